This design comes from an exercise in tuning for small area and a short achievable clock period on the open sky130 flow, not from production work. RTL that was checked went through simulation tests only; none was proved equivalent to the original. Runs are listed by start time; runs that overlapped did not see each other's results, and the first one shown may already differ from the original design. Not every run is shown, and edits may drop behaviour that the tests do not exercise. No functional check of the RTL was part of run 3. No driver is modelled on the clock port, so clocking that relies on it looks cheaper here than on a real chip. Power is estimated from default activity; no workload was simulated.

`flow/run.sh`:
```
#!/bin/bash
# synth_recipe.tcl (not shown) runs the flow's synth.tcl, then flattens the netlist and writes it again
# the make line also repeats each setting of config.mk as NAME=value (left out here)
make -C /OpenROAD-flow-scripts/flow DESIGN_CONFIG=/design/flow/config.mk WORK_HOME=/design/flow/orfs CLKGATE_MAP_FILE= SYNTH_SCRIPT=/design/flow/synth_recipe.tcl finish
```
`flow/config.mk`:
```
export PLATFORM = sky130hd
export DESIGN_NAME = fp16_mult
export DESIGN_NICKNAME = fp16_mult
export VERILOG_FILES = /design/flow/design.v
export SDC_FILE = /design/flow/constraint.sdc
export NUM_CORES = 4
export LEC_CHECK = 0
export CAP_MARGIN = 20
export CORE_MARGIN = 2
export CORE_UTILIZATION = 40
export SLEW_MARGIN = 20
```
`flow/constraint.sdc`:
```
create_clock -name core_clock -period 5.5 [get_ports {clk}]
set_input_delay 1.1000 -clock core_clock [delete_from_list [all_inputs] [get_ports {clk}]]
set_output_delay 1.1000 -clock core_clock [all_outputs]
set_load 0.01 [all_outputs]
```
`flow/design.v`:
```
`default_nettype none
module fp16_mult (
	input wire clk, reset,
   input wire [15:0] a, b,
   output reg [15:0] result
);
	reg sign_a, sign_b, sign_res, sign_norm;
	reg [4:0] exp_a, exp_b, exp_res, exp_norm;
	reg [10:0] mant_a, mant_b;
	reg [21:0] mant_res, mant_norm;
	always @(posedge clk) begin
			sign_a <= a[15];
			sign_b <= b[15];
			exp_a  <= a[14:10];
			exp_b  <= b[14:10];
			mant_a <= {1'b1, a[9:0]};   
			mant_b <= {1'b1, b[9:0]};
			mant_res <= mant_a * mant_b;
			exp_res  <= exp_a + exp_b - 15;   
			sign_res <= sign_a ^ sign_b;
			sign_norm <= sign_res;
			if (mant_res[21]) begin
				mant_norm <= mant_res >> 1;
				exp_norm  <= exp_res + 1;
			end
			else begin
				mant_norm <= mant_res;
				exp_norm  <= exp_res;
			end
	end
	always @(posedge clk or posedge reset) begin
		if (reset) 
			result <= 0;
		else
			result <= {sign_norm, exp_norm[4:0], mant_norm[19:10]};   
	end
endmodule
```
==> flow_summary.toml, run 1 <==
[outcome]
outcome = "no timing/DRC/antenna violations"

[timing]
period_needed_ps = 5044
worst_pin_slew_ps = 593.1
relSlewSlack_pct = 60.41
finalSetupViolCount = 0
rsz0062_at_grt = "false"
finalHoldViolCount = 0
timing.final.ws_setup_ps = 456.2
setup_tns_ps = 0
timing.final.crit_share_pct = 91.70
hold_slack_ps = 326.4
clock.fmax_mhz = 198.3
finalMaxSlewViolations = 0
finClkSkew_ps = 7.518

[detailed_routing]
drt_iter0_drc = 142
dr.pass1.iters = 4
dr_wl_met3_microns = 425
wl_met1_microns = 4707
routedWlPerCell_microns = 13.65
wl_met2_microns = 5151
drtAntennaViolNets = 0
num_vias = 3608
highest_layer = "met4"
routed_via_density = 4.655
drc = 0
wirelength_microns = 10580

[layout]
drive_gt1_share_pct = 6.555
finalNonFillerCells = 775
syn2layout_area_growth_pct = 16.50
nets = 768
nFillCells = 1335
postLayoutCellArea_sq_um = 6704
antennaDiodeCount = 0
postLayoutCoreUtil_pct = 47.92

[floorplanning]
pin_count = 50
die_height_microns = 123.9
core_area_sq_um = 13990
die_x_microns = 123.9
initial_core_util_pct = 41.14
num_rows = 43
fp.dieArea_sq_um = 15360

[power_and_ir_drop]
switching_share_pct = 39.43
seqPwrFrac_pct = 26.1
comb_power_share_pct = 57.6
vdd_drop_max_uv = 263.8
clock_power_share_pct = 16.2
p_int_mw = 2.069
power_density_nw_per_um2 = 509.4
p_total_mw = 3.415
power_switching_mw = 1.347
leakagePower_nw = 3.220

[setup_path]
critPathLaunchType = "flip-flop"
criticalPathCategory = "reg2reg"
crit_arrival_ps = 5260
crit_fanout = 8
worstReg2RegStart = "mant_b[2]$_DFF_P_"
critPathCaptureType = "flip-flop"
crit_required_ps = 5720
r2r_cells = 16
rr_endpoint = "mant_res[20]$_DFF_P_"
r2r_setup_slack_ps = 460

[clocking]
numCtsBuffers = 9
cts_buffer_depth = 2
h-tree-depth = 3
path_clk_slew_ps = 60
ctsRootBufferMaster = "clkbuf_16"
cts_setup_buffers = 0
cts.sinks = 82
cts-hold-fix-buffers = 0
cts-resized-gates = 0
clock_latency_ps = 340
cts_tree = "done"

[synthesis]
synth_edf_count = 0
synth-async-reset-ratio_pct = 19.51
synth_top_area_share_pct = 27.83
netlist_instances = 545
ys_top_cells_by_area = "fa_1 28%, dfxtp_1 23%, ha_1 14%"
syn-cell-area_sq_um = 5754
ys_types = 38
synth_area_leader_cell = "fa_1"
yosysSeqAreaShare_pct = 29.92
yosysWarningCount = 1
ys_ff_latch = 82
syn_area_per_cell_sq_um = 10.56
ys.flop_type = "dfxtp_1"
postSynthNetCount = 723

[placed_design]
place_worst_setup_slack_ps = 455.7
dp_hpwl_microns = 8959
dpl_cell_area_sq_um = 6424
gp_congestion = 0.8692
dp.cells = 759
portBuffers = 49

[min_path]
hold-path-endpoint = "result[13]$_DFF_PP0_"
hp-start = "exp_norm[3]$_DFF_P_"
min_path_cells = 0
hp-class = "reg2reg"

[global_routing]
antenna_found_initial = 0
grt_max_degree = 17
grt_usage_pct = 15.60
grt_pass1_wl_microns = 18240
grt_pass1_vias = 3845
overflow = 0

[job]
drv_cap = 0
worst max-delay path: stages, from the launching register on:
cell and delay, ps:
dfxtp_1 490, inv_1 220, fa_1 580, inv_1 60, fa_1 540, fa_1 450, fa_1 540, inv_1 50
fa_1 530, inv_1 40, ha_1 350, a21o_1 200, a31oi_1 220, o21ba_2 190, o31a_1 180, o21ai_0 130
xor2_1 160
cell usage after synthesis (2+ instances only):
library cell / count
inv_1: 105
fa_1: 80
xnor2_1: 15
and2_2: 5
a31oi_1: 2
o21ai_0: 5
nand2_1: 64
a21o_1: 4
a21oi_1: 10
dfxtp_1: 66
and2_1: 28
dfrtp_1: 16
o31a_1: 2
clkbuf_1: 17
nor2_1: 15
nand3b_1: 2
mux2_2: 11
nand3_1: 5
ha_1: 64
nand4_1: 4
xor2_1: 7
o211ai_1: 2
how the worst max path moves through the flow:
| stage | start | endpoint | slack [ps] | cells past startpoint |
|---|---|---|---|---|
| 5_1_grt | mant_b[8]$_DFF_P_ | mant_res[20]$_DFF_P_ | 180 | 16 |
| 3_5_place_dp | mant_b[9]$_DFF_P_ | mant_res[20]$_DFF_P_ | 460 | 16 |
| 4_1_cts | mant_b[9]$_DFF_P_ | mant_res[20]$_DFF_P_ | 430 | 16 |
| 3_3_place_gp | mant_a[2]$_DFF_P_ | mant_res[20]$_DFF_P_ | 530 | 16 |
| 6_report | mant_b[2]$_DFF_P_ | mant_res[20]$_DFF_P_ | 460 | 16 |
| 2_1_floorplan | mant_b[9]$_DFF_P_ | mant_res[20]$_DFF_P_ | 700 | 17 |
registers in the layout (all words and copies together) (netlist names):
| register | cells |
|---|---|
| sign_norm | 1 |
| sign_b | 1 |
| sign_a | 1 |
| mant_b | 10 |
| exp_res | 5 |
| exp_norm | 5 |
| result | 16 |
| mant_a | 10 |
| exp_a | 5 |
| mant_norm | 10 |
| sign_res | 1 |
| exp_b | 5 |
| mant_res | 12 |
power groups by stage:
stage               clock network, mW  logic, mW  registers, mW
finish                          0.555       1.97          0.892
global route                    0.600       2.26          0.915
floorplan                           0       1.50          0.891
detailed placement                  0       1.98          0.908
CTS                             0.577       1.99          0.895
global placement                    0       1.94          0.903
layout by cell type (no fill, tap or decap), types with 2 or more instances in the layout:
cell type        instances
nor2_1                  15
clkinvlp_4               3
clkbuf_16                9
nand3b_1                 2
clkinv_2                 2
nand4_1                  4
xnor2_1                 15
dfxtp_1                 66
and2_1                  28
dfrtp_1                 16
fa_1                    80
a31oi_1                  2
o21ai_0                  5
nand3_1                  5
clkdlybuf4s50_1         49
a21o_1                   4
o211ai_1                 2
nand2_1                 64
o31a_1                   2
inv_1                  105
xor2_1                   7
a21oi_1                 10
mux2_2                  11
ha_1                    64
and2_2                   5
buf_4                    3
layout make-up:
cell class	instances	area (sq um)	share of cell area, %
multi-input combinational	340	3570	53.25
timing repair buffer	52	513.0	7.652
inverter	105	394.1	5.879
tap	180	225.2	3.359
clock inverter	6	41.29	0.6159
sequential	82	1722	25.68
clock buffer	10	239.0	3.565
routing by layer:
layer	vias up	global-route usage, %
met5	-	0
met4	0	6.531
met3	18	2.885
met2	78	26.37
met1	1752	19.65
li1	1760	-
cells by family after synthesis:
logic type | Yosys count | share of synthesized area, %
fa+ha+maj | 144 | 41.75
simple gates | 128 | 10.65
buf+inv | 123 | 8.045
flops | 82 | 29.92
compound gates | 34 | 3.957
xor+xnor | 22 | 3.349
mux | 12 | 2.327
==> run 2: changes to the inputs <==
==> flow/design.v (replaced) <==
`default_nettype none
module fp16_mult (
  input wire clk, reset,
  input wire [15:0] a, b,
  output reg [15:0] result
);
  reg [4:0] e0;
  reg s0;
  reg [9:0] ma;
  reg [4:0] bo1, bo2, bng;
  reg b5t;
  reg q0_c99;
  reg q0_s106;
  reg q0_c101;
  reg q0_lowsum0_8;
  reg q0_s112;
  reg q0_c107;
  reg q0_s110;
  reg q0_c113;
  reg q0_c111;
  reg q0_s118;
  reg q0_s122;
  reg q0_c119;
  reg q0_s124;
  reg q0_s132;
  reg q0_c125;
  reg q0_s130;
  reg q0_c131;
  reg q0_s138;
  reg q0_s140;
  reg q0_s144;
  reg q0_c141;
  reg q0_s146;
  reg q0_s150;
  reg q0_s152;
  reg q0_c147;
  reg q0_c151;
  reg q0_s156;
  reg q0_c153;
  reg q0_s158;
  reg q0_s160;
  reg q0_c157;
  reg q0_c159;
  reg q0_s162;
  reg q0_c161;
  reg q0_pp64;
  reg q0_s164;
  reg q0_c163;
  reg q0_pp65;
  reg q0_pp76;
  reg q0_c165;
  reg q0_pp77;
  reg [4:0] e1;
  reg s1;
  reg [11:0] pr;
  reg [4:0] e2;
  reg s2;
  wire [4:0] e_in = a[14:10] + b[14:10];
  wire s_in = a[15] ^ b[15];
  wire bo1_d0 = b[0] ^ 1'b0;
  wire bo2_d0 = (b[1] & ~b[0] & ~1'b0) | (~b[1] & b[0] & 1'b0);
  wire bo1_d1 = b[2] ^ b[1];
  wire bo2_d1 = (b[3] & ~b[2] & ~b[1]) | (~b[3] & b[2] & b[1]);
  wire bo1_d2 = b[4] ^ b[3];
  wire bo2_d2 = (b[5] & ~b[4] & ~b[3]) | (~b[5] & b[4] & b[3]);
  wire bo1_d3 = b[6] ^ b[5];
  wire bo2_d3 = (b[7] & ~b[6] & ~b[5]) | (~b[7] & b[6] & b[5]);
  wire bo1_d4 = b[8] ^ b[7];
  wire bo2_d4 = (b[9] & ~b[8] & ~b[7]) | (~b[9] & b[8] & b[7]);
  wire pp1 = ((bo1[0] & ma[0])) ^ bng[0];
  wire pp2 = ((bo1[0] & ma[1]) | (bo2[0] & ma[0])) ^ bng[0];
  wire pp3 = ((bo1[0] & ma[2]) | (bo2[0] & ma[1])) ^ bng[0];
  wire pp4 = ((bo1[0] & ma[3]) | (bo2[0] & ma[2])) ^ bng[0];
  wire pp5 = ((bo1[0] & ma[4]) | (bo2[0] & ma[3])) ^ bng[0];
  wire pp6 = ((bo1[0] & ma[5]) | (bo2[0] & ma[4])) ^ bng[0];
  wire pp7 = ((bo1[0] & ma[6]) | (bo2[0] & ma[5])) ^ bng[0];
  wire pp8 = ((bo1[0] & ma[7]) | (bo2[0] & ma[6])) ^ bng[0];
  wire pp9 = ((bo1[0] & ma[8]) | (bo2[0] & ma[7])) ^ bng[0];
  wire pp10 = ((bo1[0] & ma[9]) | (bo2[0] & ma[8])) ^ bng[0];
  wire pp11 = (bo1[0] | (bo2[0] & ma[9])) ^ bng[0];
  wire pp12 = (bo2[0]) ^ bng[0];
  wire pp13 = ~bng[0];
  wire pp14 = ((bo1[1] & ma[0])) ^ bng[1];
  wire pp15 = ((bo1[1] & ma[1]) | (bo2[1] & ma[0])) ^ bng[1];
  wire pp16 = ((bo1[1] & ma[2]) | (bo2[1] & ma[1])) ^ bng[1];
  wire pp17 = ((bo1[1] & ma[3]) | (bo2[1] & ma[2])) ^ bng[1];
  wire pp18 = ((bo1[1] & ma[4]) | (bo2[1] & ma[3])) ^ bng[1];
  wire pp19 = ((bo1[1] & ma[5]) | (bo2[1] & ma[4])) ^ bng[1];
  wire pp20 = ((bo1[1] & ma[6]) | (bo2[1] & ma[5])) ^ bng[1];
  wire pp21 = ((bo1[1] & ma[7]) | (bo2[1] & ma[6])) ^ bng[1];
  wire pp22 = ((bo1[1] & ma[8]) | (bo2[1] & ma[7])) ^ bng[1];
  wire pp23 = ((bo1[1] & ma[9]) | (bo2[1] & ma[8])) ^ bng[1];
  wire pp24 = (bo1[1] | (bo2[1] & ma[9])) ^ bng[1];
  wire pp25 = (bo2[1]) ^ bng[1];
  wire pp26 = ~bng[1];
  wire pp27 = ((bo1[2] & ma[0])) ^ bng[2];
  wire pp28 = ((bo1[2] & ma[1]) | (bo2[2] & ma[0])) ^ bng[2];
  wire pp29 = ((bo1[2] & ma[2]) | (bo2[2] & ma[1])) ^ bng[2];
  wire pp30 = ((bo1[2] & ma[3]) | (bo2[2] & ma[2])) ^ bng[2];
  wire pp31 = ((bo1[2] & ma[4]) | (bo2[2] & ma[3])) ^ bng[2];
  wire pp32 = ((bo1[2] & ma[5]) | (bo2[2] & ma[4])) ^ bng[2];
  wire pp33 = ((bo1[2] & ma[6]) | (bo2[2] & ma[5])) ^ bng[2];
  wire pp34 = ((bo1[2] & ma[7]) | (bo2[2] & ma[6])) ^ bng[2];
  wire pp35 = ((bo1[2] & ma[8]) | (bo2[2] & ma[7])) ^ bng[2];
  wire pp36 = ((bo1[2] & ma[9]) | (bo2[2] & ma[8])) ^ bng[2];
  wire pp37 = (bo1[2] | (bo2[2] & ma[9])) ^ bng[2];
  wire pp38 = (bo2[2]) ^ bng[2];
  wire pp39 = ~bng[2];
  wire pp40 = ((bo1[3] & ma[0])) ^ bng[3];
  wire pp41 = ((bo1[3] & ma[1]) | (bo2[3] & ma[0])) ^ bng[3];
  wire pp42 = ((bo1[3] & ma[2]) | (bo2[3] & ma[1])) ^ bng[3];
  wire pp43 = ((bo1[3] & ma[3]) | (bo2[3] & ma[2])) ^ bng[3];
  wire pp44 = ((bo1[3] & ma[4]) | (bo2[3] & ma[3])) ^ bng[3];
  wire pp45 = ((bo1[3] & ma[5]) | (bo2[3] & ma[4])) ^ bng[3];
  wire pp46 = ((bo1[3] & ma[6]) | (bo2[3] & ma[5])) ^ bng[3];
  wire pp47 = ((bo1[3] & ma[7]) | (bo2[3] & ma[6])) ^ bng[3];
  wire pp48 = ((bo1[3] & ma[8]) | (bo2[3] & ma[7])) ^ bng[3];
  wire pp49 = ((bo1[3] & ma[9]) | (bo2[3] & ma[8])) ^ bng[3];
  wire pp50 = (bo1[3] | (bo2[3] & ma[9])) ^ bng[3];
  wire pp51 = (bo2[3]) ^ bng[3];
  wire pp52 = ~bng[3];
  wire pp53 = ((bo1[4] & ma[0])) ^ bng[4];
  wire pp54 = ((bo1[4] & ma[1]) | (bo2[4] & ma[0])) ^ bng[4];
  wire pp55 = ((bo1[4] & ma[2]) | (bo2[4] & ma[1])) ^ bng[4];
  wire pp56 = ((bo1[4] & ma[3]) | (bo2[4] & ma[2])) ^ bng[4];
  wire pp57 = ((bo1[4] & ma[4]) | (bo2[4] & ma[3])) ^ bng[4];
  wire pp58 = ((bo1[4] & ma[5]) | (bo2[4] & ma[4])) ^ bng[4];
  wire pp59 = ((bo1[4] & ma[6]) | (bo2[4] & ma[5])) ^ bng[4];
  wire pp60 = ((bo1[4] & ma[7]) | (bo2[4] & ma[6])) ^ bng[4];
  wire pp61 = ((bo1[4] & ma[8]) | (bo2[4] & ma[7])) ^ bng[4];
  wire pp62 = ((bo1[4] & ma[9]) | (bo2[4] & ma[8])) ^ bng[4];
  wire pp63 = (bo1[4] | (bo2[4] & ma[9])) ^ bng[4];
  wire pp64 = (bo2[4]) ^ bng[4];
  wire pp65 = ~bng[4];
  wire pp66 = (~b5t & ma[0]);
  wire pp67 = (~b5t & ma[1]) | (b5t & ma[0]);
  wire pp68 = (~b5t & ma[2]) | (b5t & ma[1]);
  wire pp69 = (~b5t & ma[3]) | (b5t & ma[2]);
  wire pp70 = (~b5t & ma[4]) | (b5t & ma[3]);
  wire pp71 = (~b5t & ma[5]) | (b5t & ma[4]);
  wire pp72 = (~b5t & ma[6]) | (b5t & ma[5]);
  wire pp73 = (~b5t & ma[7]) | (b5t & ma[6]);
  wire pp74 = (~b5t & ma[8]) | (b5t & ma[7]);
  wire pp75 = (~b5t & ma[9]) | (b5t & ma[8]);
  wire pp76 = ~b5t | (b5t & ma[9]);
  wire pp77 = b5t;
  wire s78 = bng[1] ^ pp3;
  wire c79 = bng[1] & pp3;
  wire s80 = pp4 ^ pp15;
  wire c81 = pp4 & pp15;
  wire s82 = bng[2] ^ pp5 ^ pp16;
  wire c83 = (bng[2] & pp5) | (bng[2] & pp16) | (pp5 & pp16);
  wire s84 = pp27 ^ c81;
  wire c85 = pp27 & c81;
  wire s86 = pp6 ^ pp17 ^ pp28;
  wire c87 = (pp6 & pp17) | (pp6 & pp28) | (pp17 & pp28);
  wire s88 = c83 ^ c85;
  wire c89 = c83 & c85;
  wire s90 = bng[3] ^ pp7 ^ pp18;
  wire c91 = (bng[3] & pp7) | (bng[3] & pp18) | (pp7 & pp18);
  wire s92 = pp29 ^ pp40 ^ c87;
  wire c93 = (pp29 & pp40) | (pp29 & c87) | (pp40 & c87);
  wire s94 = s90 ^ c89;
  wire c95 = s90 & c89;
  wire s96 = pp8 ^ pp19 ^ pp30;
  wire c97 = (pp8 & pp19) | (pp8 & pp30) | (pp19 & pp30);
  wire s98 = pp41 ^ c91 ^ s96;
  wire c99 = (pp41 & c91) | (pp41 & s96) | (c91 & s96);
  wire s100 = c93 ^ c95;
  wire c101 = c93 & c95;
  wire s102 = bng[4] ^ pp9 ^ pp20;
  wire c103 = (bng[4] & pp9) | (bng[4] & pp20) | (pp9 & pp20);
  wire s104 = pp31 ^ pp42 ^ pp53;
  wire c105 = (pp31 & pp42) | (pp31 & pp53) | (pp42 & pp53);
  wire s106 = c97 ^ s102 ^ s104;
  wire c107 = (c97 & s102) | (c97 & s104) | (s102 & s104);
  wire s108 = pp10 ^ pp21 ^ pp32;
  wire c109 = (pp10 & pp21) | (pp10 & pp32) | (pp21 & pp32);
  wire s110 = pp43 ^ pp54 ^ c103;
  wire c111 = (pp43 & pp54) | (pp43 & c103) | (pp54 & c103);
  wire s112 = c105 ^ s108;
  wire c113 = c105 & s108;
  wire s114 = pp66 ^ pp11 ^ pp22;
  wire c115 = (pp66 & pp11) | (pp66 & pp22) | (pp11 & pp22);
  wire s116 = pp33 ^ pp44 ^ pp55;
  wire c117 = (pp33 & pp44) | (pp33 & pp55) | (pp44 & pp55);
  wire s118 = c109 ^ s114 ^ s116;
  wire c119 = (c109 & s114) | (c109 & s116) | (s114 & s116);
  wire s120 = pp67 ^ pp12 ^ pp23;
  wire c121 = (pp67 & pp12) | (pp67 & pp23) | (pp12 & pp23);
  wire s122 = pp34 ^ pp45 ^ pp56;
  wire c123 = (pp34 & pp45) | (pp34 & pp56) | (pp45 & pp56);
  wire s124 = c115 ^ c117 ^ s120;
  wire c125 = (c115 & c117) | (c115 & s120) | (c117 & s120);
  wire s126 = 1'b1 ^ pp13 ^ pp68;
  wire c127 = (1'b1 & pp13) | (1'b1 & pp68) | (pp13 & pp68);
  wire s128 = pp24 ^ pp35 ^ pp46;
  wire c129 = (pp24 & pp35) | (pp24 & pp46) | (pp35 & pp46);
  wire s130 = pp57 ^ s126 ^ c121;
  wire c131 = (pp57 & s126) | (pp57 & c121) | (s126 & c121);
  wire s132 = c123 ^ s128;
  wire c133 = c123 & s128;
  wire s134 = 1'b1 ^ pp69 ^ pp25;
  wire c135 = (1'b1 & pp69) | (1'b1 & pp25) | (pp69 & pp25);
  wire s136 = pp36 ^ pp47 ^ pp58;
  wire c137 = (pp36 & pp47) | (pp36 & pp58) | (pp47 & pp58);
  wire s138 = c127 ^ c129 ^ s134;
  wire c139 = (c127 & c129) | (c127 & s134) | (c129 & s134);
  wire s140 = s136 ^ c133;
  wire c141 = s136 & c133;
  wire s142 = pp26 ^ pp70 ^ pp37;
  wire c143 = (pp26 & pp70) | (pp26 & pp37) | (pp70 & pp37);
  wire s144 = pp48 ^ pp59 ^ c135;
  wire c145 = (pp48 & pp59) | (pp48 & c135) | (pp59 & c135);
  wire s146 = c137 ^ s142 ^ c139;
  wire c147 = (c137 & s142) | (c137 & c139) | (s142 & c139);
  wire s148 = 1'b1 ^ pp71 ^ pp38;
  wire c149 = (1'b1 & pp71) | (1'b1 & pp38) | (pp71 & pp38);
  wire s150 = pp49 ^ pp60 ^ c143;
  wire c151 = (pp49 & pp60) | (pp49 & c143) | (pp60 & c143);
  wire s152 = s148 ^ c145;
  wire c153 = s148 & c145;
  wire s154 = pp39 ^ pp72 ^ pp50;
  wire c155 = (pp39 & pp72) | (pp39 & pp50) | (pp72 & pp50);
  wire s156 = pp61 ^ c149 ^ s154;
  wire c157 = (pp61 & c149) | (pp61 & s154) | (c149 & s154);
  wire s158 = 1'b1 ^ pp73 ^ pp51;
  wire c159 = (1'b1 & pp73) | (1'b1 & pp51) | (pp73 & pp51);
  wire s160 = pp62 ^ c155;
  wire c161 = pp62 & c155;
  wire s162 = pp52 ^ pp74 ^ pp63;
  wire c163 = (pp52 & pp74) | (pp52 & pp63) | (pp74 & pp63);
  wire s164 = 1'b1 ^ pp75;
  wire c165 = 1'b1 & pp75;
  wire [8:0] lowsum0 = {1'b0, s98, s92, s86, s82, c79, pp14, pp2, bng[0]} + {1'b0, s100, s94, s88, s84, s80, s78, 1'b0, pp1};
  wire s166 = q0_c99 ^ q0_s106 ^ q0_c101;
  wire c167 = (q0_c99 & q0_s106) | (q0_c99 & q0_c101) | (q0_s106 & q0_c101);
  wire s168 = q0_s112 ^ q0_c107 ^ q0_s110;
  wire c169 = (q0_s112 & q0_c107) | (q0_s112 & q0_s110) | (q0_c107 & q0_s110);
  wire s170 = q0_c113 ^ q0_c111 ^ q0_s118;
  wire c171 = (q0_c113 & q0_c111) | (q0_c113 & q0_s118) | (q0_c111 & q0_s118);
  wire s172 = q0_s122 ^ q0_c119 ^ q0_s124;
  wire c173 = (q0_s122 & q0_c119) | (q0_s122 & q0_s124) | (q0_c119 & q0_s124);
  wire s174 = q0_s132 ^ q0_c125 ^ q0_s130;
  wire c175 = (q0_s132 & q0_c125) | (q0_s132 & q0_s130) | (q0_c125 & q0_s130);
  wire s176 = q0_c131 ^ q0_s138 ^ q0_s140;
  wire c177 = (q0_c131 & q0_s138) | (q0_c131 & q0_s140) | (q0_s138 & q0_s140);
  wire s178 = q0_s144 ^ q0_c141 ^ q0_s146;
  wire c179 = (q0_s144 & q0_c141) | (q0_s144 & q0_s146) | (q0_c141 & q0_s146);
  wire s180 = q0_s150 ^ q0_s152 ^ q0_c147;
  wire c181 = (q0_s150 & q0_s152) | (q0_s150 & q0_c147) | (q0_s152 & q0_c147);
  wire s182 = q0_c151 ^ q0_s156 ^ q0_c153;
  wire c183 = (q0_c151 & q0_s156) | (q0_c151 & q0_c153) | (q0_s156 & q0_c153);
  wire s184 = q0_s158 ^ q0_s160 ^ q0_c157;
  wire c185 = (q0_s158 & q0_s160) | (q0_s158 & q0_c157) | (q0_s160 & q0_c157);
  wire s186 = q0_c159 ^ q0_s162 ^ q0_c161;
  wire c187 = (q0_c159 & q0_s162) | (q0_c159 & q0_c161) | (q0_s162 & q0_c161);
  wire s188 = q0_pp64 ^ q0_s164 ^ q0_c163;
  wire c189 = (q0_pp64 & q0_s164) | (q0_pp64 & q0_c163) | (q0_s164 & q0_c163);
  wire s190 = q0_pp65 ^ q0_pp76 ^ q0_c165;
  wire c191 = (q0_pp65 & q0_pp76) | (q0_pp65 & q0_c165) | (q0_pp76 & q0_c165);
  wire s192 = 1'b1 ^ q0_pp77;
  wire c193 = 1'b1 & q0_pp77;
  wire [13:0] cx = {s192, c189, c187, c185, c183, c181, c179, c177, c175, c173, c171, c169, c167, q0_lowsum0_8};
  wire [13:0] cy = {c191, s190, s188, s186, s184, s182, s180, s178, s176, s174, s172, s170, s168, s166};
  wire [13:0] cs = cx + cy;
  wire p21 = cs[13];
  wire [9:0] mhi = {cs[12], cs[11], cs[10], cs[9], cs[8], cs[7], cs[6], cs[5], cs[4], cs[3]};
  wire [9:0] mlo = {cs[11], cs[10], cs[9], cs[8], cs[7], cs[6], cs[5], cs[4], cs[3], cs[2]};
  wire [4:0] ef = e2 + 5'd17 + {4'd0, pr[11]};
  wire [15:0] res_d = {s2, ef, pr[11] ? pr[10:1] : pr[9:0]};
  always @(posedge clk) begin
    e0 <= e_in;
    s0 <= s_in;
    ma <= a[9:0];
    bo1 <= {bo1_d4, bo1_d3, bo1_d2, bo1_d1, bo1_d0};
    bo2 <= {bo2_d4, bo2_d3, bo2_d2, bo2_d1, bo2_d0};
    bng <= {b[9], b[7], b[5], b[3], b[1]};
    b5t <= b[9];
    q0_c99 <= c99;
    q0_s106 <= s106;
    q0_c101 <= c101;
    q0_lowsum0_8 <= lowsum0[8];
    q0_s112 <= s112;
    q0_c107 <= c107;
    q0_s110 <= s110;
    q0_c113 <= c113;
    q0_c111 <= c111;
    q0_s118 <= s118;
    q0_s122 <= s122;
    q0_c119 <= c119;
    q0_s124 <= s124;
    q0_s132 <= s132;
    q0_c125 <= c125;
    q0_s130 <= s130;
    q0_c131 <= c131;
    q0_s138 <= s138;
    q0_s140 <= s140;
    q0_s144 <= s144;
    q0_c141 <= c141;
    q0_s146 <= s146;
    q0_s150 <= s150;
    q0_s152 <= s152;
    q0_c147 <= c147;
    q0_c151 <= c151;
    q0_s156 <= s156;
    q0_c153 <= c153;
    q0_s158 <= s158;
    q0_s160 <= s160;
    q0_c157 <= c157;
    q0_c159 <= c159;
    q0_s162 <= s162;
    q0_c161 <= c161;
    q0_pp64 <= pp64;
    q0_s164 <= s164;
    q0_c163 <= c163;
    q0_pp65 <= pp65;
    q0_pp76 <= pp76;
    q0_c165 <= c165;
    q0_pp77 <= pp77;
    e1 <= e0;
    s1 <= s0;
    pr <= {p21, mhi[9], mlo};
    e2 <= e1;
    s2 <= s1;
  end
  always @(posedge clk or posedge reset) begin
    if (reset) result <= 16'd0;
    else result <= res_d;
  end
endmodule
==> flow/flow/run.sh (new file) <==
#!/bin/bash
# Own layout flow: the standard ORFS flow (standard.sh) with
#  - port buffers of a chosen cell (every input and output port still gets one),
#  - a clock tree of clkbuf cells without dummy loads.
# Each tool's full output is kept in the ORFS logs folder; make's output goes to flow_make.log.
set -euo pipefail
HERE=$(cd "$(dirname "$0")" && pwd)
export BUFFER_PORTS_ARGS="-buffer_cell ${PORT_BUF:-sky130_fd_sc_hd__buf_2}"
export CTS_ARGS="-sink_clustering_enable -repair_clock_nets -dont_use_dummy_load -buf_list {sky130_fd_sc_hd__clkbuf_8}"
bash standard.sh > flow_make.log 2>&1
==> flow/standard.sh (new file) <==
#!/bin/bash
# synth_recipe.tcl (not shown) runs the flow's synth.tcl, then flattens the netlist and writes it again
# the make line also repeats each setting of config.mk as NAME=value (left out here)
make -C /OpenROAD-flow-scripts/flow DESIGN_CONFIG=/design/flow/config.mk WORK_HOME=/design/flow/orfs CLKGATE_MAP_FILE= SYNTH_SCRIPT=/design/flow/synth_recipe.tcl "${@:-finish}"
--- a/flow/config.mk
+++ b/flow/config.mk
@@ -7,5 +7,6 @@
 export LEC_CHECK = 0
 export CAP_MARGIN = 20
 export CORE_MARGIN = 2
-export CORE_UTILIZATION = 40
+export CORE_UTILIZATION = 60
+export SETUP_SLACK_MARGIN = 3.0
 export SLEW_MARGIN = 20
removed: flow/run.sh
==> run 2 against run 1 <==
Combinational power fell by 16%. Sequential share of layout area rose by 12 points. Maximum frequency rose by 110%. Power fell by 4.7%. Synthesized cell count fell by 9.7%. Design area fell by 6.7%. Clock skew rose by 35 ps. Hold slack improved by 12 ps. Critical path type unchanged. Critical endpoint is now q0_lowsum0_8$_DFF_P_. Highest routed layer unchanged.
==> flow_summary.toml, run 2 <==
[clocking]
path_clk_slew_ps = 90
cts_buffer_depth = 2
cts_tree = "done"
numCtsBuffers = 9
ctsRootBufferMaster = "clkbuf_8"
h-tree-depth = 3
clock_latency_ps = 380
cts.sinks = 112

[layout]
nFillCells = 741
reg.largest.list = "result: 16 flops, pr: 12 flops, ma: 10 flops"
largest_reg_flops = 16
nets = 644
syn2layout_area_growth_pct = 9.320
layout_commonest_cell = "dfxtp_1"
mostFrequentLayoutCells = "78 x dfxtp_1, 66 x xnor2_1, 49 x buf_2, 44 x inv_1, 42 x a22oi_1"
antennaDiodeCount = 0
top_register = "result"
drive_gt1_share_pct = 21.25

[detailed_routing]
drc = 0
wirelength_microns = 9820
drt_iter0_drc = 172
dr.pass1.iters = 5
routed_via_density = 5.253
drtAntennaViolNets = 0
num_vias = 3446
routedWlPerCell_microns = 14.97

[synthesis]
synth_area_leader_cell = "dfxtp_1"
synth_most_common_cell = "dfxtp_1"
ys_ff_latch = 112
synth-async-reset-ratio_pct = 14.29
yosysWarningCount = 1
ys_types = 44
synthTopCellsByCount = "96 x dfxtp_1, 66 x xnor2_1, 44 x a22oi_1, 44 x inv_1, 42 x fa_1"
ys_top_cells_by_area = "dfxtp_1 34%, fa_1 15%, xnor2_1 10%"
netlist_instances = 492
postSynthNetCount = 607
syn_area_per_cell_sq_um = 11.62
ys.flop_type = "dfxtp_1"
synth_edf_count = 0
yosysSeqAreaShare_pct = 40.60
synth_top_area_share_pct = 33.60
syn-cell-area_sq_um = 5719

[timing]
setup_tns_ps = 0
finClkSkew_ps = 42.09
finalHoldViolCount = 0
finalSetupViolCount = 0
timing.final.crit_share_pct = 43.81
clock.fmax_mhz = 415.0
worst_pin_slew_ps = 653.1
period_needed_ps = 2409
relSlewSlack_pct = 56.41
finalMaxSlewViolations = 0
rsz0062_at_grt = "true"

[setup_path]
crit_required_ps = 5740
criticalPathCategory = "reg2reg"
cp_cell_sequence = "a22oi_1 > xnor2_1 > fa_1 > inv_1 > fa_1 > inv_1 > ha_1 > nor2_1 > a21oi_2"
rr_endpoint = "q0_lowsum0_8$_DFF_P_"
crit_fanout = 11
path_buf_inv = 2
slowest_stage = "fa_1"
critPathCaptureType = "flip-flop"
r2r_setup_slack_ps = 3090
crit_arrival_ps = 2650
worstReg2RegStart = "bo2[0]$_DFF_P_"
critPathLaunchType = "flip-flop"
critical_path.top_delay_family = "adder cells"
cpPeakStageDelay_ps = 540
r2r_cells = 9

[power_and_ir_drop]
power_density_nw_per_um2 = 520.8
p_total_mw = 3.256
leakagePower_nw = 2.713
vdd_drop_max_uv = 307.9

[floorplanning]
initial_core_util_pct = 61.90
die_height_microns = 101.6
die_x_microns = 101.6
num_rows = 35
fp.dieArea_sq_um = 10330
pin_count = 50
core_area_sq_um = 9240

[min_path]
hp-class = "reg2reg"
hold-path-endpoint = "s1$_DFF_P_"
hp-start = "s0$_DFF_P_"
min_path_cells = 0

[global_routing]
antenna_found_initial = 0
grt_pass1_wl_microns = 16730
grt_pass1_vias = 3559
grt_usage_pct = 21.17
grt_max_degree = 25
overflow = 0

[job]
drv_cap = 0

[placed_design]
portBuffers = 49
gp_congestion = 0.8351
dp_hpwl_microns = 7518

[outcome]
outcome = "no timing/DRC/antenna violations"
==> run 2: changes by cell type after synthesis, sizes merged, moves of 30 or more <==
cell,delta
a22oi,+46
and2,-32
dfxtp,+30
fa,-38
inv,-61
nand2,-57
xnor2,+51
==> run 2: how the worst max path moves through the flow <==
stage | startpoint | end | depth (start not counted)
3_3_place_gp | bng[1]$_DFF_P_ | q0_lowsum0_8$_DFF_P_ | 9
3_5_place_dp | bng[1]$_DFF_P_ | q0_lowsum0_8$_DFF_P_ | 9
6_report | bo2[0]$_DFF_P_ | q0_lowsum0_8$_DFF_P_ | 9
2_1_floorplan | bo2[0]$_DFF_P_ | q0_lowsum0_8$_DFF_P_ | 10
4_1_cts | ma[7]$_DFF_P_ | q0_lowsum0_8$_DFF_P_ | 9
5_1_grt | ma[5]$_DFF_P_ | q0_lowsum0_8$_DFF_P_ | 9
==> run 2: cells by family after synthesis <==
family          count (synthesis)  share of synthesized area (%)
compound gates                 88                          11.73
xor+xnor                       82                          12.56
fa+ha+maj                      81                          23.23
buf+inv                        75                          5.076
flops                         112                          40.60
mux                            19                          3.610
simple gates                   35                          3.194
==> run 2: metal layers <==
| layer | global-route usage [%] | vias to the layer above | wire [microns] |
|---|---|---|---|
| li1 | - | 1697 | - |
| met1 | 28.18 | 1643 | 4391 |
| met2 | 34.21 | 97 | 4699 |
| met3 | 4.762 | 9 | 595 |
| met4 | 7.380 | 0 | 133 |
| met5 | 0 | - | 0 |
==> run 2: per-stage QoR <==
step                      hold WS, ps  instances  utilization, %  instance area [sq um]  setup slack, ps
after floorplan                 309.6        492               -                   5722             3008
after CTS                       339.9        653           66.97                   6188             3020
final                           337.9        656           67.66                   6252             3091
after global placement          309.9        643           65.17                   6022             2780
after detailed placement        312.1        643           65.17                   6022             2646
after global routing            343.7        656           67.66                   6252             2952
==> run 2: area by class of cell <==
type	count	area [sq um]	share of cell area [%]
clock buffers	9	123.9	1.981
well taps	129	161.4	2.582
inverters	47	182.7	2.922
flip-flops and latches	112	2377	38.02
multi-input cells	305	3124	49.97
repair buffers	54	282.8	4.523
==> run 2: worst register-to-register path, cell delays in order (launching register included) <==
cell	delay, ps
dfxtp_4	400
a22oi_1	220
xnor2_1	120
fa_1	540
inv_1	50
fa_1	470
inv_1	40
ha_1	270
nor2_1	150
a21oi_2	50
==> run 2: power breakdown <==
group / internal, mW / switching, mW / leakage, nW
Combinational: 0.800 / 0.853 / 1.65
Sequential: 1.08 / 0.145 / 1.00
Clock: 0.148 / 0.234 / 0.0647
==> run 2: repair_timing <==
action	4_1_cts	5_1_grt
gates resized for setup	23	14
pin swaps	0	0
buffers inserted	1	3
hold buffers	0	0
setup endpoints to repair	3	3
==> run 3: changes to the inputs <==
--- a/flow/design.v
+++ b/flow/design.v
@@ -52,7 +52,26 @@
   reg q0_pp77;
   reg [4:0] e1;
   reg s1;
-  reg [11:0] pr;
+  reg q1_lowsum1_2;
+  reg q1_lowsum1_3;
+  reg q1_lowsum1_4;
+  reg q1_lowsum1_5;
+  reg q1_lowsum1_6;
+  reg q1_lowsum1_7;
+  reg q1_c181;
+  reg q1_s182;
+  reg q1_lowsum1_8;
+  reg q1_c183;
+  reg q1_s184;
+  reg q1_c185;
+  reg q1_s186;
+  reg q1_c187;
+  reg q1_s188;
+  reg q1_c189;
+  reg q1_s190;
+  reg q1_s192;
+  reg q1_c191;
+  reg q1_c193;
   reg [4:0] e2;
   reg s2;
   wire [4:0] e_in = a[14:10] + b[14:10];
@@ -261,14 +280,27 @@
   wire c191 = (q0_pp65 & q0_pp76) | (q0_pp65 & q0_c165) | (q0_pp76 & q0_c165);
   wire s192 = 1'b1 ^ q0_pp77;
   wire c193 = 1'b1 & q0_pp77;
-  wire [13:0] cx = {s192, c189, c187, c185, c183, c181, c179, c177, c175, c173, c171, c169, c167, q0_lowsum0_8};
-  wire [13:0] cy = {c191, s190, s188, s186, s184, s182, s180, s178, s176, s174, s172, s170, s168, s166};
-  wire [13:0] cs = cx + cy;
-  wire p21 = cs[13];
-  wire [9:0] mhi = {cs[12], cs[11], cs[10], cs[9], cs[8], cs[7], cs[6], cs[5], cs[4], cs[3]};
-  wire [9:0] mlo = {cs[11], cs[10], cs[9], cs[8], cs[7], cs[6], cs[5], cs[4], cs[3], cs[2]};
-  wire [4:0] ef = e2 + 5'd17 + {4'd0, pr[11]};
-  wire [15:0] res_d = {s2, ef, pr[11] ? pr[10:1] : pr[9:0]};
+  wire [8:0] lowsum1 = {1'b0, c179, c177, c175, c173, c171, c169, c167, q0_lowsum0_8} + {1'b0, s180, s178, s176, s174, s172, s170, s168, s166};
+  wire s194 = q1_c181 ^ q1_s182;
+  wire c195 = q1_c181 & q1_s182;
+  wire s196 = q1_c183 ^ q1_s184;
+  wire c197 = q1_c183 & q1_s184;
+  wire s198 = q1_c185 ^ q1_s186;
+  wire c199 = q1_c185 & q1_s186;
+  wire s200 = q1_c187 ^ q1_s188;
+  wire c201 = q1_c187 & q1_s188;
+  wire s202 = q1_c189 ^ q1_s190;
+  wire c203 = q1_c189 & q1_s190;
+  wire s204 = q1_s192 ^ q1_c191;
+  wire c205 = q1_s192 & q1_c191;
+  wire [11:0] cx = {c203, c201, c199, c197, c195, q1_lowsum1_8, q1_lowsum1_7, q1_lowsum1_6, q1_lowsum1_5, q1_lowsum1_4, q1_lowsum1_3, q1_lowsum1_2};
+  wire [11:0] cy = {s204, s202, s200, s198, s196, s194, 1'b0, 1'b0, 1'b0, 1'b0, 1'b0, 1'b0};
+  wire [11:0] cs = cx + cy;
+  wire p21 = cs[11];
+  wire [9:0] mhi = {cs[10], cs[9], cs[8], cs[7], cs[6], cs[5], cs[4], cs[3], cs[2], cs[1]};
+  wire [9:0] mlo = {cs[9], cs[8], cs[7], cs[6], cs[5], cs[4], cs[3], cs[2], cs[1], cs[0]};
+  wire [4:0] ef = e2 + 5'd17 + {4'd0, p21};
+  wire [15:0] res_d = {s2, ef, p21 ? mhi : mlo};
   always @(posedge clk) begin
     e0 <= e_in;
     s0 <= s_in;
@@ -320,7 +352,26 @@
     q0_pp77 <= pp77;
     e1 <= e0;
     s1 <= s0;
-    pr <= {p21, mhi[9], mlo};
+    q1_lowsum1_2 <= lowsum1[2];
+    q1_lowsum1_3 <= lowsum1[3];
+    q1_lowsum1_4 <= lowsum1[4];
+    q1_lowsum1_5 <= lowsum1[5];
+    q1_lowsum1_6 <= lowsum1[6];
+    q1_lowsum1_7 <= lowsum1[7];
+    q1_c181 <= c181;
+    q1_s182 <= s182;
+    q1_lowsum1_8 <= lowsum1[8];
+    q1_c183 <= c183;
+    q1_s184 <= s184;
+    q1_c185 <= c185;
+    q1_s186 <= s186;
+    q1_c187 <= c187;
+    q1_s188 <= s188;
+    q1_c189 <= c189;
+    q1_s190 <= s190;
+    q1_s192 <= s192;
+    q1_c191 <= c191;
+    q1_c193 <= c193;
     e2 <= e1;
     s2 <= s1;
   end
--- a/flow/flow/run.sh
+++ b/flow/flow/run.sh
@@ -6,5 +6,5 @@
 set -euo pipefail
 HERE=$(cd "$(dirname "$0")" && pwd)
 export BUFFER_PORTS_ARGS="-buffer_cell ${PORT_BUF:-sky130_fd_sc_hd__buf_2}"
-export CTS_ARGS="-sink_clustering_enable -repair_clock_nets -dont_use_dummy_load -buf_list {sky130_fd_sc_hd__clkbuf_8}"
+export CTS_ARGS="-sink_clustering_enable -repair_clock_nets -dont_use_dummy_load -root_buf sky130_fd_sc_hd__clkbuf_16 -buf_list {sky130_fd_sc_hd__clkbuf_8} -sink_clustering_size 10"
 bash standard.sh > flow_make.log 2>&1
==> run 3 against run 2 <==
Global-route usage rose by 1.6 points. First-iteration DRC count fell by 6.4%. Clock skew fell by 13 ps. Via count rose by 2.1%. Combinational power barely moved. Critical path depth rose by 1. Maximum frequency fell by 3.4%. Highest routed layer unchanged. Clock power rose by 48%. Clock-buffer cell count rose by 8. Design area rose by 6.5%. Critical path type unchanged. Register-to-register slack got worse by 80 ps.
==> flow_summary.toml, run 3 <==
[timing]
rsz0062_at_grt = "true"
finClkSkew_ps = 28.96
timing.final.ws_setup_ps = 3007
clock.fmax_mhz = 401.1
worst_pin_slew_ps = 571.8
relSlewSlack_pct = 61.84
finalHoldViolCount = 0
period_needed_ps = 2493
finalSetupViolCount = 0
timing.final.crit_share_pct = 45.33
finalMaxSlewViolations = 0
setup_tns_ps = 0

[clocking]
clock_latency_ps = 360
cts-hold-fix-buffers = 0
path_clk_slew_ps = 60
h-tree-depth = 4
ctsRootBufferMaster = "clkbuf_16"
numCtsBuffers = 17
cts_buffer_depth = 2
cts_tree = "done"
cts.sinks = 119

[floorplanning]
pin_count = 50
die_height_microns = 102.4
die_x_microns = 102.4
core_area_sq_um = 9328
initial_core_util_pct = 62.27
fp.dieArea_sq_um = 10480
num_rows = 35

[placed_design]
dpl_cell_area_sq_um = 6131
place_worst_setup_slack_ps = 2517
portBuffers = 49
gp_congestion = 0.8860
dp_hpwl_microns = 7776

[global_routing]
grt_pass1_wl_microns = 17870
grt_usage_pct = 22.76
grt_pass1_vias = 3748
overflow = 0
grt_max_degree = 19
antenna_found_initial = 0

[layout]
antennaDiodeCount = 0
mostFrequentLayoutCells = "85 x dfxtp_1, 61 x xnor2_1, 49 x buf_2, 41 x fa_1, 40 x inv_1"
nFillCells = 683
nets = 662
reg.largest.list = "result: 16 flops, ma: 10 flops"
largest_reg_flops = 16
postLayoutCellArea_sq_um = 6659
layout_commonest_cell = "dfxtp_1"
drive_gt1_share_pct = 25.60
syn2layout_area_growth_pct = 14.65
top_register = "result"

[synthesis]
synth-async-reset-ratio_pct = 13.45
yosysWarningCount = 1
syn_area_per_cell_sq_um = 12.00
ys_ff_latch = 119
synth_most_common_cell = "dfxtp_1"
postSynthNetCount = 605
synthXorXnorAreaFrac_pct = 12.21
synth_edf_count = 0
synthTopCellsByCount = "103 x dfxtp_1, 65 x xnor2_1, 44 x a22oi_1, 44 x ha_1, 43 x fa_1"
yosys.area_share.adder_pct = 24.30
ys_types = 32
ys_top_cells_by_area = "dfxtp_1 36%, fa_1 15%, xnor2_1 9.8%"
synth_area_leader_cell = "dfxtp_1"
yosysSeqAreaShare_pct = 42.40
synth_top_area_share_pct = 35.50
syn-cell-area_sq_um = 5808
yosys.area_share.simple_pct = 2.456
synth_compound_area_share_pct = 9.673
netlist_instances = 484
ys.flop_type = "dfxtp_1"
synth_top_family_by_area = "adder cells"
synth_mux_area_share_pct = 4.136

[detailed_routing]
drc = 0
num_vias = 3518
wirelength_microns = 10510
routedWlPerCell_microns = 15.74
drtAntennaViolNets = 0
dr.pass1.iters = 6
routed_via_density = 5.266
drt_iter0_drc = 161

[min_path]
hp-class = "reg2reg"
hp-start = "e0[0]$_DFF_P_"

[setup_path]
cp-startpoint = "bo2[0]$_DFF_P_"
critPathLaunchType = "flip-flop"
cp_cell_sequence = "buf_4 > a22oi_2 > xnor2_2 > fa_1 > ha_1 > ha_2 > ha_4 > ha_4 > a21o_1 > a31o_2"
critical_path.most_common_cell = "ha_4"
criticalPathCategory = "reg2reg"
crit_arrival_ps = 2740
crit_fanout = 7
slowest_stage = "fa_1"
cpPeakStageDelay_ps = 410
worstReg2RegStart = "bo2[0]$_DFF_P_"
critPathCaptureType = "flip-flop"
crit_required_ps = 5750

[power_and_ir_drop]
leakagePower_nw = 2.967
vdd_drop_max_uv = 349.1
power_density_nw_per_um2 = 528.2

[outcome]
outcome = "no timing/DRC/antenna violations"

[job]
drv_cap = 0
-- run 3: cell count changes in the layout (fill, tap and decap cells not counted), moves of 4 or more --
| cell | change |
|---|---|
| mux2_2 | -9 |
| buf_4 | +10 |
| nor2_1 | -5 |
| a21o_1 | +4 |
| mux2_4 | +9 |
| ha_4 | +5 |
| clkbuf_8 | +7 |
| xnor2_2 | +4 |
| xnor2_1 | -5 |
| inv_1 | -4 |
| dfxtp_1 | +7 |
-- run 3: power breakdown --
group | leakage [nW] | internal [mW] | switching [mW]
Combinational | 1.78 | 0.885 | 0.784
Sequential | 1.06 | 1.15 | 0.136
Clock | 0.127 | 0.289 | 0.279
Total | 2.97 | 2.32 | 1.20
-- run 3: per-layer routing --
metal	vias to the layer above	track usage [%]	part of all wire [%]
li1	1701	-	-
met1	1682	28.36	43
met2	109	37.30	49
met3	26	5.814	5.3
met4	0	10.67	2.7
met5	-	0	0
-- run 3: final timing paths --
check | end | slack (ps) | depth (start not counted)
hold reg to reg | e1[0]$_DFF_P_ | 320 | 0
max in group asynchronous | result[3]$_DFF_PP0_ | 4330 | 2
setup reg to reg | q0_lowsum0_8$_DFF_P_ | 3010 | 10
setup / recovery | q0_lowsum0_8$_DFF_P_ | 3010 | 10
min in group asynchronous | result[8]$_DFF_PP0_ | 780 | 2
hold / removal | e1[0]$_DFF_P_ | 320 | 0
-- run 3: metrics by stage --
step                      hold WS, ps  utilization [%]  std cells  power (mW)
after CTS                       318.8            69.64        661       3.483
after detailed placement        314.7            65.73        636       2.858
after global placement          310.0            65.73        636       2.762
after global routing            324.5            71.39        668       3.820
after floorplan                 309.6                -        484       2.488
final                           316.7            71.39        668       3.517
-- run 3: cells by family after synthesis --
| kind of cell | count (synthesis) |
|---|---|
| flops | 119 |
| fa+ha+maj | 87 |
| compound gates | 81 |
| xor+xnor | 81 |
| buf+inv | 71 |
| simple gates | 26 |
| mux | 19 |
-- run 3: worst max-delay path, delay by kind of cell, from the launching register on --
family	cells	cell delay (ps)
adder cells (fa/ha/maj)	5	1260
AO/OA/AOI/OAI	3	540
buffers and inverters	1	130
flip-flops	1	370
XOR/XNOR	1	90
-- run 3: final cells by class --
class,instances,area [sq um],share of cell area [%]
inverter,43,165.2,2.480
multi-input combinational,294,3191,47.91
tap,129,161.4,2.424
timing repair buffer,66,374.1,5.618
clock buffer,17,245.2,3.683
sequential,119,2522,37.88
-- run 3: what timing repair did --
| action | 4_1_cts | 5_1_grt |
|---|---|---|
| gates resized for setup | 33 | 16 |
| pin swaps | 0 | 6 |
| buffers inserted | 8 | 7 |
| setup endpoints to repair | 6 | 4 |
==> run 4: changes to the inputs <==
==> flow/design.v: back to that of run 2 <==
==> run 4 against run 3 <==
Sequential power is 5% lower. First-iteration DRC count is 20% higher. Design area is 4.6% lower. Still clean. Final cell count is 1.9% lower. Synthesized area is 1.5% lower. Via count is 2.2% lower. Critical path depth is 1 lower.
==> flow_summary.toml, run 4 <==
[timing]
finalHoldViolCount = 0
finalSetupViolCount = 0
hold_slack_ps = 331.9
worst_pin_slew_ps = 657.0
timing.final.crit_share_pct = 43.94
finalMaxSlewViolations = 0
rsz0062_at_grt = "true"
relSlewSlack_pct = 56.15
setup_tns_ps = 0
clock.fmax_mhz = 413.8
finClkSkew_ps = 26.88
period_needed_ps = 2417

[detailed_routing]
num_vias = 3440
drtAntennaViolNets = 0
wirelength_microns = 9817
routed_via_density = 5.252
drc = 0
routedWlPerCell_microns = 14.99
drt_iter0_drc = 193
dr.pass1.iters = 4

[floorplanning]
num_rows = 35
die_x_microns = 101.6
fp.dieArea_sq_um = 10330
initial_core_util_pct = 61.90
core_area_sq_um = 9240
pin_count = 50
die_height_microns = 101.6

[min_path]
min_path_cells = 0
hold-path-endpoint = "s1$_DFF_P_"
hp-start = "s0$_DFF_P_"
hp-class = "reg2reg"

[global_routing]
grt_max_degree = 25
grt_usage_pct = 21.24
overflow = 0
antenna_found_initial = 0
grt_pass1_vias = 3544
grt_pass1_wl_microns = 16850

[setup_path]
criticalPathCategory = "reg2reg"
critical_path.top_delay_family = "adder cells"
slowest_stage = "fa_1"
crit_fanout = 11
crit_arrival_ps = 2630
cp_cell_sequence = "a22oi_1 > xnor2_1 > fa_1 > inv_1 > fa_1 > inv_1 > ha_1 > nor2_1 > a21oi_2"
r2r_setup_slack_ps = 3080
path_buf_inv = 2
critPathLaunchType = "flip-flop"
critPathCaptureType = "flip-flop"
r2r_cells = 9
cpPeakStageDelay_ps = 540
worstReg2RegStart = "bo2[0]$_DFF_P_"
rr_endpoint = "q0_lowsum0_8$_DFF_P_"
crit_required_ps = 5720

[synthesis]
synth_most_common_cell = "dfxtp_1"
synth_area_leader_cell = "dfxtp_1"
synth_top_area_share_pct = 33.60
postSynthNetCount = 607
yosysWarningCount = 1
ys_types = 44
ys.flop_type = "dfxtp_1"
synth_edf_count = 0
ys_top_cells_by_area = "dfxtp_1 34%, fa_1 15%, xnor2_1 10%"
yosysSeqAreaShare_pct = 40.60
syn-cell-area_sq_um = 5719
syn_area_per_cell_sq_um = 11.62
synthTopCellsByCount = "96 x dfxtp_1, 66 x xnor2_1, 44 x a22oi_1, 44 x inv_1, 42 x fa_1"
synth-async-reset-ratio_pct = 14.29
ys_ff_latch = 112
netlist_instances = 492

[clocking]
cts.sinks = 112
clock_latency_ps = 350
cts_tree = "done"
h-tree-depth = 3
path_clk_slew_ps = 70
cts_buffer_depth = 2
ctsRootBufferMaster = "clkbuf_16"
numCtsBuffers = 9

[layout]
reg.largest.list = "result: 16 flops, pr: 12 flops, ma: 10 flops"
multi_input_area_sq_um = 3129
seq_area_sq_um = 2377
layout_commonest_cell = "dfxtp_1"
nets = 643
antennaDiodeCount = 0
nFillCells = 724
syn2layout_area_growth_pct = 11.03
postLayoutCoreUtil_pct = 68.72
largest_reg_flops = 16
drive_gt1_share_pct = 21.29
mostFrequentLayoutCells = "78 x dfxtp_1, 66 x xnor2_1, 49 x buf_2, 44 x inv_1"
top_register = "result"

[placed_design]
portBuffers = 49
dp_hpwl_microns = 7518
gp_congestion = 0.8351

[power_and_ir_drop]
vdd_drop_max_uv = 308.1
p_total_mw = 3.418
leakagePower_nw = 2.759
power_density_nw_per_um2 = 538.3

[job]
drv_cap = 0

[outcome]
outcome = "no timing/DRC/antenna violations"
[run 4: area by class of cell]
cell class                 instances  share of cell area [%]
sequential                       112                   37.44
tap                              129                   2.542
multi-input combinational        305                   49.28
timing repair buffer              53                   4.335
inverter                          47                   2.857
clock buffer                       9                   3.547
[run 4: logic make-up after synthesis]
logic type	synth area share, %
and+or+nand+nor	3.194
xor gates and xnor gates	12.56
muxes	3.610
DFF	40.60
buffers and inverters	5.076
adders and majority gates	23.23
AOI/OAI and AO/OA	11.73
[run 4: worst max-delay path by stage]
| stage | start | end | slack (ps) | cells past startpoint |
|---|---|---|---|---|
| after global routing | ma[4]$_DFF_P_ | q0_lowsum0_8$_DFF_P_ | 2970 | 9 |
| after global placement | bng[1]$_DFF_P_ | q0_lowsum0_8$_DFF_P_ | 2780 | 9 |
| final | bo2[0]$_DFF_P_ | q0_lowsum0_8$_DFF_P_ | 3080 | 9 |
| after floorplan | bo2[0]$_DFF_P_ | q0_lowsum0_8$_DFF_P_ | 3010 | 10 |
| after detailed placement | bng[1]$_DFF_P_ | q0_lowsum0_8$_DFF_P_ | 2650 | 9 |
| after CTS | bng[2]$_DFF_P_ | q0_lowsum0_8$_DFF_P_ | 2930 | 9 |
[run 4: where the power goes]
part	switching (mW)	leakage, nW	internal (mW)
Clock	0.253	0.111	0.289
Combinational	0.851	1.65	0.800
Sequential	0.147	1.00	1.08
[run 4: per-layer routing]
metal  part of all wire [%]  vias up  global-route usage [%]  wire length [microns]
met3                    5.6       14                   3.796                    554
met5                      0        -                       0                      0
met4                    1.7        0                   6.965                    165
met2                     48      101                   35.17                   4745
li1                       -     1697                       -                      -
met1                     44     1628                   28.34                   4352
[run 4: what timing repair did]
item,CTS,global route
setup buffers,0,3
gates resized for setup,18,21
hold buffers,0,0
setup endpoints to repair,4,2
[run 4: stage by stage]
stage	worst slack, ps	instance area [sq um]	instances
floorplan	3008	5722	492
global placement	2780	6022	643
detailed placement	2646	6022	643
CTS	2928	6271	652
global route	2969	6350	655
finish	3083	6350	655
==> run 5: changes to the inputs <==
==> flow/flow/run.sh (replaced) <==
#!/bin/bash
# Own layout flow: the standard ORFS flow (standard.sh) with
#  - port buffers of a chosen cell (every input and output port still gets one),
#  - a clock tree of clkbuf cells without dummy loads,
set -euo pipefail
HERE=$(cd "$(dirname "$0")" && pwd)
S=sky130_fd_sc_hd__
export BUFFER_PORTS_ARGS="-buffer_cell ${S}buf_2"
export CTS_ARGS="-sink_clustering_enable -repair_clock_nets -dont_use_dummy_load -root_buf ${S}clkbuf_16 -buf_list {${S}clkbuf_8} -sink_clustering_size 10"
export SKEW_GROUPS="{q0_* 20 ${S}clkdlybuf4s25_1 ${S}clkbuf_1 ${S}clkbuf_1 ${S}clkbuf_8} {pr* 20 ${S}clkdlybuf4s50_1 ${S}clkbuf_8}"
export POST_CTS_TCL="$HERE/post_cts.tcl"
bash standard.sh > flow_make.log 2>&1
==> flow/flow/post_cts.tcl (new file) <==
# POST_CTS hook: add the useful-skew clock buffers (skew.tcl), then legalise and repair
# setup and hold as cts.tcl does after clock tree synthesis.
source [file join [file dirname [info script]] skew.tcl]
estimate_parasitics -placement
detailed_placement
estimate_parasitics -placement
repair_timing_helper
detailed_placement
check_placement -verbose
==> flow/flow/skew.tcl (new file) <==

proc skew_root_net { } {
  set clk_net [get_nets clk]
  foreach pin [get_pins -of_objects $clk_net] {
    set inst [get_cells -of_objects $pin]
    if { [string match *clkbuf* [get_property $inst ref_name]] } {
      return [get_nets -of_objects [get_pins [get_full_name $inst]/X]]
    }
  }
  error "skew: no root clock buffer on net clk"
}

proc skew_cluster_group { root pattern maxregs cells } {
  set block [ord::get_db_block]
  set regs {}
  foreach inst [$block getInsts] {
    if { ![string match $pattern [$inst getName]] } { continue }
    if { [$inst findITerm CLK] == "NULL" } { continue }
    set loc [$inst getLocation]
    lappend regs [list [$inst getName] [lindex $loc 0] [lindex $loc 1]]
  }
  set n [llength $regs]
  if { $n == 0 } { return }
  set k [expr {($n + $maxregs - 1) / $maxregs}]
  # split into k clusters: sort by x, cut into k columns of equal size
  set regs [lsort -integer -index 1 $regs]
  set per [expr {($n + $k - 1) / $k}]
  set dbu [$block getDbUnitsPerMicron]
  set tag [string map {* x ? x [ x ] x} $pattern]
  for { set c 0 } { $c < $k } { incr c } {
    set chunk [lrange $regs [expr {$c * $per}] [expr {($c + 1) * $per - 1}]]
    if { [llength $chunk] == 0 } { continue }
    set sx 0; set sy 0; set pins {}
    foreach r $chunk {
      set sx [expr {$sx + [lindex $r 1]}]
      set sy [expr {$sy + [lindex $r 2]}]
      lappend pins [get_pins "[lindex $r 0]/CLK"]
    }
    set x [expr {double($sx) / [llength $chunk] / $dbu}]
    set y [expr {double($sy) / [llength $chunk] / $dbu}]
    set cur [get_full_name $root]
    set i 0
    foreach cell $cells {
      set bname "skewbuf_${tag}_${c}_$i"
      set nname "skewnet_${tag}_${c}_$i"
      if { $i == 0 } {
        insert_buffer -buffer_cell $cell -net [get_nets $cur] -load_pins $pins \
          -load_pins_on_diff_nets -location [list $x $y] -buffer_name $bname -net_name $nname
      } else {
        insert_buffer -buffer_cell $cell -net [get_nets $cur] -load_pins $pins \
          -location [list $x $y] -buffer_name $bname -net_name $nname
      }
      set cur $nname
      incr i
    }
    puts "skew: $pattern cluster $c: [llength $chunk] registers behind $cells"
  }
}

proc skew_remove_idle_clock_buffers { } {
  set block [ord::get_db_block]
  set again 1
  while { $again } {
    set again 0
    foreach inst [$block getInsts] {
      if { ![string match *clkbuf* [[$inst getMaster] getName]] } { continue }
      set x [$inst findITerm X]
      if { $x == "NULL" } { continue }
      set net [$x getNet]
      if { $net == "NULL" } { continue }
      if { [llength [$net getITerms]] == 1 && [llength [$net getBTerms]] == 0 } {
        puts "skew: removing idle clock buffer [$inst getName]"
        set nname [$net getName]
        delete_instance [get_cells [$inst getName]]
        delete_net [get_nets $nname]
        set again 1
        break
      }
    }
  }
}

set skew_root [skew_root_net]
foreach g $::env(SKEW_GROUPS) {
  skew_cluster_group $skew_root [lindex $g 0] [lindex $g 1] [lrange $g 2 end]
}
skew_remove_idle_clock_buffers
==> run 5 against run 4 <==
Worst setup slack better by 240 ps. Routed wire length rose by 3.4%. Hold slack worse by 170 ps. Critical path depth down 2. Critical endpoint is now pr[6]$_DFF_P_. Largest cell class unchanged. Largest power group unchanged. Highest routed layer unchanged.
==> flow_summary.toml, run 5 <==
[synthesis]
ys_types = 44
ys.flop_type = "dfxtp_1"
postSynthNetCount = 607
synth_top_area_share_pct = 33.60
netlist_instances = 492
synth_most_common_cell = "dfxtp_1"
synth-async-reset-ratio_pct = 14.29
syn_area_per_cell_sq_um = 11.62
synth_edf_count = 0
yosysSeqAreaShare_pct = 40.60
ys_top_cells_by_area = "dfxtp_1 34%, fa_1 15%, xnor2_1 10%"
ys_ff_latch = 112
synth_area_leader_cell = "dfxtp_1"
syn-cell-area_sq_um = 5719
yosysWarningCount = 1
synthTopCellsByCount = "96 x dfxtp_1, 66 x xnor2_1, 44 x a22oi_1, 44 x inv_1, 42 x fa_1"

[placed_design]
gp_congestion = 0.8351
dp_hpwl_microns = 7518
portBuffers = 49
dp.cells = 643
place_worst_setup_slack_ps = 2646

[outcome]
outcome = "no timing/DRC/antenna violations"

[timing]
timing.final.ws_setup_ps = 3321
rsz0062_at_grt = "false"
worst_pin_slew_ps = 653.2
clock.fmax_mhz = 459.0
timing.final.crit_share_pct = 39.61
finalSetupViolCount = 0
finalMaxSlewViolations = 0
finClkSkew_ps = 542.6
setup_tns_ps = 0
finalHoldViolCount = 0
relSlewSlack_pct = 56.40
period_needed_ps = 2179

[detailed_routing]
dr.pass1.iters = 9
drc = 0
wl_met2_microns = 4944
num_vias = 3572
routedWlPerCell_microns = 15.24
wl_met1_microns = 4287
dr_wl_met3_microns = 704
routed_via_density = 5.363
drt_iter0_drc = 298
wirelength_microns = 10150
drtAntennaViolNets = 0
highest_layer = "met4"

[setup_path]
crit_fanout = 6
cpPeakStageDelay_ps = 450
rr_endpoint = "pr[6]$_DFF_P_"
critical_path.top_delay_family = "compound AO/OA/AOI/OAI gates"
slowest_stage = "fa_1"
path_buf_inv = 0
crit_cells = 7
crit_arrival_ps = 2930
critPathLaunchType = "flip-flop"
cp-startpoint = "q0_c107$_DFF_P_"
crit_required_ps = 6250
r2r_setup_slack_ps = 3320
crit_path_end = "pr[6]$_DFF_P_"
worstReg2RegStart = "q0_c107$_DFF_P_"
r2r_cells = 7
criticalPathCategory = "reg2reg"
critPathCaptureType = "flip-flop"
cp_cell_sequence = "fa_1 > ha_1 > a31oi_4 > a22oi_4 > a21oi_2 > o22ai_1 > o31a_1"

[layout]
antennaDiodeCount = 0
finalNonFillerCells = 666
reg.largest.list = "result: 16 flops, pr: 12 flops, ma: 10 flops"
largest_reg_flops = 16
nets = 654
layout_commonest_cell = "dfxtp_1"
drive_gt1_share_pct = 19.74
syn2layout_area_growth_pct = 11.70
multi_input_area_sq_um = 3107
seq_area_sq_um = 2345
nFillCells = 716
top_register = "result"
mostFrequentLayoutCells = "80 x dfxtp_1, 66 x xnor2_1, 49 x buf_2, 44 x a22oi_1, 44 x inv_1"

[floorplanning]
pin_count = 50
die_x_microns = 101.6
core_area_sq_um = 9240
die_height_microns = 101.6
fp.dieArea_sq_um = 10330
num_rows = 35
initial_core_util_pct = 61.90

[global_routing]
grt_max_degree = 25
grt_pass1_vias = 3686
grt_usage_pct = 24.09
overflow = 0
antenna_found_initial = 0
grt_pass1_wl_microns = 17230

[clocking]
cts_tree = "done"
cts.sinks = 112
clock_latency_ps = 860
path_clk_slew_ps = 90

[min_path]
hp-class = "reg2reg"

[job]
drv_cap = 0

[power_and_ir_drop]
power_density_nw_per_um2 = 560.2
leakagePower_nw = 2.791
p_total_mw = 3.579
vdd_drop_max_uv = 309.1
==> run 5: cell counts after synthesis <==
No cell type changed its count.
==> run 5: worst reg2reg max path, cell delays in order, from the launching register on <==
cell     delay, ps
dfxtp_1        320
fa_1           450
ha_1           320
a31oi_4        250
a22oi_4        170
a21oi_2        240
o22ai_1        120
o31a_1         250
==> run 5: cell type report, without the clock buffers <==
class / instances / share of cell area (%)
inverter: 47 / 2.820
multi-input combinational: 305 / 48.63
sequential: 112 / 36.70
tap: 129 / 2.526
timing repair buffer: 50 / 3.956
==> run 5: cells by family after synthesis <==
logic type | Yosys count | share of synthesized area [%]
DFF | 112 | 40.60
muxes | 19 | 3.610
and+or+nand+nor | 35 | 3.194
xor gates and xnor gates | 82 | 12.56
AOI/OAI and AO/OA | 88 | 11.73
buffers and inverters | 75 | 5.076
adders and majority gates | 81 | 23.23
==> run 5: worst min-delay path by stage <==
| stage | from | to | cells after the start |
|---|---|---|---|
| after floorplan | e0[0]$_DFF_P_ | e1[0]$_DFF_P_ | 0 |
| after global placement | e1[1]$_DFF_P_ | e2[1]$_DFF_P_ | 0 |
| after detailed placement | e1[3]$_DFF_P_ | e2[3]$_DFF_P_ | 0 |
| after global routing | bng[4]$_DFF_P_ | q0_pp77$_DFF_P_ | 1 |
| final | bng[4]$_DFF_P_ | q0_pp77$_DFF_P_ | 1 |
==> run 5: routing by layer <==
metal	global-route usage, %	vias to the layer above
li1	-	1718
met1	29.36	1671
met2	41.55	158
met3	5.659	25
met4	8.940	0
met5	0	-
==> run 5: where the power goes <==
group / internal (mW) / total (mW) / switching [mW] / leakage [nW]
clock: 0.407 / 0.704 / 0.297 / 0.162
combinational: 0.794 / 1.65 / 0.854 / 1.63
sequential: 1.08 / 1.23 / 0.146 / 0.996
==> run 5: through the flow <==
| stage | util (%) | instance area [sq um] | hold WS [ps] |
|---|---|---|---|
| after global routing | 69.14 | 6389 | 163.3 |
| after detailed placement | 65.17 | 6022 | 312.1 |
| after global placement | 65.17 | 6022 | 309.9 |
| after floorplan | - | 5722 | 309.6 |
| final | 69.14 | 6389 | 160.8 |
==> run 6: changes to the inputs <==
==> flow/flow/run.sh (replaced) <==
#!/bin/bash
# Own layout flow: the standard ORFS flow (standard.sh) with
#  - port buffers of a chosen cell (every input and output port still gets one),
#  - a clock tree of clkbuf cells without dummy loads,
set -euo pipefail
HERE=$(cd "$(dirname "$0")" && pwd)
S=sky130_fd_sc_hd__
export BUFFER_PORTS_ARGS="-buffer_cell ${S}buf_1"
export CTS_ARGS="-sink_clustering_enable -repair_clock_nets -dont_use_dummy_load -buf_list {${S}clkbuf_8} -sink_clustering_size 12"
export SKEW_GROUPS="{q0_* 20 ${S}clkdlybuf4s25_1 ${S}clkbuf_8} {pr* 20 ${S}clkdlybuf4s25_1 ${S}clkbuf_8}"
export POST_CTS_TCL="$HERE/post_cts.tcl"
bash standard.sh > flow_make.log 2>&1
--- a/flow/flow/skew.tcl
+++ b/flow/flow/skew.tcl
@@ -10,6 +10,7 @@
   error "skew: no root clock buffer on net clk"
 }
 
+# returns the list of chain-head nets (net after the first cell of each cluster's chain)
 proc skew_cluster_group { root pattern maxregs cells } {
   set block [ord::get_db_block]
   set regs {}
@@ -20,13 +21,13 @@
     lappend regs [list [$inst getName] [lindex $loc 0] [lindex $loc 1]]
   }
   set n [llength $regs]
-  if { $n == 0 } { return }
+  if { $n == 0 } { return {} }
   set k [expr {($n + $maxregs - 1) / $maxregs}]
-  # split into k clusters: sort by x, cut into k columns of equal size
   set regs [lsort -integer -index 1 $regs]
   set per [expr {($n + $k - 1) / $k}]
   set dbu [$block getDbUnitsPerMicron]
   set tag [string map {* x ? x [ x ] x} $pattern]
+  set heads {}
   for { set c 0 } { $c < $k } { incr c } {
     set chunk [lrange $regs [expr {$c * $per}] [expr {($c + 1) * $per - 1}]]
     if { [llength $chunk] == 0 } { continue }
@@ -40,21 +41,60 @@
     set y [expr {double($sy) / [llength $chunk] / $dbu}]
     set cur [get_full_name $root]
     set i 0
+    set chain {}
     foreach cell $cells {
       set bname "skewbuf_${tag}_${c}_$i"
       set nname "skewnet_${tag}_${c}_$i"
-      if { $i == 0 } {
-        insert_buffer -buffer_cell $cell -net [get_nets $cur] -load_pins $pins \
-          -load_pins_on_diff_nets -location [list $x $y] -buffer_name $bname -net_name $nname
-      } else {
-        insert_buffer -buffer_cell $cell -net [get_nets $cur] -load_pins $pins \
-          -location [list $x $y] -buffer_name $bname -net_name $nname
-      }
+      set extra {}
+      if { $i == 0 } { set extra -load_pins_on_diff_nets }
+      insert_buffer -buffer_cell $cell -net [get_nets $cur] -load_pins $pins \
+        {*}$extra -location [list $x $y] -buffer_name $bname -net_name $nname
       set cur $nname
       incr i
     }
     puts "skew: $pattern cluster $c: [llength $chunk] registers behind $cells"
   }
+  return $heads
+}
+
+# add one delay cell right before the last cell of every chain of the group
+proc skew_add_step { pattern cell } {
+  set block [ord::get_db_block]
+  set tag [string map {* x ? x [ x ] x} $pattern]
+  set done 0
+  foreach inst [$block getInsts] {
+    set nm [$inst getName]
+    if { ![string match "skewbuf_${tag}_*" $nm] } { continue }
+    # the last cell of a chain drives the registers: its output net has a CLK load
+    set xnet [[$inst findITerm X] getNet]
+    set drives_regs 0
+    foreach it [$xnet getITerms] {
+      if { [[$it getMTerm] getName] == "CLK" } { set drives_regs 1; break }
+    }
+    if { !$drives_regs } { continue }
+    set anet [[$inst findITerm A] getNet]
+    set loc [$inst getLocation]
+    set dbu [$block getDbUnitsPerMicron]
+    global skew_step_count
+    incr skew_step_count
+    insert_buffer -buffer_cell $cell -net [get_nets [$anet getName]] \
+      -load_pins [get_pins "$nm/A"] \
+      -location [list [expr {double([lindex $loc 0]) / $dbu}] [expr {double([lindex $loc 1]) / $dbu}]] \
+      -buffer_name "skewstep_${tag}_$skew_step_count" -net_name "skewstepnet_${tag}_$skew_step_count"
+    incr done
+  }
+  return $done
+}
+
+proc skew_worst { pattern } {
+  set pins [get_pins -quiet "$pattern/D"]
+  if { [llength $pins] == 0 } { return 1e9 }
+  set w 1e9
+  foreach p $pins {
+    set s [get_property $p slack_max]
+    if { $s < $w } { set w $s }
+  }
+  return $w
 }
 
 proc skew_remove_idle_clock_buffers { } {
@@ -80,8 +120,34 @@
   }
 }
 
+set skew_step_count 0
 set skew_root [skew_root_net]
 foreach g $::env(SKEW_GROUPS) {
   skew_cluster_group $skew_root [lindex $g 0] [lindex $g 1] [lrange $g 2 end]
 }
 skew_remove_idle_clock_buffers
+
+# stage endpoints: A ends at q0_*, B at pr*, C at result*
+set step_cell sky130_fd_sc_hd__clkbuf_1
+if { [info exists ::env(SKEW_STEP)] } { set step_cell $::env(SKEW_STEP) }
+set step_est 0.09
+for { set it 0 } { $it < 12 } { incr it } {
+  estimate_parasitics -placement
+  set sa [skew_worst {q0_*}]
+  set sb [skew_worst {pr*}]
+  set sc [skew_worst {result*}]
+  puts [format "skew: step %d slacks A %.3f B %.3f C %.3f" $it $sa $sb $sc]
+  if { $sa <= $sb && $sa <= $sc } {
+    if { $sb - $step_est > $sa + 0.02 } {
+      skew_add_step {q0_*} $step_cell
+    } elseif { $sc - $step_est > $sa + 0.02 } {
+      skew_add_step {pr*} $step_cell
+    } else {
+      break
+    }
+  } elseif { $sb <= $sc && $sc - $step_est > $sb + 0.02 } {
+    skew_add_step {pr*} $step_cell
+  } else {
+    break
+  }
+}
==> run 6 against run 5 <==
Synthesized cell count unchanged. Critical endpoint is now result[14]$_DFF_PP0_. Via count up 0.25%. Sequential power about the same. Power down 4.5%. First-iteration DRC count up 2.0%. Maximum frequency up 3.0%.
==> flow_summary.toml, run 6 <==
[layout]
syn2layout_area_growth_pct = 9.407
finalNonFillerCells = 668
reg.largest.list = "result: 16 flops, pr: 12 flops, ma: 10 flops"
layout_commonest_cell = "dfxtp_1"
mostFrequentLayoutCells = "78 x dfxtp_1, 66 x xnor2_1, 49 x buf_1, 44 x a22oi_1, 44 x inv_1"
postLayoutCoreUtil_pct = 67.72
largest_reg_flops = 16
postLayoutCellArea_sq_um = 6257
top_register = "result"
nets = 656
antennaDiodeCount = 0
drive_gt1_share_pct = 11.32

[timing]
hold_slack_ps = 280.3
finalMaxSlewViolations = 0
finalSetupViolCount = 0
finClkSkew_ps = 574.6
finalHoldViolCount = 0
period_needed_ps = 2115
setup_tns_ps = 0
clock.fmax_mhz = 472.9
worst_pin_slew_ps = 675.3
timing.final.crit_share_pct = 38.45
relSlewSlack_pct = 54.93
rsz0062_at_grt = "false"

[global_routing]
grt_pass1_wl_microns = 17210
antenna_found_initial = 0
overflow = 0
grt_usage_pct = 24.18
grt_pass1_vias = 3702
grt_max_degree = 25

[synthesis]
synth_compound_area_share_pct = 11.73
postSynthNetCount = 607
synthTopCellsByCount = "96 x dfxtp_1, 66 x xnor2_1, 44 x a22oi_1, 44 x inv_1, 42 x fa_1"
ys_ff_latch = 112
syn_area_per_cell_sq_um = 11.62
synth_area_leader_cell = "dfxtp_1"
yosysWarningCount = 1
ys_top_cells_by_area = "dfxtp_1 34%, fa_1 15%, xnor2_1 10%"
ys_types = 44
synth_edf_count = 0
synth-async-reset-ratio_pct = 14.29
yosys.area_share.adder_pct = 23.23
synth_top_area_share_pct = 33.60
syn-cell-area_sq_um = 5719
synth_mux_area_share_pct = 3.610
yosys.area_share.simple_pct = 3.194
synth_most_common_cell = "dfxtp_1"
synthXorXnorAreaFrac_pct = 12.56
ys.flop_type = "dfxtp_1"
yosysSeqAreaShare_pct = 40.60
synth_top_family_by_area = "adder cells"
netlist_instances = 492

[placed_design]
portBuffers = 49
gp_congestion = 0.8472
dp_hpwl_microns = 7470
dp.cells = 643
dpl_cell_area_sq_um = 5961

[detailed_routing]
routed_via_density = 5.361
dr.pass1.iters = 9
routedWlPerCell_microns = 15.09
wirelength_microns = 10080
drc = 0
drtAntennaViolNets = 0
drt_iter0_drc = 304
num_vias = 3581

[setup_path]
crit_fanout = 11
slowest_stage = "dfxtp_1"
critPathCaptureType = "flip-flop"
cp_cell_sequence = "inv_1 > ha_1 > inv_1 > ha_1 > nand3_1 > xor2_1"
critPathLaunchType = "flip-flop"
crit_arrival_ps = 2410
critical_path.top_delay_family = "flip-flops"
crit_required_ps = 5800
criticalPathCategory = "reg2reg"
cpPeakStageDelay_ps = 620
path_buf_inv = 2

[min_path]
hp-class = "reg2reg"

[clocking]
clock_latency_ps = 910
cts_tree = "done"
path_clk_slew_ps = 110
cts.sinks = 112

[power_and_ir_drop]
p_int_mw = 2.124
seqPwrFrac_pct = 35.8
switching_share_pct = 37.87
clock_power_share_pct = 16.0
comb_power_share_pct = 48.2
power_density_nw_per_um2 = 546.5
vdd_drop_max_uv = 302.6
power_switching_mw = 1.295
leakagePower_nw = 2.618

[floorplanning]
initial_core_util_pct = 61.90
num_rows = 35
die_height_microns = 101.6
core_area_sq_um = 9240
die_x_microns = 101.6
pin_count = 50
fp.dieArea_sq_um = 10330

[outcome]
outcome = "no timing/DRC/antenna violations"

[job]
drv_cap = 0
[run 6: per-stage QoR]
stage | worst slack, ps | power [mW]
final | 3385 | 3.419
after global routing | 3165 | 3.743
after detailed placement | 2642 | 2.886
after global placement | 2770 | 2.839
after floorplan | 3008 | 2.544
[run 6: power groups by stage]
stage | clock, mW | sequential [mW] | combinational, mW
floorplan | 0 | 1.21 | 1.33
global placement | 0 | 1.24 | 1.60
finish | 0.548 | 1.22 | 1.65
global route | 0.608 | 1.26 | 1.88
detailed placement | 0 | 1.25 | 1.64
[run 6: final cells by class, without the clock buffers]
| type | count | area (sq um) |
|---|---|---|
| fillers | 720 | 2983 |
| multi-input cells | 305 | 3109 |
| inverters | 47 | 178.9 |
| repair buffers | 52 | 206.4 |
| well taps | 129 | 161.4 |
| flip-flops and latches | 112 | 2360 |
[run 6: path summary, 6_finish.rpt]
check	from	end	slack, ps	cells after the start
setup / recovery	pr[11]$_DFF_P_	result[14]$_DFF_PP0_	3390	6
hold / removal	bo2[4]$_DFF_P_	q0_pp64$_DFF_P_	280	1
setup reg to reg	pr[11]$_DFF_P_	result[14]$_DFF_PP0_	3390	6
hold reg to reg	bo2[4]$_DFF_P_	q0_pp64$_DFF_P_	280	1
max in group asynchronous	reset	result[1]$_DFF_PP0_	4240	2
min in group asynchronous	reset	result[10]$_DFF_PP0_	760	2
[run 6: kinds of logic (layout without fill, tap and decap cells)]
kind of cell,count (synthesis),after routing
multiplexers,19,19
buffers and inverters,75,122
XOR/XNOR,82,82
AND/OR/NAND/NOR,35,35
flip-flops,112,112
adder cells (fa/ha/maj),81,81
AO/OA/AOI/OAI,88,88
[run 6: routing by layer]
| layer | GRT usage (%) | vias to the layer above | routed length, microns |
|---|---|---|---|
| li1 | - | 1715 | - |
| met1 | 28.98 | 1684 | 4279 |
| met2 | 39.93 | 160 | 4884 |
| met3 | 6.487 | 22 | 728 |
| met4 | 12.47 | 0 | 187 |
| met5 | 0 | - | 0 |
[run 6: worst reg2reg max path, delay by kind of cell, from the launching register on]
kind / cells / cell delay (ps)
flip-flops: 1 / 620
buffers and inverters: 2 / 230
adder cells (fa/ha/maj): 2 / 400
AND/OR/NAND/NOR: 1 / 100
XOR/XNOR: 1 / 150
==> run 7: changes to the inputs <==
--- a/flow/flow/run.sh
+++ b/flow/flow/run.sh
@@ -9,4 +9,6 @@
 export CTS_ARGS="-sink_clustering_enable -repair_clock_nets -dont_use_dummy_load -buf_list {${S}clkbuf_8} -sink_clustering_size 12"
 export SKEW_GROUPS="{q0_* 20 ${S}clkdlybuf4s25_1 ${S}clkbuf_8} {pr* 20 ${S}clkdlybuf4s25_1 ${S}clkbuf_8}"
 export POST_CTS_TCL="$HERE/post_cts.tcl"
+export PRE_GLOBAL_ROUTE_TCL="$HERE/pre_grt.tcl"
+export SKEW_MARGIN=${SKEW_MARGIN:-3.45}
 bash standard.sh > flow_make.log 2>&1
==> flow/flow/post_cts.tcl (replaced) <==
# POST_CTS hook: add the useful-skew clock buffers (skew.tcl), then legalise and repair
# setup and hold as cts.tcl does after clock tree synthesis, now with the setup margin
# SKEW_MARGIN (the stages are balanced only from here on).
source [file join [file dirname [info script]] skew.tcl]
if { [info exists ::env(SKEW_MARGIN)] } { set ::env(SETUP_SLACK_MARGIN) $::env(SKEW_MARGIN) }
estimate_parasitics -placement
detailed_placement
estimate_parasitics -placement
repair_timing_helper
detailed_placement
check_placement -verbose
==> flow/flow/pre_grt.tcl (new file) <==
# PRE_GLOBAL_ROUTE hook: repair after global routing with the setup margin SKEW_MARGIN.
if { [info exists ::env(SKEW_MARGIN)] } { set ::env(SETUP_SLACK_MARGIN) $::env(SKEW_MARGIN) }
--- a/flow/flow/skew.tcl
+++ b/flow/flow/skew.tcl
@@ -128,25 +128,31 @@
 skew_remove_idle_clock_buffers
 
 # stage endpoints: A ends at q0_*, B at pr*, C at result*
-set step_cell sky130_fd_sc_hd__clkbuf_1
-if { [info exists ::env(SKEW_STEP)] } { set step_cell $::env(SKEW_STEP) }
-set step_est 0.09
-for { set it 0 } { $it < 12 } { incr it } {
+# the step cell: a slow delay cell while the stages are far apart, a small buffer near balance
+proc skew_step { pattern gap } {
+  if { $gap > 0.5 } {
+    skew_add_step $pattern sky130_fd_sc_hd__clkdlybuf4s25_1
+  } else {
+    skew_add_step $pattern sky130_fd_sc_hd__clkbuf_1
+  }
+}
+for { set it 0 } { $it < 16 } { incr it } {
   estimate_parasitics -placement
   set sa [skew_worst {q0_*}]
   set sb [skew_worst {pr*}]
   set sc [skew_worst {result*}]
   puts [format "skew: step %d slacks A %.3f B %.3f C %.3f" $it $sa $sb $sc]
+  set small 0.09
   if { $sa <= $sb && $sa <= $sc } {
-    if { $sb - $step_est > $sa + 0.02 } {
-      skew_add_step {q0_*} $step_cell
-    } elseif { $sc - $step_est > $sa + 0.02 } {
-      skew_add_step {pr*} $step_cell
+    if { $sb - $small > $sa + 0.02 } {
+      skew_step {q0_*} [expr {$sb - $sa}]
+    } elseif { $sc - $small > $sa + 0.02 } {
+      skew_step {pr*} [expr {$sc - $sa}]
     } else {
       break
     }
-  } elseif { $sb <= $sc && $sc - $step_est > $sb + 0.02 } {
-    skew_add_step {pr*} $step_cell
+  } elseif { $sb <= $sc && $sc - $small > $sb + 0.02 } {
+    skew_step {pr*} [expr {$sc - $sb}]
   } else {
     break
   }
==> run 7 against run 6 <==
Still clean on timing, DRC and antenna. Synthesized cell count unchanged. Maximum frequency increased by 5.1%. Critical path depth increased by 1. Highest routed layer unchanged. Power increased by 2.0%. Routed wire length increased by 0.29%. Critical endpoint is now pr[8]$_DFF_P_. Sequential cell count unchanged. Core utilization increased by 0.91 points.
==> flow_summary.toml, run 7 <==
[timing]
worst_pin_slew_ps = 672.2
timing.final.crit_share_pct = 36.57
finalSetupViolCount = 0
clock.fmax_mhz = 497.2
relSlewSlack_pct = 55.14
finalMaxSlewViolations = 0
period_needed_ps = 2011
finClkSkew_ps = 604.6
setup_tns_ps = 0
finalHoldViolCount = 0
rsz0062_at_grt = "true"

[global_routing]
grt_usage_pct = 24.08
antenna_found_initial = 0
grt_pass1_vias = 3674
use_met1_pct = 28.72
grt_max_degree = 25
use_met3_pct = 6.073
grtUsageMet2_pct = 42.61
grt_pass1_wl_microns = 17100
grt_busiest_layer = "met2"
overflow = 0

[detailed_routing]
dr.pass1.iters = 16
routed_via_density = 5.382
wirelength_microns = 10110
drt_iter0_drc = 289
drc = 0
num_vias = 3595
drtAntennaViolNets = 0
routedWlPerCell_microns = 15.13

[floorplanning]
initial_core_util_pct = 61.90
fp.dieArea_sq_um = 10330
die_x_microns = 101.6
die_height_microns = 101.6
pin_count = 50
num_rows = 35
core_area_sq_um = 9240

[clocking]
clock_latency_ps = 940
cts_tree = "done"
cts.sinks = 112
path_clk_slew_ps = 100

[layout]
drive_gt1_share_pct = 14.29
top_register = "result"
syn2layout_area_growth_pct = 10.87
largest_reg_flops = 16
reg.largest.list = "result: 16 flops, pr: 12 flops, ma: 10 flops"
mostFrequentLayoutCells = "75 x dfxtp_1, 66 x xnor2_1, 45 x buf_1, 44 x inv_1, 42 x a22oi_1"
layout_commonest_cell = "dfxtp_1"
antennaDiodeCount = 0
postLayoutCoreUtil_pct = 68.63
nFillCells = 709
nets = 656

[synthesis]
synthTopCellsByCount = "96 x dfxtp_1, 66 x xnor2_1, 44 x a22oi_1, 44 x inv_1, 42 x fa_1"
ys.flop_type = "dfxtp_1"
ys_top_cells_by_area = "dfxtp_1 34%, fa_1 15%, xnor2_1 10%"
synth_most_common_cell = "dfxtp_1"
synth_top_area_share_pct = 33.60
syn_area_per_cell_sq_um = 11.62
syn-cell-area_sq_um = 5719
synth-async-reset-ratio_pct = 14.29
ys_types = 44
yosysSeqAreaShare_pct = 40.60
postSynthNetCount = 607
ys_ff_latch = 112
synth_area_leader_cell = "dfxtp_1"
synth_edf_count = 0
yosysWarningCount = 1
netlist_instances = 492

[placed_design]
gp_congestion = 0.8472
dp_hpwl_microns = 7470
portBuffers = 49

[setup_path]
criticalPathCategory = "reg2reg"
crit_arrival_ps = 2840
cpPeakStageDelay_ps = 580
worstReg2RegStart = "q0_s150$_DFF_P_"
r2r_setup_slack_ps = 3490
cp_cell_sequence = "fa_1 > ha_4 > a21oi_1 > o22ai_2 > a311oi_4 > o21bai_2 > xor2_1"
rr_endpoint = "pr[8]$_DFF_P_"
crit_cells = 7
crit_path_end = "pr[8]$_DFF_P_"
cp-startpoint = "q0_s150$_DFF_P_"
crit_required_ps = 6330
crit_fanout = 5
critical_path.top_delay_family = "adder cells"
r2r_cells = 7
critPathLaunchType = "flip-flop"
critPathCaptureType = "flip-flop"
slowest_stage = "fa_1"
path_buf_inv = 0

[power_and_ir_drop]
power_density_nw_per_um2 = 549.8
vdd_drop_max_uv = 313.3
leakagePower_nw = 2.632

[job]
drv_cap = 0

[outcome]
outcome = "no timing/DRC/antenna violations"

[min_path]
hp-class = "reg2reg"
==> run 7: cell count changes in the layout (fill, tap and decap cells not counted), sizes merged <==
cell / previous run / this run
clkbuf: 19 / 23
clkinv: 3 / 2
clkinvlp: 0 / 1
buf: 52 / 48
==> run 7: per-layer routing <==
layer | wire length, microns | vias to the layer above
met5 | 0 | -
met2 | 4830 | 152
li1 | - | 1718
met3 | 643 | 40
met1 | 4316 | 1685
met4 | 319 | 0
==> run 7: worst min-delay path by stage <==
stage,endpoint,cells after the start,slack (ps),start
global route,q0_pp76$_DFF_P_,1,280,ma[9]$_DFF_P_
floorplan,e1[0]$_DFF_P_,0,310,e0[0]$_DFF_P_
global placement,e2[1]$_DFF_P_,0,310,e1[1]$_DFF_P_
finish,q0_s164$_DFF_P_,1,250,ma[9]$_DFF_P_
detailed placement,e2[3]$_DFF_P_,0,310,e1[3]$_DFF_P_
==> run 7: cells by family (layout without fill, tap and decap cells) <==
logic type                 count (synthesis)  count (layout)  synth area share (%)
DFF                                      112             112                 40.60
and+or+nand+nor                           35              35                 3.194
adders and majority gates                 81              81                 23.23
xor gates and xnor gates                  82              82                 12.56
buffers and inverters                     75             122                 5.076
muxes                                     19              19                 3.610
AOI/OAI and AO/OA                         88              88                 11.73
==> run 7: layout make-up, without the clock buffers <==
class,instances,area (sq um),area share (%)
multi-input cells,305,3161,49.84
flip-flops and latches,112,2384,37.59
repair buffers,52,211.5,3.335
inverters,47,182.7,2.881
well taps,129,161.4,2.545
==> run 7: power by group <==
part | total, mW | internal [mW] | leakage (nW) | switching, mW
clock network | 0.546 | 0.265 | 0.116 | 0.281
logic | 1.72 | 0.829 | 1.52 | 0.886
registers | 1.22 | 1.08 | 1.00 | 0.144
total | 3.49 | 2.17 | 2.63 | 1.31
==> run 7: metrics by stage <==
stage / instance area [sq um] / setup WS (ps) / power (mW) / hold WS, ps / cells
2_1_floorplan: 5722 / 3008 / 2.544 / 309.6 / 492
3_3_place_gp: 5961 / 2770 / 2.839 / 310.0 / 643
6_report: 6341 / 3489 / 3.486 / 248.1 / 668
5_1_grt: 6341 / 3369 / 3.815 / 275.2 / 668
3_5_place_dp: 5961 / 2642 / 2.886 / 312.1 / 643
==> run 8: changes to the inputs <==
--- a/flow/flow/run.sh
+++ b/flow/flow/run.sh
@@ -10,5 +10,5 @@
 export SKEW_GROUPS="{q0_* 20 ${S}clkdlybuf4s25_1 ${S}clkbuf_8} {pr* 20 ${S}clkdlybuf4s25_1 ${S}clkbuf_8}"
 export POST_CTS_TCL="$HERE/post_cts.tcl"
 export PRE_GLOBAL_ROUTE_TCL="$HERE/pre_grt.tcl"
-export SKEW_MARGIN=${SKEW_MARGIN:-3.45}
+export SKEW_MARGIN=${SKEW_MARGIN:-3.6}
 bash standard.sh > flow_make.log 2>&1
--- a/flow/config.mk
+++ b/flow/config.mk
@@ -7,6 +7,6 @@
 export LEC_CHECK = 0
 export CAP_MARGIN = 20
 export CORE_MARGIN = 2
-export CORE_UTILIZATION = 60
+export CORE_UTILIZATION = 50
 export SETUP_SLACK_MARGIN = 3.0
 export SLEW_MARGIN = 20
==> run 8 against run 7 <==
Still clean on timing, DRC and antenna. Critical path depth is 6 lower. Power grew 6.0%. Sequential power is essentially flat. Combinational power up 13%. Via count up 2.0%. Die area is 19% higher. Final cell count increased by 4.8%. Sequential share of layout area is 1.4 points lower. Design area rose by 4.5%. Routed wire length is 4.5% higher. Worst setup slack improved by 19 ps. Critical path type is now reg2out. Highest routed layer unchanged.
==> flow_summary.toml, run 8 <==
[detailed_routing]
drt_iter0_drc = 333
routedWlPerCell_microns = 15.09
dr.pass1.iters = 5
routed_via_density = 5.237
wirelength_microns = 10570
num_vias = 3666
drc = 0
drtAntennaViolNets = 0

[placed_design]
portBuffers = 49
gp_congestion = 0.9059
dp_hpwl_microns = 7459
place_worst_setup_slack_ps = 2717

[synthesis]
synth_most_common_cell = "dfxtp_1"
synth_area_leader_cell = "dfxtp_1"
ys_top_cells_by_area = "dfxtp_1 34%, fa_1 15%, xnor2_1 10%"
synth_edf_count = 0
syn_area_per_cell_sq_um = 11.62
synth-async-reset-ratio_pct = 14.29
netlist_instances = 492
yosysSeqAreaShare_pct = 40.60
synth_top_area_share_pct = 33.60
synthTopCellsByCount = "96 x dfxtp_1, 66 x xnor2_1, 44 x a22oi_1, 44 x inv_1, 42 x fa_1"
ys_types = 44
syn-cell-area_sq_um = 5719
yosysWarningCount = 1
postSynthNetCount = 607
ys.flop_type = "dfxtp_1"
ys_ff_latch = 112

[setup_path]
crit_fanout = 1
cp_cell_sequence = "clkbuf_2"
slowest_stage = "dfrtp_1"
critPathCaptureType = "output port"
rr_endpoint = "pr[8]$_DFF_P_"
criticalPathCategory = "reg2out"
critical_path.top_delay_family = "flip-flops"
crit_arrival_ps = 890
r2r_cells = 7
r2r_setup_slack_ps = 3530
cpPeakStageDelay_ps = 380
path_buf_inv = 1
crit_required_ps = 4400
worstReg2RegStart = "q0_c131$_DFF_P_"
critPathLaunchType = "flip-flop"

[clocking]
cts.sinks = 112
path_clk_slew_ps = 100
cts_tree = "done"
clock_latency_ps = 950

[global_routing]
grt_pass1_vias = 3735
grt_usage_pct = 20.45
grt_max_degree = 25
antenna_found_initial = 0
overflow = 0
grt_pass1_wl_microns = 18040

[min_path]
min_path_cells = 1
hp-start = "ma[9]$_DFF_P_"
hp-class = "reg2reg"
hold-path-endpoint = "q0_s164$_DFF_P_"

[floorplanning]
num_rows = 39
core_area_sq_um = 11270
die_height_microns = 111.0
pin_count = 50
fp.dieArea_sq_um = 12310
die_x_microns = 111.0
initial_core_util_pct = 50.74

[layout]
nets = 674
syn2layout_area_growth_pct = 15.88
mostFrequentLayoutCells = "74 x dfxtp_1, 62 x xnor2_1, 44 x inv_1, 40 x fa_1, 38 x buf_1"
top_register = "result"
largest_reg_flops = 16
drive_gt1_share_pct = 21.54
antennaDiodeCount = 0
reg.largest.list = "result: 16 flops, pr: 12 flops, ma: 10 flops"
layout_commonest_cell = "dfxtp_1"

[timing]
finalHoldViolCount = 0
timing.final.crit_share_pct = 36.22
finalSetupViolCount = 0
relSlewSlack_pct = 57.06
period_needed_ps = 1992
clock.fmax_mhz = 502.0
finalMaxSlewViolations = 0
setup_tns_ps = 0
worst_pin_slew_ps = 643.3
finClkSkew_ps = 614.8
timing.final.ws_setup_ps = 3508
rsz0062_at_grt = "true"

[power_and_ir_drop]
vdd_drop_max_uv = 386.8
leakagePower_nw = 2.772
power_density_nw_per_um2 = 557.6
p_total_mw = 3.695

[job]
drv_cap = 0

[outcome]
outcome = "no timing/DRC/antenna violations"
run 8: cell type report, without the clock buffers:
cell class                      count  area [sq um]
Multi-Input combinational cell    305          3271
Inverter                           47         180.2
Tap cell                          143         178.9
Timing Repair Buffer               70         359.1
Fill cell                         904          4644
Sequential cell                   112          2397
run 8: where the power goes:
group / internal (mW) / switching [mW]
clock network: 0.266 / 0.285
registers: 1.08 / 0.128
logic: 0.969 / 0.968
run 8: cell families after synthesis:
kind of cell	share of synthesized area, %
buf+inv	5.076
fa+ha+maj	23.23
xor+xnor	12.56
mux	3.610
flops	40.60
compound gates	11.73
simple gates	3.194
run 8: worst max-delay path by stage:
| stage | startpoint | slack (ps) | cells after the start | endpoint |
|---|---|---|---|---|
| after floorplan | bo2[0]$_DFF_P_ | 3010 | 10 | q0_lowsum0_8$_DFF_P_ |
| after global routing | result[11]$_DFF_PP0_ | 3450 | 1 | result[11] |
| after global placement | bng[1]$_DFF_P_ | 2770 | 9 | q0_lowsum0_8$_DFF_P_ |
| after detailed placement | bng[1]$_DFF_P_ | 2720 | 9 | q0_lowsum0_8$_DFF_P_ |
| final | result[12]$_DFF_PP0_ | 3510 | 1 | result[12] |
run 8: metrics by stage:
stage                     std cells  utilization (%)  hold WS, ps  cell area [sq um]
after global routing            700            58.80        184.6               6628
after floorplan                 492                -        309.6               5722
final                           700            58.80        264.6               6628
after detailed placement        657            53.04        312.1               5978
after global placement          657            53.04        309.9               5978
run 8: layer usage:
metal	wire [microns]	track usage, %	share of wire (%)	vias up
met1	4693	25.04	44	1728
met5	0	0	0	-
li1	-	-	-	1760
met2	5059	33.42	48	149
met3	550	6.124	5.2	29
met4	262	9.167	2.5	0
==> run 9: changes to the inputs <==
--- a/flow/flow/run.sh
+++ b/flow/flow/run.sh
@@ -10,5 +10,5 @@
 export SKEW_GROUPS="{q0_* 20 ${S}clkdlybuf4s25_1 ${S}clkbuf_8} {pr* 20 ${S}clkdlybuf4s25_1 ${S}clkbuf_8}"
 export POST_CTS_TCL="$HERE/post_cts.tcl"
 export PRE_GLOBAL_ROUTE_TCL="$HERE/pre_grt.tcl"
-export SKEW_MARGIN=${SKEW_MARGIN:-3.6}
+export SKEW_MARGIN=${SKEW_MARGIN:-3.4}
 bash standard.sh > flow_make.log 2>&1
==> run 9 against run 8 <==
Largest cell class unchanged. Clock skew fell by 32 ps. Die area unchanged. Global-route usage is 0.69 points lower. Sequential power is essentially flat. Critical endpoint is now pr[8]$_DFF_P_. Routed wire length decreased by 4.1%. Still clean on timing, DRC and antenna. Design area shrank 4.6%. First-iteration DRC count increased by 11%. Worst setup slack got worse by 82 ps. Maximum frequency fell by 4.0%. Critical path depth grew 6.
==> flow_summary.toml, run 9 <==
[floorplanning]
die_x_microns = 111.0
core_area_sq_um = 11270
pin_count = 50
die_height_microns = 111.0
initial_core_util_pct = 50.74
fp.dieArea_sq_um = 12310
num_rows = 39

[detailed_routing]
dr.pass1.iters = 8
drtAntennaViolNets = 0
drt_iter0_drc = 371
routedWlPerCell_microns = 14.81
routed_via_density = 5.219
num_vias = 3570
wirelength_microns = 10130
drc = 0

[synthesis]
synth_edf_count = 0
netlist_instances = 492
syn-cell-area_sq_um = 5719
synthTopCellsByCount = "96 x dfxtp_1, 66 x xnor2_1, 44 x a22oi_1, 44 x inv_1, 42 x fa_1"
synth_area_leader_cell = "dfxtp_1"
synth_top_area_share_pct = 33.60
synth_most_common_cell = "dfxtp_1"
ys_types = 44
postSynthNetCount = 607
yosysWarningCount = 1
ys_top_cells_by_area = "dfxtp_1 34%, fa_1 15%, xnor2_1 10%"
ys_ff_latch = 112
syn_area_per_cell_sq_um = 11.62
synth-async-reset-ratio_pct = 14.29
ys.flop_type = "dfxtp_1"
yosysSeqAreaShare_pct = 40.60

[clocking]
clock_latency_ps = 920
path_clk_slew_ps = 100
cts.sinks = 112
cts_tree = "done"

[layout]
antennaDiodeCount = 0
drive_gt1_share_pct = 12.57
largest_reg_flops = 16
nFillCells = 950
syn2layout_area_growth_pct = 10.54
postLayoutCellArea_sq_um = 6322
top_register = "result"
layout_commonest_cell = "dfxtp_1"
mostFrequentLayoutCells = "77 x dfxtp_1, 66 x xnor2_1, 49 x buf_1, 44 x inv_1"
reg.largest.list = "result: 16 flops, pr: 12 flops, ma: 10 flops"
nets = 658

[timing]
period_needed_ps = 2075
rsz0062_at_grt = "false"
finalSetupViolCount = 0
setup_tns_ps = 0
clock.fmax_mhz = 482.0
worst_pin_slew_ps = 643.9
finClkSkew_ps = 583.2
finalHoldViolCount = 0
timing.final.crit_share_pct = 37.72
finalMaxSlewViolations = 0
relSlewSlack_pct = 57.03

[placed_design]
dp_hpwl_microns = 7459
dpl_cell_area_sq_um = 5978
portBuffers = 49
gp_congestion = 0.9059

[power_and_ir_drop]
p_total_mw = 3.410
vdd_drop_max_uv = 380.4
leakagePower_nw = 2.629
power_density_nw_per_um2 = 539.4

[setup_path]
critPathLaunchType = "flip-flop"
critPathCaptureType = "flip-flop"
cp_cell_sequence = "fa_1 > ha_1 > a31oi_4 > a22oi_4 > a311oi_4 > o21bai_2 > xor2_1"
cpPeakStageDelay_ps = 480
crit_fanout = 6
crit_required_ps = 6310
crit_arrival_ps = 2890
slowest_stage = "fa_1"
criticalPathCategory = "reg2reg"

[min_path]
hp-class = "reg2reg"

[global_routing]
grt_pass1_vias = 3650
grt_pass1_wl_microns = 17460
grt_max_degree = 25
grt_usage_pct = 19.75
antenna_found_initial = 0
overflow = 0

[outcome]
outcome = "no timing/DRC/antenna violations"

[job]
drv_cap = 0
-- run 9: changes by cell type in the layout (fill, tap and decap cells not counted), sizes merged --
cell      change
clkbuf       -11
clkinvlp      +1
clkinv        -1
buf           -5
-- run 9: final timing paths --
| kind | start | slack (ps) | depth (start not counted) | end |
|---|---|---|---|---|
| worst min register to register | bo2[4]$_DFF_P_ | 300 | 1 | q0_pp64$_DFF_P_ |
| worst min-delay path | bo2[4]$_DFF_P_ | 300 | 1 | q0_pp64$_DFF_P_ |
| worst max register to register | q0_s112$_DFF_P_ | 3430 | 7 | pr[8]$_DFF_P_ |
| min in group asynchronous | reset | 750 | 2 | result[14]$_DFF_PP0_ |
| worst max-delay path | q0_s112$_DFF_P_ | 3430 | 7 | pr[8]$_DFF_P_ |
| max in group asynchronous | reset | 4270 | 2 | result[1]$_DFF_PP0_ |
-- run 9: per-layer routing --
metal | global-route usage (%) | vias up | part of all wire [%]
met2 | 32.02 | 139 | 48
met5 | 0 | - | 0
met4 | 8.417 | 0 | 1.8
li1 | - | 1721 | -
met1 | 24.79 | 1690 | 45
met3 | 5.631 | 20 | 5.5
-- run 9: area by class of cell, without the clock buffers --
type	count	area (sq um)	share of cell area [%]
multi-input combinational	305	3124	49.42
tap	143	178.9	2.830
inverter	47	182.7	2.889
timing repair buffer	54	221.5	3.503
sequential	112	2374	37.54
-- run 9: cell families (layout without fill, tap and decap cells) --
logic type	Yosys count	in the layout	synth area share, %
simple gates	35	35	3.194
compound gates	88	88	11.73
fa+ha+maj	81	81	23.23
mux	19	19	3.610
xor+xnor	82	82	12.56
buf+inv	75	124	5.076
flops	112	112	40.60
-- run 9: metrics by stage --
stage | worst slack, ps | std cells | utilization (%) | hold slack, ps
after floorplan | 3008 | 492 | - | 309.6
after global placement | 2770 | 657 | 53.04 | 309.9
after detailed placement | 2717 | 657 | 53.04 | 312.1
after global routing | 3399 | 684 | 56.09 | 212.5
final | 3426 | 684 | 56.09 | 299.2
-- run 9: critical path: cells and delay by family, from the launching register on --
family                   cells  cell delay, ps
adder cells (fa/ha/maj)      2             800
AO/OA/AOI/OAI                4             890
flip-flops                   1             320
XOR/XNOR                     1             140
-- run 9: where the power goes --
part	leakage (nW)	switching, mW	internal, mW
clock	0.116	0.283	0.266
combinational	1.51	0.863	0.784
sequential	0.999	0.134	1.08
==> run 10: changes to the inputs <==
--- a/flow/flow/run.sh
+++ b/flow/flow/run.sh
@@ -10,5 +10,5 @@
 export SKEW_GROUPS="{q0_* 20 ${S}clkdlybuf4s25_1 ${S}clkbuf_8} {pr* 20 ${S}clkdlybuf4s25_1 ${S}clkbuf_8}"
 export POST_CTS_TCL="$HERE/post_cts.tcl"
 export PRE_GLOBAL_ROUTE_TCL="$HERE/pre_grt.tcl"
-export SKEW_MARGIN=${SKEW_MARGIN:-3.4}
+export SKEW_MARGIN=${SKEW_MARGIN:-3.5}
 bash standard.sh > flow_make.log 2>&1
==> run 10 against run 9 <==
Still clean. Worst setup slack better by 81 ps. Core utilization is 1.8 points higher. Clock skew is 53 ps higher. Final cell count is 1.9% higher. Global-route usage is 0.28 points higher. Via count is 1.5% higher. Critical path depth is 6 lower. Die area stayed put. Synthesized area stayed put. Sequential share of layout area is 0.91 points lower. First-iteration DRC count is 6.2% lower. Critical path type is now reg2out. Critical endpoint is now result[12].
==> flow_summary.toml, run 10 <==
[job]
drv_cap = 0

[floorplanning]
fp.dieArea_sq_um = 12310
pin_count = 50
initial_core_util_pct = 50.74
die_x_microns = 111.0
die_height_microns = 111.0
core_area_sq_um = 11270
num_rows = 39

[power_and_ir_drop]
power_density_nw_per_um2 = 549.3
vdd_drop_max_uv = 388.2
leakagePower_nw = 2.715

[synthesis]
yosys.area_share.simple_pct = 3.194
synth-async-reset-ratio_pct = 14.29
postSynthNetCount = 607
syn-cell-area_sq_um = 5719
synth_top_area_share_pct = 33.60
ys_top_cells_by_area = "dfxtp_1 34%, fa_1 15%, xnor2_1 10%"
synthXorXnorAreaFrac_pct = 12.56
ys.flop_type = "dfxtp_1"
ys_types = 44
synth_most_common_cell = "dfxtp_1"
yosysSeqAreaShare_pct = 40.60
synth_compound_area_share_pct = 11.73
synth_top_family_by_area = "adder cells"
ys_ff_latch = 112
synth_edf_count = 0
yosys.area_share.adder_pct = 23.23
netlist_instances = 492
synth_mux_area_share_pct = 3.610
synthTopCellsByCount = "96 x dfxtp_1, 66 x xnor2_1, 44 x a22oi_1, 44 x inv_1, 42 x fa_1"
yosysWarningCount = 1
synth_area_leader_cell = "dfxtp_1"
syn_area_per_cell_sq_um = 11.62

[placed_design]
portBuffers = 49
dp_hpwl_microns = 7459
gp_congestion = 0.9059

[timing]
finClkSkew_ps = 636.6
finalHoldViolCount = 0
clock.fmax_mhz = 501.7
worst_pin_slew_ps = 641.9
relSlewSlack_pct = 57.16
timing.final.crit_share_pct = 36.24
finalSetupViolCount = 0
rsz0062_at_grt = "true"
setup_tns_ps = 0
finalMaxSlewViolations = 0
period_needed_ps = 1993

[layout]
antennaDiodeCount = 0
top_register = "result"
nets = 671
largest_reg_flops = 16
drive_gt1_share_pct = 17.51
layout_commonest_cell = "dfxtp_1"
syn2layout_area_growth_pct = 14.00
reg.largest.list = "result: 16 flops, pr: 12 flops, ma: 10 flops"
mostFrequentLayoutCells = "75 x dfxtp_1, 64 x xnor2_1, 46 x buf_1, 44 x inv_1, 41 x fa_1"
seq_area_sq_um = 2389
nFillCells = 926
postLayoutCoreUtil_pct = 57.84
multi_input_area_sq_um = 3206

[setup_path]
criticalPathCategory = "reg2out"
crit_fanout = 1
slowest_stage = "dfrtp_1"
crit_arrival_ps = 890
critPathLaunchType = "flip-flop"
path_buf_inv = 1
crit_required_ps = 4400
cpPeakStageDelay_ps = 380
cp_cell_sequence = "clkbuf_2"
critPathCaptureType = "output port"
critical_path.top_delay_family = "flip-flops"

[detailed_routing]
routed_via_density = 5.201
drc = 0
drtAntennaViolNets = 0
dr_wl_met3_microns = 540
highest_layer = "met4"
drt_iter0_drc = 348
dr.pass1.iters = 10
wl_met1_microns = 4708
routedWlPerCell_microns = 14.93
wirelength_microns = 10400
wl_met2_microns = 4952
num_vias = 3625

[global_routing]
grt_usage_pct = 20.04
overflow = 0
grt_pass1_vias = 3684
antenna_found_initial = 0
grt_max_degree = 25
grt_pass1_wl_microns = 17700

[clocking]
cts.sinks = 112
path_clk_slew_ps = 100
clock_latency_ps = 970
cts_tree = "done"

[outcome]
outcome = "no timing/DRC/antenna violations"

[min_path]
hp-class = "reg2reg"
## run 10: cell counts after synthesis
Identical to the previous run, type by type.
## run 10: final cells by class, without the clock buffers
cell class | instances | area share [%]
Sequential cell | 112 | 36.63
Timing Repair Buffer | 67 | 4.951
Inverter | 47 | 2.802
Multi-Input combinational cell | 305 | 49.17
Tap cell | 143 | 2.744
## run 10: power by group
part	leakage [nW]	switching [mW]	internal [mW]	total (mW)
registers	1.00	0.131	1.08	1.21
logic	1.60	0.925	0.894	1.82
clock network	0.116	0.287	0.266	0.552
total	2.72	1.34	2.24	3.58
## run 10: path summary, 6_finish.rpt
kind                                      startpoint  cells after the start              endpoint  slack, ps
min in group asynchronous                      reset                      2  result[14]$_DFF_PP0_        750
worst max register to register       q0_c131$_DFF_P_                      7         pr[8]$_DFF_P_       3530
worst min register to register         ma[9]$_DFF_P_                      1       q0_s164$_DFF_P_        260
worst max-delay path            result[12]$_DFF_PP0_                      1            result[12]       3510
worst min-delay path                   ma[9]$_DFF_P_                      1       q0_s164$_DFF_P_        260
max in group asynchronous                      reset                      2   result[5]$_DFF_PP0_       4270
## run 10: kinds of logic (layout without fill, tap and decap cells)
| family | Yosys count | in the layout |
|---|---|---|
| adders and majority gates | 81 | 81 |
| AOI/OAI and AO/OA | 88 | 88 |
| DFF | 112 | 112 |
| muxes | 19 | 19 |
| and+or+nand+nor | 35 | 35 |
| xor gates and xnor gates | 82 | 82 |
| buffers and inverters | 75 | 137 |
## run 10: metal layers
metal	vias up	global-route usage, %
met3	19	6.124
met2	135	32.39
met4	0	8.833
met1	1725	24.82
met5	-	0
li1	1746	-
## run 10: per-stage QoR
stage               total power, mW  hold slack (ps)  setup WS (ps)  cell area (sq um)  std cells
floorplan                     2.544            309.6           3008               5722        492
detailed placement            2.879            312.1           2717               5978        657
finish                        3.581            256.3           3507               6520        697
global placement              2.850            309.9           2770               5978        657
global route                  3.891            182.7           3446               6520        697
==> run 11: changes to the inputs <==
--- a/flow/flow/run.sh
+++ b/flow/flow/run.sh
@@ -10,5 +10,5 @@
 export SKEW_GROUPS="{q0_* 20 ${S}clkdlybuf4s25_1 ${S}clkbuf_8} {pr* 20 ${S}clkdlybuf4s25_1 ${S}clkbuf_8}"
 export POST_CTS_TCL="$HERE/post_cts.tcl"
 export PRE_GLOBAL_ROUTE_TCL="$HERE/pre_grt.tcl"
-export SKEW_MARGIN=${SKEW_MARGIN:-3.5}
+export SKEW_MARGIN=${SKEW_MARGIN:-3.45}
 bash standard.sh > flow_make.log 2>&1
--- a/flow/config.mk
+++ b/flow/config.mk
@@ -7,6 +7,6 @@
 export LEC_CHECK = 0
 export CAP_MARGIN = 20
 export CORE_MARGIN = 2
-export CORE_UTILIZATION = 50
-export SETUP_SLACK_MARGIN = 3.0
+export CORE_UTILIZATION = 55
+export SETUP_SLACK_MARGIN = 2.5
 export SLEW_MARGIN = 20
==> run 11 against run 10 <==
Global-route usage up 3.0 points. Largest cell class unchanged. Sequential power about the same. Critical endpoint is now pr[8]$_DFF_P_. Still clean on timing, DRC and antenna. Combinational power up 6%. Highest routed layer unchanged. Critical path type is now reg2reg.
==> flow_summary.toml, run 11 <==
[layout]
top_register = "result"
antennaDiodeCount = 0
reg.largest.list = "result: 16 flops, pr: 12 flops, ma: 10 flops"
layout_commonest_cell = "dfxtp_1"
largest_reg_flops = 16
mostFrequentLayoutCells = "87 x dfxtp_1, 65 x xnor2_1, 47 x buf_1, 44 x a22oi_1, 44 x inv_1"
syn2layout_area_growth_pct = 12.58
nets = 677
drive_gt1_share_pct = 11.79
postLayoutCoreUtil_pct = 62.93

[detailed_routing]
drtAntennaViolNets = 0
dr.pass1.iters = 14
wirelength_microns = 10430
drt_iter0_drc = 365
num_vias = 3716
routedWlPerCell_microns = 14.99
drc = 0
routed_via_density = 5.339

[power_and_ir_drop]
seqPwrFrac_pct = 32.5
switching_share_pct = 37.27
power_density_nw_per_um2 = 586.9
clock_power_share_pct = 16.4
power_switching_mw = 1.408
vdd_drop_max_uv = 326.3
comb_power_share_pct = 51.1
p_int_mw = 2.370
leakagePower_nw = 2.686

[timing]
relSlewSlack_pct = 55.26
clock.fmax_mhz = 442.5
finalSetupViolCount = 0
period_needed_ps = 2260
finalMaxSlewViolations = 0
rsz0062_at_grt = "true"
finClkSkew_ps = 812.7
timing.final.crit_share_pct = 41.09
setup_tns_ps = 0
finalHoldViolCount = 0
worst_pin_slew_ps = 670.4

[clocking]
clock_latency_ps = 1160
path_clk_slew_ps = 100
cts.sinks = 112
cts_tree = "done"

[global_routing]
grt_pass1_vias = 3789
grt_pass1_wl_microns = 17590
grt_max_degree = 25
antenna_found_initial = 0
grt_usage_pct = 22.99
overflow = 0

[synthesis]
ys_types = 44
syn-cell-area_sq_um = 5719
synthXorXnorAreaFrac_pct = 12.56
yosys.area_share.adder_pct = 23.23
yosysWarningCount = 1
ys_top_cells_by_area = "dfxtp_1 34%, fa_1 15%, xnor2_1 10%"
netlist_instances = 492
synth_top_family_by_area = "adder cells"
ys.flop_type = "dfxtp_1"
syn_area_per_cell_sq_um = 11.62
yosysSeqAreaShare_pct = 40.60
synthTopCellsByCount = "96 x dfxtp_1, 66 x xnor2_1, 44 x a22oi_1, 44 x inv_1, 42 x fa_1"
ys_ff_latch = 112
synth_most_common_cell = "dfxtp_1"
synth_mux_area_share_pct = 3.610
synth_area_leader_cell = "dfxtp_1"
synth_edf_count = 0
synth-async-reset-ratio_pct = 14.29
postSynthNetCount = 607
synth_compound_area_share_pct = 11.73
yosys.area_share.simple_pct = 3.194
synth_top_area_share_pct = 33.60

[setup_path]
crit_arrival_ps = 3240
crit_required_ps = 6480
criticalPathCategory = "reg2reg"
r2r_cells = 7
critPathLaunchType = "flip-flop"
crit_fanout = 5
r2r_setup_slack_ps = 3240
worstReg2RegStart = "q0_s110$_DFF_P_"
critPathCaptureType = "flip-flop"
rr_endpoint = "pr[8]$_DFF_P_"

[min_path]
hp-class = "reg2reg"
hp-start = "ma[9]$_DFF_P_"
hold-path-endpoint = "q0_s164$_DFF_P_"
min_path_cells = 1

[floorplanning]
die_x_microns = 106.0
initial_core_util_pct = 55.90
fp.dieArea_sq_um = 11230
core_area_sq_um = 10230
num_rows = 37
die_height_microns = 106.0
pin_count = 50

[outcome]
outcome = "no timing/DRC/antenna violations"

[placed_design]
dp_hpwl_microns = 7497
gp_congestion = 0.8688
portBuffers = 49

[job]
drv_cap = 0
[run 11: kinds of logic after synthesis]
family                     count (synthesis)
AOI/OAI and AO/OA                         88
xor gates and xnor gates                  82
adders and majority gates                 81
buffers and inverters                     75
DFF                                      112
muxes                                     19
and+or+nand+nor                           35
[run 11: worst max path at each step]
stage,from,end
3_5_place_dp,bng[1]$_DFF_P_,q0_lowsum0_8$_DFF_P_
2_1_floorplan,bng[1]$_DFF_P_,q0_lowsum0_8$_DFF_P_
5_1_grt,q0_s110$_DFF_P_,pr[8]$_DFF_P_
6_report,q0_s110$_DFF_P_,pr[8]$_DFF_P_
3_3_place_gp,bng[1]$_DFF_P_,q0_lowsum0_8$_DFF_P_
[run 11: layer usage]
layer | track usage (%) | vias up | wire length, microns
met2 | 39.68 | 198 | 4900
met4 | 9.023 | 0 | 276
li1 | - | 1759 | -
met3 | 6.499 | 32 | 707
met1 | 27.19 | 1727 | 4546
met5 | 0 | - | 0
[run 11: per-stage QoR]
stage / setup WS (ps) / cells / hold WS (ps) / power (mW) / cell area, sq um
floorplan: 2990 / 492 / 309.6 / 2.544 / 5719
global placement: 2678 / 650 / 309.6 / 2.853 / 5967
detailed placement: 2592 / 650 / 312.1 / 2.879 / 5967
global route: 3141 / 696 / 69.20 / 4.091 / 6439
finish: 3240 / 696 / 58.93 / 3.779 / 6439
[run 11: area by class of cell, without the clock buffers]
type | count | area, sq um
well taps | 136 | 170.2
fillers | 852 | 3792
multi-input cells | 305 | 3168
flip-flops and latches | 112 | 2333
inverters | 47 | 180.2
repair buffers | 61 | 294.0
[run 11: power groups by stage]
stage | logic [mW] | registers, mW | clock network (mW)
final | 1.93 | 1.23 | 0.620
after global routing | 2.15 | 1.26 | 0.678
after detailed placement | 1.63 | 1.25 | 0
after global placement | 1.61 | 1.24 | 0
after floorplan | 1.33 | 1.21 | 0
[run 11: critical path: stages (launching register included)]
cell and delay [ps]:
dfxtp_2 330, fa_1 580, ha_4 220, a31oi_4 170, a22oi_4 150, a311oi_4 390
o21bai_2 90, xor2_1 140
==> run 12: changes to the inputs <==
--- a/flow/flow/run.sh
+++ b/flow/flow/run.sh
@@ -10,5 +10,5 @@
 export SKEW_GROUPS="{q0_* 20 ${S}clkdlybuf4s25_1 ${S}clkbuf_8} {pr* 20 ${S}clkdlybuf4s25_1 ${S}clkbuf_8}"
 export POST_CTS_TCL="$HERE/post_cts.tcl"
 export PRE_GLOBAL_ROUTE_TCL="$HERE/pre_grt.tcl"
-export SKEW_MARGIN=${SKEW_MARGIN:-3.45}
+export SKEW_MARGIN=${SKEW_MARGIN:-3.5}
 bash standard.sh > flow_make.log 2>&1
--- a/flow/config.mk
+++ b/flow/config.mk
@@ -7,6 +7,6 @@
 export LEC_CHECK = 0
 export CAP_MARGIN = 20
 export CORE_MARGIN = 2
-export CORE_UTILIZATION = 55
-export SETUP_SLACK_MARGIN = 2.5
+export CORE_UTILIZATION = 60
+export SETUP_SLACK_MARGIN = 3.0
 export SLEW_MARGIN = 20
==> run 12 against run 11 <==
Still clean on timing, DRC and antenna. Hold slack gained 220 ps. Critical path depth shrank 6. Sequential share of layout area grew 1.0 points. Core utilization grew 6.6 points. Power fell by 4.8%. Maximum frequency rose by 13%. Routed wire length shrank 2.1%. Worst setup slack improved by 250 ps. Synthesized cell count stayed put. Critical path type is now reg2out.
==> flow_summary.toml, run 12 <==
[synthesis]
ys_types = 44
netlist_instances = 492
syn-cell-area_sq_um = 5719
synth_area_leader_cell = "dfxtp_1"
yosysSeqAreaShare_pct = 40.60
postSynthNetCount = 607
synth_most_common_cell = "dfxtp_1"
synth_top_area_share_pct = 33.60
synthTopCellsByCount = "96 x dfxtp_1, 66 x xnor2_1, 44 x a22oi_1, 44 x inv_1, 42 x fa_1"
synth-async-reset-ratio_pct = 14.29
syn_area_per_cell_sq_um = 11.62
ys_ff_latch = 112
ys_top_cells_by_area = "dfxtp_1 34%, fa_1 15%, xnor2_1 10%"
synth_edf_count = 0
yosysWarningCount = 1
ys.flop_type = "dfxtp_1"

[timing]
period_needed_ps = 2008
clock.fmax_mhz = 498.1
relSlewSlack_pct = 55.33
timing.final.crit_share_pct = 36.50
finClkSkew_ps = 574.7
rsz0062_at_grt = "true"
worst_pin_slew_ps = 669.4
finalMaxSlewViolations = 0
timing.final.ws_setup_ps = 3492
setup_tns_ps = 0
finalHoldViolCount = 0
finalSetupViolCount = 0

[floorplanning]
pin_count = 50
die_x_microns = 101.6
initial_core_util_pct = 61.90
num_rows = 35
core_area_sq_um = 9240
die_height_microns = 101.6
fp.dieArea_sq_um = 10330

[job]
drv_cap = 0

[power_and_ir_drop]
leakagePower_nw = 2.655
power_switching_mw = 1.355
switching_share_pct = 37.66
clock_power_share_pct = 15.1
p_int_mw = 2.243
comb_power_share_pct = 50.9
power_density_nw_per_um2 = 560.0
seqPwrFrac_pct = 34.0
vdd_drop_max_uv = 369.5

[detailed_routing]
routedWlPerCell_microns = 15.20
drc = 0
routed_via_density = 5.402
num_vias = 3630
dr.pass1.iters = 8
wirelength_microns = 10210
drtAntennaViolNets = 0
drt_iter0_drc = 299

[layout]
nets = 660
layout_commonest_cell = "dfxtp_1"
reg.largest.list = "result: 16 flops, pr: 12 flops, ma: 10 flops"
largest_reg_flops = 16
drive_gt1_share_pct = 16.94
postLayoutCellArea_sq_um = 6425
antennaDiodeCount = 0
top_register = "result"
mostFrequentLayoutCells = "75 x dfxtp_1, 66 x xnor2_1, 44 x inv_1, 43 x buf_1, 41 x a22oi_1"
postLayoutCoreUtil_pct = 69.53
nFillCells = 698
syn2layout_area_growth_pct = 12.34

[placed_design]
gp_congestion = 0.8472
dp_hpwl_microns = 7470
portBuffers = 49
dpl_cell_area_sq_um = 5961
place_worst_setup_slack_ps = 2642

[global_routing]
antenna_found_initial = 0
grt_pass1_wl_microns = 17280
grt_max_degree = 25
grt_pass1_vias = 3708
overflow = 0
grt_usage_pct = 23.30

[setup_path]
crit_fanout = 1
crit_required_ps = 4400
critPathCaptureType = "output port"
critPathLaunchType = "flip-flop"
path_buf_inv = 1
crit_arrival_ps = 910
critical_path.top_delay_family = "flip-flops"
cpPeakStageDelay_ps = 380
slowest_stage = "dfrtp_1"
criticalPathCategory = "reg2out"
cp_cell_sequence = "clkbuf_2"

[clocking]
cts_tree = "done"
path_clk_slew_ps = 110
clock_latency_ps = 910
cts.sinks = 112

[outcome]
outcome = "no timing/DRC/antenna violations"

[min_path]
hp-class = "reg2reg"
-- run 12: changes by cell type in the layout (fill, tap and decap cells not counted), moves of 6 or more --
cell / delta
dfxtp_1: -12
clkbuf_1: -11
dfxtp_2: -6
dfxtp_4: +18
-- run 12: power by group through the flow --
stage / Clock (mW) / Combinational [mW] / Sequential, mW
after global routing: 0.606 / 2.06 / 1.26
after detailed placement: 0 / 1.64 / 1.25
final: 0.544 / 1.83 / 1.22
after global placement: 0 / 1.60 / 1.24
after floorplan: 0 / 1.33 / 1.21
-- run 12: per-stage QoR --
stage               total power [mW]  instances  hold WS (ps)
floorplan                      2.544        492         309.6
global placement               2.839        643         310.0
detailed placement             2.886        643         312.1
global route                   3.924        672         276.2
finish                         3.598        672         282.8
-- run 12: per-layer routing --
layer  global-route usage [%]  share of wire, %
met3                    4.003               5.7
met2                    40.08                48
met5                        0                 0
met4                    8.732               2.7
met1                    29.40                43
-- run 12: worst paths after layout --
path | start | endpoint | slack [ps] | depth (start not counted)
setup / recovery | result[14]$_DFF_PP0_ | result[14] | 3490 | 1
hold / removal | ma[9]$_DFF_P_ | q0_s164$_DFF_P_ | 280 | 1
setup reg to reg | bo2[0]$_DFF_P_ | q0_lowsum0_8$_DFF_P_ | 3500 | 9
hold reg to reg | ma[9]$_DFF_P_ | q0_s164$_DFF_P_ | 280 | 1
max in group asynchronous | reset | result[1]$_DFF_PP0_ | 4240 | 2
min in group asynchronous | reset | result[10]$_DFF_PP0_ | 760 | 2
-- run 12: cells by family after synthesis --
family | Yosys count | synth area share (%)
mux | 19 | 3.610
buf+inv | 75 | 5.076
xor+xnor | 82 | 12.56
flops | 112 | 40.60
fa+ha+maj | 81 | 23.23
simple gates | 35 | 3.194
compound gates | 88 | 11.73
-- run 12: area by class of cell, without the clock buffers --
class                      count  area (sq um)  share of cell area [%]
timing repair buffer          56         244.0                   3.797
multi-input combinational    305          3202                   49.83
sequential                   112          2394                   37.25
inverter                      47         182.7                   2.843
tap                          129         161.4                   2.512

## re-timing with driven ports
In the flow no input, the clock included, has a driving cell. The finished layouts below were timed again as built, in two steps.
Step 1 assumes that a clkbuf_16 drives the clock port and a buf_2 every other input.
Step 2, shift: input delay + t, output delay - t, t = (earliest + latest rising clock arrival at the registers) / 2. This alone moves slack from input paths to output paths.
Slacks: ideal / step 1 / step 2; pairs: ideal / step 1.
run | t, ns | slack for setup (ns) | hold WS [ns] | worst setup path after step 2 | latest minus earliest clock arrival (ns)
run 1 | 0.376 | 0.456 / 0.456 / 0.456 | 0.326 / 0.326 / 0.326 | register to register | 0.009 / 0.009
run 2 | 0.396 | 3.091 / 3.091 / 3.091 | 0.338 / 0.338 / 0.338 | register to register | 0.043 / 0.043
run 3 | 0.386 | 3.007 / 3.007 / 3.007 | 0.317 / 0.317 / 0.317 | register to register | 0.029 / 0.029
run 4 | 0.374 | 3.083 / 3.083 / 3.083 | 0.332 / 0.332 / 0.332 | register to register | 0.028 / 0.029
run 5 | 0.623 | 3.321 / 3.321 / 2.992 | 0.161 / 0.161 / 0.161 | input to register | 0.543 / 0.543
run 6 | 0.656 | 3.385 / 3.385 / 3.000 | 0.280 / 0.280 / 0.280 | input to register | 0.574 / 0.575
run 7 | 0.663 | 3.489 / 3.468 / 2.984 | 0.248 / 0.248 / 0.248 | input to register | 0.605 / 0.605
run 8 | 0.676 | 3.508 / 3.475 / 2.987 | 0.265 / 0.265 / 0.265 | input to register | 0.615 / 0.615
run 9 | 0.661 | 3.425 / 3.425 / 3.004 | 0.299 / 0.299 / 0.299 | input to register | 0.583 / 0.583
run 10 | 0.687 | 3.507 / 3.475 / 2.977 | 0.256 / 0.256 / 0.256 | input to register | 0.636 / 0.636
run 11 | 0.782 | 3.240 / 3.240 / 2.886 | 0.059 / 0.059 / 0.059 | input to register | 0.832 / 0.832
run 12 | 0.653 | 3.492 / 3.463 / 3.000 | 0.283 / 0.283 / 0.283 | input to register | 0.574 / 0.574
In 8 of these runs the clock reaches the registers at very different times; t lies between them, and the last value is a rough guide only. For run 10, which loses most, drivers alone change the setup slack by -0.032 ns; drivers and shift together by -0.530 ns.
